What follows belongs to an exercise in optimizing a design on an open flow for small area; a production flow would make more cautious choices. RTL that was checked went through simulation tests only; none was proved equivalent to the original. The runs stand in the order in which they began. Some may have run side by side, so a run need not build on the results above it, and the first need not be the original design. Not every run is shown, and edits may drop behaviour that the tests do not exercise. Only the layout flow was run in run 1; the RTL was not checked for function there. No activity file was given, so power comes from the tool's default toggle rates.

File: flow/design.v
module ExtendMUX(
	 input[23:0] in,
	 input[1:0] ImmSrc,
	 output reg[31:0] ExtImm
	 );
	integer i;
	always @ (*)
	begin
		case(ImmSrc)
		2'b00:  
		begin
			ExtImm[7:0] = in[7:0];
			for(i=8;i<32;i=i+1)
				ExtImm[i] = in[7];
		end
		2'b01: 
		begin
			ExtImm[11:0] = in[11:0];
			for(i=12;i<32;i=i+1)
				ExtImm[i] = 'b0;
		end
		2'b10:  
		begin
			ExtImm[1:0] = 2'b00;
			ExtImm[25:2] = in[23:0];
			for(i=26;i<32;i=i+1)
				ExtImm[i] = in[23];
		end
		default:
			ExtImm = 'h00000000;
		endcase
	end
endmodule
module RegisterFile(
	input clk,
	input reset,
	input we,
	input RegSrcW,
	input[1:0] RegSrc,
	input[3:0] addr1,
	input[3:0] addr2,
	input[3:0] addr3,
	input[3:0] waddr,
	input[31:0] wdata,
	input[31:0] pcin,
	output reg[31:0] data1,
	output reg[31:0] data2,
	output reg[31:0] data3,
	output[31:0] pcout
	);
	reg[31:0] registers[15:0];
	integer idx;
	assign pcout = registers[15] + 32'd4;
	always @ (negedge clk)
	begin
		if (reset)
		begin
			for(idx=0; idx<=15; idx=idx+1) begin
				registers[idx] <= 'h00000000;
			end
		end
		else
		  begin
			if(we)
					registers[waddr] <= wdata;
		    if (RegSrcW == 1'b1) registers[15] <= pcin;
			else if (waddr != 4'b1111)
			    registers[15] <= pcin;	
		end
	end
	always @ (posedge clk)
	begin
		if (reset)
		begin
			data1 <= 'h00000000;
			data2 <= 'h00000000;
		end
		else
	    begin
			if (addr1 == 15) begin
				data1 <= registers[15] +32'd8;
			end
			else begin
				if(RegSrc[0] != 1'b1)
					data1 <= registers[addr1];
				else
					data1 <= registers[15] + 32'd8;
			end
			if (addr2 == 15) begin
				data2 <= registers[15] + 32'd8;
			end
			else
			begin
					data2 <= registers[addr2];
			end
			if (addr3 == 15) begin
				data3 <= registers[15] + 32'd8;
			end
			else begin
				data3 <= registers[addr3];
			end
		end
	end
endmodule
module armreduced(
	input clk,
	input reset,
	output[31:0] pc,
	input[31:0] inst,
	input nIRQ,
	output[3:0] be,
	output[31:0] memaddr,
	output memwrite,
	output memread,
	output[31:0] writedata,
	input[31:0] readdata
	);
	wire PCSrcD, PCSrcE, PCSrcM, PCSrcW;
	wire RegWriteD, RegWriteE, RegWriteM, RegWriteW;
	wire MemtoRegD, MemtoRegE, MemtoRegM, MemtoRegW;
	wire MemWriteD, MemWriteE, MemWriteM;
	wire [3:0] ALUControlD, ALUControlE;
	wire BranchD, BranchE, BranchTakenE;
	wire ALUSrcD, ALUSrcE;
	wire FlagWriteD, FlagWriteE;
	wire [1:0] ImmSrcD;
	wire [1:0] RegSrcD;
	wire [3:0] condE;
	wire condEx;
	wire [3:0] NZCV, FlagsE;
	wire newPCSrcE, newRegWriteE, newMemWriteE;
	wire [3:0] ALUFlags;
	wire InvalidRegD, InvalidRegE;
	wire StallF, StallD;
	wire FlushD, FlushE;
	wire FlushCtrlD;
	wire [1:0] ForwardAE, ForwardBE;
	wire[31:0] PCPlus4F, PCBranch;
	wire[31:0] NextPC;
	wire [31:0] PCF;
	wire [31:0] ResultW;
	assign be = 4'b1111;
	assign PCBranch = ALUResultE;
	assign NextPC = (BranchTakenE == 1'b1) ? PCBranch : (PCSrcW == 1'b1) ? ResultW : PCPlus4F;
	RegisterWBIF _RegisterWBIF(.clk(clk), .en(~StallF), .PC(NextPC), .PCF(PCF), .reset(reset));
	wire [31:0] instF;
	wire [31:0] instD;
	assign pc = PCF;
	assign PCPlus4F = PCF + 32'd4;
	RegisterIFID _RegisterIFID(.instF(inst), .clk(clk), .clr(FlushD), .en(~StallD), .instD(instD), .reset(reset));
	wire [1:0] OpcodeD;
	wire [3:0] ReadAddr1, ReadAddr2, WriteAddr, WA3D;
	wire [31:0] ReadData1, ReadData2, ReadData3;
	assign OpcodeD = instD[27:26];
	assign ReadAddr1 = instD[19:16];
	assign ReadAddr2 = (RegSrcD[1] == 1'b0) ? instD[3:0] : instD[15:12];
	assign WA3D = instD[15:12];
	ctrlSig _ctrlSig(.op(OpcodeD), .funct(instD[25:20]), .ALUOp(ALUControlD), .ImmSrc(ImmSrcD), .RegSrc(RegSrcD),  
		.PCSrc(PCSrcD), .RegWrite(RegWriteD), .MemWrite(MemWriteD), .MemtoReg(MemtoRegD), 
		.ALUSrc(ALUSrcD), .Svalue(FlagWriteD), .Branch(BranchD), .InvalidReg(InvalidRegD));
	wire newPCSrcD;
	assign newPCSrcD = (instD[15:12] == 4'b1111 && instD[24:21] == 4'b1101) ? 1'b1 : 1'b0;
	wire[31:0] pcoutD, pcoutE, pcoutM, pcoutW;	
	RegisterFile _RegisterFile(.clk(clk), .reset(reset), .we(RegWriteW), .RegSrcW(RegSrcW), .RegSrc(RegSrcD), 
		.addr1(ReadAddr1), .addr2(ReadAddr2), .addr3(WA3D), .waddr(WA3W), .wdata(ResultW), .pcin(PCF), 
		.data1(ReadData1), .data2(ReadData2), .data3(ReadData3), .pcout(pcoutD));
    wire IsReadAddr1_ValidD; 
    wire IsReadAddr2_ValidD;  
    assign IsReadAddr1_ValidD = ((instD[25:21] == 4'b1101 && OpcodeD == 2'b00) || BranchD)?  1'b0 : 1'b1;
    assign IsReadAddr2_ValidD = ( RegSrcD[1] == 1'b0 || (OpcodeD == 2'b01 && instD[20] == 1'b1 ) || (instD[25:21] ==4'b1101 &&
    OpcodeD == 2'b00)) ? 1'b1 : 1'b0;
	wire [31:0] ExtImmD;
	ExtendMUX _ExtendMUX(.in(instD[23:0]), .ImmSrc(ImmSrcD), .ExtImm(ExtImmD));
    wire RegSrcE;
	wire [1:0] OpcodeE;
    wire [3:0] ReadAddr1E, ReadAddr2E;
    wire [31:0] ReadData1E, ReadData2E;
    wire [3:0] WA3E, newWA3E;
    wire [31:0] ExtImmE;
	RegisterIDEXE _RegisterIDEXE(.ReadAddr1D(ReadAddr1), .ReadAddr2D(ReadAddr2), .OpcodeD(OpcodeD),
		.PCSrcD(newPCSrcD), .RegWriteD(RegWriteD), .MemtoRegD(MemtoRegD), .MemWriteD(MemWriteD),
        .ALUControlD(ALUControlD),.BranchD(BranchD),.ALUSrcD(ALUSrcD),.FlagWriteD(FlagWriteD),
		.CondD(instD[31:28]),.FlagsD(NZCV), .RegSrcD(RegSrcD[0]),
		.ReadData1D(ReadData1), .ReadData2D(ReadData2), .WriteAddress3D(WA3D),
		.ExtImmD(ExtImmD), .IsReadAddr1_ValidD(IsReadAddr1_ValidD), .IsReadAddr2_ValidD(IsReadAddr2_ValidD),
		.pcoutD(pcoutD), .clk(clk), .clr(FlushE), .reset(reset), .flushCtrlSig(FlushCtrlD),
        .ReadAddr1E(ReadAddr1E), .ReadAddr2E(ReadAddr2E), .OpcodeE(OpcodeE),
		.PCSrcE(PCSrcE),.RegWriteE(RegWriteE), .MemtoRegE(MemtoRegE),.MemWriteE(MemWriteE),
		.ALUControlE(ALUControlE),.BranchE(BranchE),.ALUSrcE(ALUSrcE), .FlagWriteE(FlagWriteE),
		.condE(condE),.FlagsE(FlagsE), .RegSrcE(RegSrcE),
		.ReadData1E(ReadData1E),.ReadData2E(ReadData2E),.WriteAddress3E(WA3E),
		.ExtImmE(ExtImmE), .IsReadAddr1_ValidE(IsReadAddr1_ValidE), .IsReadAddr2_ValidE(IsReadAddr2_ValidE), .pcoutE(pcoutE)
    );
	wire [31:0] WriteDataE, ALUResultE;
    wire [31:0] SrcAE,SrcBE; 
    wire IsReadAddr1_ValidE, IsReadAddr2_ValidE;
    assign  newWA3E = (BranchTakenE) ? 4'd14 : WA3E;
    assign SrcAE = (ForwardAE == 2'b00) ? ReadData1E : (ForwardAE == 2'b01) ? ResultW : ALUOutM;
    assign WriteDataE = (ForwardBE == 2'b00) ? ReadData2E :(ForwardBE == 2'b01) ? ResultW : ALUOutM;
    assign SrcBE = (ALUSrcE == 1'b0) ? WriteDataE : ExtImmE;
    ALU32bit _ALU32bit (.SrcA(SrcAE), .SrcB(SrcBE), .ALUOp(ALUControlE), .ALUResult(ALUResultE), .ALUFlags(ALUFlags));
	conditionUnit _conditionUnit(.FlagWriteE(FlagWriteE), .condE(condE), .FlagsE(FlagsE), .ALUFlags(ALUFlags), 
		.NZCV(NZCV), .condEx(condEx));
	assign BranchTakenE = BranchE & condEx;
    assign newPCSrcE = PCSrcE & condEx;
    assign newRegWriteE = RegWriteE & condEx;
    assign newMemWriteE = MemWriteE & condEx;
	wire [3:0] WA3M;
    wire [31:0] WriteDataM;
    wire [31:0] ALUOutM;
    wire RegSrcM;
    wire BranchTakenM, BranchTakenW;
    RegisterEXEMEM _RegisterEXEMEM(
		.PCSrcE(newPCSrcE),.RegWriteE(newRegWriteE),.MemtoRegE(MemtoRegE),.MemWriteE(newMemWriteE),
        .clk(clk), .reset(reset),
		.ALUResultE(ALUResultE),.WriteDataE(WriteDataE),.WA3E(newWA3E), .RegSrcE(RegSrcE), .pcoutE(pcoutE), .BranchTakenE(BranchTakenE), 
        .PCSrcM(PCSrcM), .RegWriteM(RegWriteM), .MemtoRegM(MemtoRegM), .MemWriteM(MemWriteM), 
        .WriteDataM(WriteDataM),.ALUOutM(ALUOutM), .WA3M(WA3M), .RegSrcM(RegSrcM), .pcoutM(pcoutM), .BranchTakenM(BranchTakenM));
	assign memaddr = ALUOutM;
    assign memread = 1'b1;  
    assign memwrite = MemWriteM;
    assign writedata = WriteDataM;
	wire [31:0] ReadDataW, ALUOutW;
	wire [3:0] WA3W;
	wire RegSrcW;
	RegisterMEMWB _RegisterMEMWB(
		.clk(clk),
		.reset(reset),
		.PCSrcM(PCSrcM),
		.RegWriteM(RegWriteM),
		.MemtoRegM(MemtoRegM),
		.ALUOutM(ALUOutM),
		.ReadDataM(readdata),
		.WA3M(WA3M),
		.RegSrcM(RegSrcM),
		.pcoutM(pcoutM),
		.BranchTakenM(BranchTakenM),
		.PCSrcW(PCSrcW),
		.RegWriteW(RegWriteW),
		.MemtoRegW(MemtoRegW),
		.ReadDataW(ReadDataW),
		.ALUOutW(ALUOutW),
		.WA3W(WA3W),
		.RegSrcW(RegSrcW),
		.pcoutW(pcoutW),
		.BranchTakenW(BranchTakenW));
	assign ResultW = (BranchTakenW) ? pcoutW : (MemtoRegW == 1'b1) ? ReadDataW : ALUOutW;
	StallforControlHazard _StallforControlHazard(.newPCSrcE(newPCSrcE), .PCSrcM(PCSrcM), .PCSrcW(PCSrcW), 
	 .BranchTakenE(BranchTakenE), .FlushD(FlushD), .FlushE(FlushE));
    StallforDataHazard _StallforDataHazard(
		.ReadRegister1(ReadAddr1), .ReadRegister2(ReadAddr2),.WriteRegisterE(WA3E),
		.OpcodeE(OpcodeE), .RegWriteE(RegWriteE), .BranchTakenE(BranchTakenE),
		.StallF(StallF),.StallD(StallD),.FlushCtrlD(FlushCtrlD), .IsReadAddr1_ValidE(IsReadAddr1_ValidE),
		.WriteRegisterW(WA3W), .RegWriteW(RegWriteW));
	ForwardforDataHazard _ForwardforDataHazard(
    	.ReadAddr1E(ReadAddr1E), .ReadAddr2E(ReadAddr2E),
		.WriteAddrM(WA3M),.regWriteM(RegWriteM),
    	.WriteAddrW(WA3W), .regWriteW(RegWriteW), 
		.ForwardAE(ForwardAE), .ForwardBE(ForwardBE),
		.IsReadAddr1_ValidE(IsReadAddr1_ValidE), 
        .IsReadAddr2_ValidE(IsReadAddr2_ValidE) 
		);
endmodule
module RegisterIFID(
    input [31:0] instF,
    input clk,
    input clr,
    input en,
    input reset,
    output reg [31:0] instD
);
    always @(negedge clk) begin
        if (clr)
            instD <= 32'd0;
        else if (reset)
            instD <= 32'd0;
        else if (en)
            instD <= instF;
        else 
            instD <= instD;
    end
endmodule
module RegisterIDEXE(
    input [3:0]ReadAddr1D,
    input [3:0]ReadAddr2D,
    input [1:0]OpcodeD,
    input PCSrcD,
    input RegWriteD,
    input MemtoRegD,
    input MemWriteD,
    input [3:0] ALUControlD,
    input BranchD,
    input ALUSrcD,
    input FlagWriteD,
    input [3:0] CondD,
    input [3:0] FlagsD,
    input RegSrcD,
    input [31:0] ReadData1D,
    input [31:0] ReadData2D,
    input [3:0] WriteAddress3D,
    input [31:0] ExtImmD,
    input flushCtrlSig,
    input InvalidRegD,
    input IsReadAddr1_ValidD,
    input IsReadAddr2_ValidD,
    input [31:0]pcoutD,
    input clk,
    input clr,
    input reset,
    output reg [3:0] ReadAddr1E,
    output reg [3:0] ReadAddr2E,
    output reg [1:0] OpcodeE,
    output reg PCSrcE,
    output reg RegWriteE,
    output reg MemtoRegE,
    output reg MemWriteE,
    output reg [3:0] ALUControlE,
    output reg BranchE,
    output reg ALUSrcE,
    output reg FlagWriteE,
    output reg [3:0] condE,
    output reg [3:0] FlagsE,
    output reg RegSrcE,
    output reg [31:0] ReadData1E,
    output reg [31:0] ReadData2E,
    output reg [3:0] WriteAddress3E,
    output reg [31:0] ExtImmE,
    output reg InvalidRegE,
    output reg IsReadAddr1_ValidE,
    output reg IsReadAddr2_ValidE,
    output reg [31:0] pcoutE
);
    always @(negedge clk) begin
        if (clr) begin
            ReadAddr1E <= 4'b0;
            ReadAddr2E <= 4'b0;
            OpcodeE <= 2'b0;
            PCSrcE <= 1'b0;
            RegWriteE <= 1'b0;
            MemtoRegE <= 1'b0;
            MemWriteE <= 1'b0;
            ALUControlE <= 4'b0000;
            BranchE <= 1'b0;
            ALUSrcE <= 1'b0;
            FlagWriteE <= 1'b0;
            condE <= 4'b0;
            RegSrcE <= 1'b0;
            ReadData1E <= 32'b0;
            ReadData2E <= 32'b0;
            WriteAddress3E <= 4'b0;
            ExtImmE <= 32'b0;
            InvalidRegE <= 1'b0;
            IsReadAddr1_ValidE <= 1'b0; 
            IsReadAddr2_ValidE <= 1'b0;
            pcoutE <= 32'b0;
            FlagsE <= 4'b0000;
        end
        else if (reset) begin
            ReadAddr1E <= 4'b0;
            ReadAddr2E <= 4'b0;
            OpcodeE <= 2'b0;
            PCSrcE <= 1'b0;
            RegWriteE <= 1'b0;
            MemtoRegE <= 1'b0;
            MemWriteE <= 1'b0;
            ALUControlE <= 4'b0000;
            BranchE <= 1'b0;
            ALUSrcE <= 1'b0;
            FlagWriteE <= 1'b0;
            condE <= 4'b0;
            RegSrcE <= 1'b0;
            FlagsE <= 4'b0;
            ReadData1E <= 32'b0;
            ReadData2E <= 32'b0;
            WriteAddress3E <= 4'b0;
            ExtImmE <= 32'b0;
            InvalidRegE <= 1'b0;
            IsReadAddr1_ValidE <= 1'b0; 
            IsReadAddr2_ValidE <= 1'b0;
            pcoutE <= 32'b0;
            FlagsE <= 4'b0000;
		end
        else begin
            if (flushCtrlSig == 1'b1) begin
                PCSrcE <= 1'b0;
                RegWriteE <= 1'b0;
                MemtoRegE <= 1'b0;
                MemWriteE <= 1'b0;
                ALUControlE <= 4'b0000;
                BranchE <= 1'b0;
                ALUSrcE <= 1'b0;
                FlagWriteE <= 1'b0;
                condE <= 4'b0;     
                RegSrcE <= 1'b0;
                InvalidRegE <= 1'b0;   
                IsReadAddr1_ValidE <= 1'b0; 
                IsReadAddr2_ValidE <= 1'b0;
            end
            else begin
                PCSrcE <= PCSrcD;
                RegWriteE <= RegWriteD;
                MemtoRegE <= MemtoRegD;
                MemWriteE <= MemWriteD;
                ALUControlE <= ALUControlD;
                BranchE <= BranchD;
                ALUSrcE <= ALUSrcD;
                FlagWriteE <= FlagWriteD;
                condE <= CondD;
                RegSrcE <= RegSrcD;
                InvalidRegE <= InvalidRegD;
                IsReadAddr1_ValidE <= IsReadAddr1_ValidD; 
                IsReadAddr2_ValidE <= IsReadAddr2_ValidD; 
            end
            ReadAddr1E <= ReadAddr1D;
            ReadAddr2E <= ReadAddr2D;
            OpcodeE <= OpcodeD;
            ReadData1E <= ReadData1D;
            ReadData2E <= ReadData2D;
            WriteAddress3E <= WriteAddress3D;
            ExtImmE <= ExtImmD;
            pcoutE <= pcoutD;
            FlagsE <= FlagsD;
        end
    end
endmodule
module RegisterEXEMEM(
   input PCSrcE,
   input RegWriteE,
   input MemtoRegE,
   input MemWriteE,
   input clk,
   input reset,
   input [31:0] ALUResultE,
   input [31:0] WriteDataE,
   input [3:0] WA3E,
   input RegSrcE,
   input [31:0]pcoutE,
   input BranchTakenE,
   output reg PCSrcM,
   output reg RegWriteM,
   output reg MemtoRegM,
   output reg MemWriteM,
   output reg [3:0] WA3M,
   output reg [31:0] WriteDataM,
   output reg [31:0] ALUOutM,
   output reg RegSrcM,
   output reg [31:0]pcoutM,
   output reg BranchTakenM
   );
   always @ (negedge clk) begin
      if (reset) begin
            PCSrcM <= 1'b0;
            RegWriteM <= 1'b0;
            MemtoRegM <= 1'b0;
            MemWriteM <= 1'b0;
            WA3M <= 4'b0;
            ALUOutM <= 32'b0;
            WriteDataM <= 32'b0;
            RegSrcM <= 1'b0;
            pcoutM <= 32'b0;
            BranchTakenM <= 1'b0;
      end
      else
            PCSrcM <= PCSrcE;
            RegWriteM <= RegWriteE;
            MemtoRegM <= MemtoRegE;
            MemWriteM <= MemWriteE;
            WA3M <= WA3E;
            ALUOutM <= ALUResultE;
            WriteDataM <= WriteDataE;
            RegSrcM <= RegSrcE;
            pcoutM <= pcoutE;
            BranchTakenM <= BranchTakenE;
      end
endmodule
module RegisterMEMWB(
   input clk,
   input reset,
   input PCSrcM,
   input RegWriteM,
   input MemtoRegM,
   input [31:0] ALUOutM,
   input [31:0] ReadDataM,
   input [3:0] WA3M,
   input RegSrcM,
   input [31:0]pcoutM,
   input BranchTakenM,
   output reg PCSrcW,
   output reg RegWriteW,
   output reg MemtoRegW,
   output reg [31:0]ReadDataW,
   output reg [31:0] ALUOutW,
   output reg [3:0] WA3W,
   output reg RegSrcW,
   output reg [31:0]pcoutW,
   output reg BranchTakenW
);
 always @ (negedge clk) begin
      if (reset) begin
            PCSrcW <= 1'b0;
            RegWriteW <= 1'b0;
            MemtoRegW <= 1'b0;
            ReadDataW <= 32'b0;
            ALUOutW <= 32'b0;
            WA3W <= 4'b0;
            RegSrcW <= 1'b0;
            pcoutW <= 32'b0;
            BranchTakenW <= 1'b0;
      end
      else
           PCSrcW <= PCSrcM;
           RegWriteW <= RegWriteM;
           MemtoRegW <= MemtoRegM;
           ReadDataW <= ReadDataM;
           ALUOutW <= ALUOutM;
           WA3W <= WA3M;
           RegSrcW <= RegSrcM;
           pcoutW <= pcoutM;
           BranchTakenW <= BranchTakenM;
      end
endmodule
module RegisterWBIF(
    input clk,
    input en,
    input [31:0] PC,
    input reset,
    output reg [31:0] PCF
);
    always @(negedge clk) begin
		if (reset)
			PCF <= 'h00000000;
        else if (en)
            PCF <= PC;
        else
            PCF <= PCF;
    end
endmodule
module StallforControlHazard(
    input newPCSrcE,
    input PCSrcM,
    input PCSrcW,
    input BranchTakenE,
    output reg FlushD,
    output reg FlushE
);
  always @(*) begin
    if (BranchTakenE == 1'b1) begin
       FlushD = 1'b1;
       FlushE = 1'b1;
    end
    else if (newPCSrcE == 1'b1 || PCSrcM == 1'b1 || PCSrcW == 1'b1) begin
       FlushD = 1'b1;
       FlushE = 1'b1;
    end
    else begin
       FlushD = 1'b0;
       FlushE = 1'b0;
    end
  end
endmodule
module StallforDataHazard(
    input [3:0] ReadRegister1,
    input [3:0] ReadRegister2,
    input [3:0] WriteRegisterE,
    input [3:0] WriteRegisterW,
    input [1:0] OpcodeE,
    input RegWriteE,
    input RegWriteW,
    input BranchTakenE,
    input IsReadAddr1_ValidE,
    output reg StallF,
    output reg StallD,
    output reg FlushCtrlD
);
    always @(*) begin
        if (RegWriteE == 1'b1 && OpcodeE == 2'b01 && (WriteRegisterE == ReadRegister1 || WriteRegisterE == ReadRegister2
    )) begin  
                StallF = 1;  
                StallD = 1;
                FlushCtrlD = 1;
          end
        else if (BranchTakenE == 1'b0 && RegWriteW == 1'b1 && (WriteRegisterW == ReadRegister1 || WriteRegisterW == ReadRegister2))
           begin StallF = 1; StallD = 1; FlushCtrlD = 1;
           end
        else begin
            StallF = 0;
            StallD = 0;
            FlushCtrlD = 0;
        end
    end
endmodule
module ForwardforDataHazard(
    input [3:0] ReadAddr1E,
    input [3:0] ReadAddr2E,
    input InvalidRegE,  
    input [3:0] WriteAddrM,
    input regWriteM,
    input [3:0] WriteAddrW,
    input regWriteW,
    input IsReadAddr1_ValidE, 
    input IsReadAddr2_ValidE, 
    output reg [1:0] ForwardAE,
    output reg [1:0] ForwardBE
);
    wire match1EM;
    wire match1EW;
    wire match2EM;
    wire match2EW;
    assign match1EM = (ReadAddr1E == WriteAddrM) ? 1'b1 : 1'b0;
    assign match1EW = (ReadAddr1E == WriteAddrW) ? 1'b1 : 1'b0;
    assign match2EM = (ReadAddr2E == WriteAddrM) ? 1'b1 : 1'b0;
    assign match2EW = (ReadAddr2E == WriteAddrW) ? 1'b1 : 1'b0;
    always @(*) begin
        begin
            if (match1EM && regWriteM)
                ForwardAE = 2'b10;
            else if (match1EW && regWriteW)
                ForwardAE = 2'b01;
            else
                ForwardAE = 2'b00;
        end
        begin
            if (match2EM && regWriteM)
                ForwardBE = 2'b10;
            else if (match2EW && regWriteW)
                ForwardBE = 2'b01;
            else
                ForwardBE = 2'b00;
        end
    end
endmodule
module ctrlSig(
	input [1:0] op,
	input [5:0] funct,
	output reg [3:0] ALUOp,
	output reg [1:0] ImmSrc,
	output reg [1:0] RegSrc,
	output reg PCSrc,
	output reg RegWrite,
	output reg MemWrite,
	output reg MemtoReg,
	output reg ALUSrc,
	output reg Svalue,
	output reg Branch,
	output reg InvalidReg
	);
	wire [3:0] cmd = funct[4:1];
	wire cmpOnly = (cmd[3:2] == 2'b10);
	always @ (*)
	begin
		ALUOp = 4'b0100;
		ImmSrc = 2'b00;
		RegSrc = 2'b00;
		PCSrc = 1'b0;
		RegWrite = 1'b0;
		MemWrite = 1'b0;
		MemtoReg = 1'b0;
		ALUSrc = 1'b0;
		Svalue = 1'b0;
		Branch = 1'b0;
		InvalidReg = 1'b0;
		case(op)
		2'b00:  
		begin
			ALUOp = cmd;
			ImmSrc = 2'b00;
			ALUSrc = funct[5];
			RegWrite = ~cmpOnly;
			Svalue = funct[0] | cmpOnly;
		end
		2'b01:  
		begin
			ALUOp = funct[3] ? 4'b0100 : 4'b0010;
			ImmSrc = 2'b01;
			ALUSrc = 1'b1;
			RegWrite = funct[0];
			MemtoReg = funct[0];
			MemWrite = ~funct[0];
			RegSrc = {~funct[0], 1'b0};
		end
		2'b10:  
		begin
			ALUOp = 4'b0100;
			ImmSrc = 2'b10;
			ALUSrc = 1'b1;
			RegSrc = 2'b01;
			Branch = 1'b1;
			RegWrite = funct[4];
		end
		default: ;
		endcase
	end
endmodule
module ALU32bit(
	input [31:0] SrcA,
	input [31:0] SrcB,
	input [3:0] ALUOp,
	output reg [31:0] ALUResult,
	output [3:0] ALUFlags
	);
	reg [32:0] sum;
	reg arith;
	reg [31:0] opA, opB;
	always @ (*)
	begin
		arith = 1'b0;
		opA = SrcA;
		opB = SrcB;
		sum = 33'd0;
		case(ALUOp)
		4'b0000, 4'b1000: ALUResult = SrcA & SrcB;        
		4'b0001, 4'b1001: ALUResult = SrcA ^ SrcB;        
		4'b0010, 4'b0110, 4'b1010:                        
		begin
			arith = 1'b1;
			opB = ~SrcB;
			sum = {1'b0, SrcA} + {1'b0, ~SrcB} + 33'd1;
			ALUResult = sum[31:0];
		end
		4'b0011, 4'b0111:                                 
		begin
			arith = 1'b1;
			opA = SrcB;
			opB = ~SrcA;
			sum = {1'b0, SrcB} + {1'b0, ~SrcA} + 33'd1;
			ALUResult = sum[31:0];
		end
		4'b0100, 4'b0101, 4'b1011:                        
		begin
			arith = 1'b1;
			sum = {1'b0, SrcA} + {1'b0, SrcB};
			ALUResult = sum[31:0];
		end
		4'b1100: ALUResult = SrcA | SrcB;                 
		4'b1101: ALUResult = SrcB;                        
		4'b1110: ALUResult = SrcA & ~SrcB;                
		default: ALUResult = ~SrcB;                       
		endcase
	end
	assign ALUFlags[3] = ALUResult[31];
	assign ALUFlags[2] = (ALUResult == 32'd0);
	assign ALUFlags[1] = arith & sum[32];
	assign ALUFlags[0] = arith & (opA[31] == opB[31]) & (ALUResult[31] != opA[31]);
endmodule
module conditionUnit(
	input FlagWriteE,
	input [3:0] condE,
	input [3:0] FlagsE,
	input [3:0] ALUFlags,
	output [3:0] NZCV,
	output reg condEx
	);
	wire N = FlagsE[3];
	wire Z = FlagsE[2];
	wire C = FlagsE[1];
	wire V = FlagsE[0];
	always @ (*)
	begin
		case(condE)
		4'b0000: condEx = Z;                  
		4'b0001: condEx = ~Z;                 
		4'b0010: condEx = C;                  
		4'b0011: condEx = ~C;                 
		4'b0100: condEx = N;                  
		4'b0101: condEx = ~N;                 
		4'b0110: condEx = V;                  
		4'b0111: condEx = ~V;                 
		4'b1000: condEx = C & ~Z;             
		4'b1001: condEx = ~C | Z;             
		4'b1010: condEx = (N == V);           
		4'b1011: condEx = (N != V);           
		4'b1100: condEx = ~Z & (N == V);      
		4'b1101: condEx = Z | (N != V);       
		default: condEx = 1'b1;               
		endcase
	end
	assign NZCV = (FlagWriteE & condEx) ? ALUFlags : FlagsE;
endmodule
File: flow/run.sh
#!/bin/bash
# synth_recipe.tcl (not shown) runs the flow's synth.tcl, then flattens the netlist and writes it again
# the make line also repeats each setting of config.mk as NAME=value (left out here)
make -C /OpenROAD-flow-scripts/flow DESIGN_CONFIG=/design/flow/config.mk WORK_HOME=/design/flow/orfs CLKGATE_MAP_FILE= SYNTH_SCRIPT=/design/flow/synth_recipe.tcl finish
File: flow/config.mk
export PLATFORM = sky130hd
export DESIGN_NAME = armreduced
export DESIGN_NICKNAME = armreduced
export VERILOG_FILES = /design/flow/design.v
export SDC_FILE = /design/flow/constraint.sdc
export NUM_CORES = 4
export LEC_CHECK = 0
export CAP_MARGIN = 20
export CORE_MARGIN = 2
export CORE_UTILIZATION = 40
export SLEW_MARGIN = 20
File: flow/constraint.sdc
create_clock -name core_clock -period 20.0 [get_ports {clk}]
set_input_delay 4.0000 -clock core_clock [delete_from_list [all_inputs] [get_ports {clk}]]
set_output_delay 4.0000 -clock core_clock [all_outputs]
set_load 0.01 [all_outputs]
==> summary.md, run 1 <==
| Metric | Value |
|---|---|
| Fin util | `48.3%` |
| Synthesized flop and latch total | `1,010` |
| Met3 usage | `6.58%` |
| YS warnings | `13` |
| Top reg by flops | `_RegisterFile.registers` |
| Synth cell types | `112` |
| PostCTS Resize Cnt | `0` |
| Pre-antenna DRT Iters | `6` |
| CTS Buf Count | `110` |
| Die height | `368 µm` |
| Die W | `368 µm` |
| Hold EP | `_RegisterMEMWB.pcoutW[25]$_DFF_N_` |
| Post-synth top area cell | `edfxtp_1` |
| Final Wtd Congestion | `0.993` |
| Syn avg cell area | `9.64 µm²` |
| Largest cells by area after synthesis | `edfxtp_1 29%, dfxtp_1 19%, mux4_2 7.4%` |
| Post-route setup TNS | `0 ns` |
| Clock Skew | `0.0409 ns` |
| Clock-pin slew on the worst setup and hold paths | `0.05 ns` |
| R2r startpoint | `_RegisterIFID.instD[27]$_SDFFE_NP0N_` |
| Leak | `26.7 nW` |
| Clk pwr share | `42.5%` |
| Starting density of the core | `40.3%` |
| Worst Tran Pin Value | `1.18 ns` |
| Initial antenna violation count | `8` |
| Vias in the first global route | `47,255` |
| CP arrival | `7.13 ns` |
| Critical Path Start Type | `primary input` |
| Crit path buffers/inverters | `1` |
| Switching Fraction | `37.6%` |
| Power Density | `108 nW/µm²` |
| FF-to-FF setup slack | `5.47 ns` |
| Top cell family by delay on the critical path | `simple AND/OR/NAND/NOR gates` |
| Core Box Area | `132,000 µm²` |
| FF-to-FF path depth | `15` |
| Max Root-Sink Buffers | `3` |
| Min-delay worst type | `register to register` |
| Crit-path cells | `buf_4 > nor2b_1 > nor3b_1 > nand3_2 > nand2b_2` |
| Post-CTS setup buffers | `0` |
| Largest net degree at the start of global routing | `154` |
| Sequential Power Share | `35.6%` |
| Hold depth | `0` |
| Placed cell count | `7,091` |
| Max stage delay cell, worst path | `nand2b_2` |
| Global-route wire length before repair | `299,000 µm` |
| CP max stage delay | `1.14 ns` |
| Peak supply drop | `0.0000893 V` |
| RSZ-0062 raised after global routing | `no` |
| Number of flip-flops in the largest register | `512` |
| Final setup viols | `0` |
| CTS tree | `built` |
| Final Power | `6.89 mW` |
| GRT busiest layer | `met2` |
| R2R Path End | `_RegisterFile.data2[25]$_SDFF_PP0_` |
| Routed wire length | `205,000 µm` |
| Max-slew violations | `0` |
| Final WS setup | `3.21 ns` |
| ANT nets after route | `0` |
| Top_reg_cell synth | `edfxtp_1` |
| Headroom to the max-slew limit | `20.9%` |
| Area delta synth->final | `19.9%` |
| Dpl ws | `2.51 ns` |
| Crit end category | `register` |
| Peak fanout along the critical path | `39` |
| Gate power share | `21.9%` |
| DRC | `0` |
| Commonest cells after routing, fill and taps aside | `1,085 x inv_1, 792 x nand2_1, 788 x nor2_1, 512 x edfxtp_1, 491 x dfxtp_1` |
| Post-synth EDFFs | `512` |
| WL/cell | `24.9 µm` |
| Final Hold Viols | `0` |
| Kind of critical path | `primary input to register` |
| Commonest non-fill, non-tap cell in the layout | `inv_1` |
| Layout Cells excl Fill | `8,241` |
| Hold path start | `_RegisterEXEMEM.pcoutM[25]$_DFF_N_` |
| Met2 usage | `46.0%` |
| FFs w/ async S/R, synth | `0%` |
| Hpwl dp | `138,000 µm` |
| Synth Instances | `5,502` |
| Number of DRC markers in iteration 0 | `5,386` |
| Ports | `169` |
| Status | `finished clean` |
| Clock sink count | `1,010` |
| Global-route usage over all layers | `29.4%` |
| Yosys top cell area share | `29.0%` |
| CTS Root Cell | `clkbuf_16` |
| Port Buffers | `162` |
| Max-capacitance violation count | `0` |
| Netlist Area Pre-Place | `53,100 µm²` |
| Met1 Use GR | `36.8%` |
| Die ar. | `136,000 µm²` |
| Vias per inst | `5.83` |
| Vias after detailed routing | `48,028` |
| WP data required | `10.33 ns` |
| Int Pwr | `4.30 mW` |
| Switch Pwr | `2.59 mW` |
| # rows | `133` |
| Seq/Total Area, Yosys | `47.8%` |
| Nets | `6,608` |
| H-tree levels | `3` |
| Share of layout cells above drive strength 1 | `9.75%` |
| Skew-Pair Late Insertion Delay | `0.74 ns` |
| Hold_buf cts | `0` |
| Grt ovf | `0` |
==> metrics by stage <==
| stage | hold slack [ns] | area [µm²] |
|---|---|---|
| floorplan | 0.310 | 53100 |
| global placement | 0.310 | 56200 |
| detailed placement | 0.312 | 56200 |
| CTS | 0.310 | 63600 |
| global route | 0.314 | 63600 |
| finish | 0.309 | 63600 |
==> layer usage <==
layer  part of all wire [%]  up-vias
met5                  0.013        -
met4                    5.7        4
met3                    9.1      510
met2                     46     2569
met1                     39    23459
li1                       -    21486
==> how the worst max path moves through the flow <==
stage,startpoint,endpoint,slack [ns],cells past startpoint
3_3_place_gp,reset,_RegisterFile.registers[12][25]$_SDFFCE_NN0P_,2.51,5
4_1_cts,reset,_RegisterFile.registers[12][15]$_SDFFCE_NN0P_,3.24,5
2_1_floorplan,reset,_RegisterFile.registers[12][0]$_SDFFCE_NN0P_,3.92,5
6_report,reset,_RegisterFile.registers[12][27]$_SDFFCE_NN0P_,3.21,5
3_5_place_dp,reset,_RegisterFile.registers[12][27]$_SDFFCE_NN0P_,2.51,5
5_1_grt,reset,_RegisterFile.registers[12][15]$_SDFFCE_NN0P_,3.01,5
==> logic make-up after synthesis <==
logic type | Yosys count | synth area share (%)
AO/OA/AOI/OAI | 1099 | 14.1
adder cells (fa/ha/maj) | 148 | 3.53
multiplexers | 280 | 9.56
other | 1 | 0.00707
XOR/XNOR | 128 | 2.11
buffers and inverters | 585 | 4.43
AND/OR/NAND/NOR | 2251 | 18.5
flip-flops | 1010 | 47.8
==> Yosys cell counts (all sizes together) (22+ instances only) <==
library cell / n
a31oi: 69
o21ai: 254
nand2: 793
a221oi: 32
xnor2: 91
nor2b: 34
nor2: 795
nand4: 32
a21oi: 254
nand3: 208
and2: 92
a211oi: 121
clkbuf: 343
mux2: 26
o22ai: 22
dfxtp: 498
xor2: 37
mux4: 174
buf: 100
and3: 74
nor3: 100
inv: 139
o31ai: 26
mux2i: 80
a311oi: 73
edfxtp: 512
nand2b: 39
ha: 145
o211ai: 53
nor4: 23
==> cell type report <==
cell class / instances / area [µm²]
Fill cell: 12325 / 68000
Multi-Input combinational cell: 3911 / 25600
Sequential cell: 1010 / 25400
Clock inverter: 1034 / 4560
Clock buffer: 115 / 2820
Timing Repair Buffer: 273 / 2500
Tap cell: 1755 / 2200
Inverter: 141 / 532
Antenna cell: 2 / 5.00
==> power by group through the flow <==
stage / logic, mW / clock network, mW / registers, mW
floorplan: 0.888 / 0.282 / 2.42
global placement: 1.45 / 0.282 / 2.47
detailed placement: 1.46 / 0.282 / 2.48
CTS: 1.46 / 2.98 / 2.45
global route: 1.58 / 3.20 / 2.46
finish: 1.51 / 2.93 / 2.45
==> run 2: changes to the inputs <==
==> flow/design.v (replaced) <==
module armreduced(
	input clk,
	input reset,
	output[31:0] pc,
	input[31:0] inst,
	input nIRQ,
	output[3:0] be,
	output[31:0] memaddr,
	output memwrite,
	output memread,
	output[31:0] writedata,
	input[31:0] readdata
	);
	reg [31:0] PCF;
	reg [31:0] instD;
	reg [31:0] rf [0:14];      
	reg [14:0] valid_q;        
	reg [31:0] r15;            
	reg [31:0] instE;          
	reg        validE;         
	reg [3:0]  FlagsE;
	reg [31:0] ReadData1E, ReadData2E;
	reg [31:0] ALUOutM, WriteDataM;
	reg        RegWriteM, MemtoRegM, MemWriteM, PCSrcM, RegSrcM, BranchTakenM;
	reg [3:0]  WA3M;
	reg [31:0] ResultW;
	reg        RegWriteW, PCSrcW, RegSrcW;
	reg [3:0]  WA3W;
	assign be = 4'b1111;
	assign memread = 1'b1;
	assign pc = PCF;
	assign memaddr = ALUOutM;
	assign memwrite = MemWriteM;
	assign writedata = WriteDataM;
	wire brD = (instD[27:26] == 2'b10);
	wire [3:0] RA1D = instD[19:16];
	wire [3:0] RA2D = (instD[27:26] == 2'b01 && !instD[20]) ? instD[15:12] : instD[3:0];
	wire [28:0] r15inc = r15[31:3] + 29'd1;
	wire [31:0] r15p8 = {r15inc, r15[2:0]};
	wire [31:0] r15p4 = {r15[2] ? r15inc : r15[31:3], ~r15[2], r15[1:0]};
	reg [31:0] RD1, RD2;
	integer k;
	always @(*) begin
		RD1 = (brD || RA1D == 4'd15) ? r15p8 : 32'd0;
		RD2 = brD ? r15p4 : (RA2D == 4'd15) ? r15p8 : 32'd0;
		for (k = 0; k < 15; k = k + 1) begin
			RD1 = RD1 | ({32{!brD && valid_q[k] && RA1D == k}} & rf[k]);
			RD2 = RD2 | ({32{!brD && valid_q[k] && RA2D == k}} & rf[k]);
		end
	end
	wire [1:0] opE  = instE[27:26];
	wire [3:0] cmdE = instE[24:21];
	wire dpE  = (opE == 2'b00);
	wire memE = (opE == 2'b01);
	wire brE  = (opE == 2'b10);
	wire LE   = instE[20];
	wire cmpOnlyE = (cmdE[3:2] == 2'b10);
	wire RegWriteE  = validE & ((dpE & ~cmpOnlyE) | (memE & LE) | (brE & instE[24]));
	wire MemtoRegE  = validE & memE & LE;
	wire MemWriteE  = validE & memE & ~LE;
	wire BranchE    = validE & brE;
	wire RegSrcE    = validE & brE;
	wire FlagWriteE = validE & dpE & (instE[20] | cmpOnlyE);
	wire PCSrcE     = validE & (instE[15:12] == 4'b1111) & (cmdE == 4'b1101);
	wire ALUSrcE    = dpE ? instE[25] : ~opE[1] | ~opE[0];
	wire [3:0] ALUOpE = dpE ? cmdE : (memE & ~instE[23]) ? 4'b0010 : 4'b0100;
	wire [3:0] RA1E = instE[19:16];
	wire [3:0] RA2E = (memE && !LE) ? instE[15:12] : instE[3:0];
	wire [3:0] WA3E = instE[15:12];
	wire [31:0] ExtImmE = memE ? {20'd0, instE[11:0]} :
	                      brE  ? {{6{instE[23]}}, instE[23:0], 2'b00} :
	                             {{24{instE[7]}}, instE[7:0]};
	wire fA_M = RegWriteM && (RA1E == WA3M);
	wire fA_W = RegWriteW && (RA1E == WA3W);
	wire fB_M = !brE && RegWriteM && (RA2E == WA3M);
	wire fB_W = !brE && RegWriteW && (RA2E == WA3W);
	wire [31:0] SrcAE = fA_M ? ALUOutM : fA_W ? ResultW : ReadData1E;
	wire [31:0] WriteDataE = fB_M ? ALUOutM : fB_W ? ResultW : ReadData2E;
	wire [31:0] SrcBE = ALUSrcE ? ExtImmE : WriteDataE;
	wire [31:0] ALUResultE;
	wire [3:0] ALUFlags;
	ALU32bit _ALU32bit(.SrcA(SrcAE), .SrcB(SrcBE), .ALUOp(ALUOpE), .ALUResult(ALUResultE), .ALUFlags(ALUFlags));
	wire condEx;
	condCheck _condCheck(.cond(instE[31:28]), .flags(FlagsE), .condEx(condEx));
	wire BranchTakenE = BranchE & condEx;
	wire [3:0] NZCV = (FlagWriteE & condEx) ? ALUFlags : FlagsE;
	wire Flush = BranchTakenE | (PCSrcE & condEx) | PCSrcM | PCSrcW;
	wire Stall = (RegWriteE && memE && (WA3E == RA1D || WA3E == RA2D)) ||
	             (!BranchTakenE && RegWriteW && (WA3W == RA1D || WA3W == RA2D));
	wire [31:0] NextPC = BranchTakenE ? ALUResultE : PCSrcW ? ResultW : PCF + 32'd4;
	always @(negedge clk) begin
		if (reset)
			PCF <= 32'd0;
		else if (!Stall)
			PCF <= NextPC;
		if (Flush || reset)
			instD <= 32'd0;
		else if (!Stall)
			instD <= inst;
		instE <= instD;
		if (Flush || reset)
			instE[15:12] <= 4'd0;
		validE <= !(Flush || reset || Stall);
		FlagsE <= (Flush || reset) ? 4'd0 : NZCV;
		ReadData1E <= RD1;
		ReadData2E <= RD2;
		PCSrcM <= reset ? 1'b0 : (PCSrcE & condEx);
		RegWriteM <= RegWriteE & condEx;
		MemtoRegM <= MemtoRegE;
		MemWriteM <= MemWriteE & condEx;
		WA3M <= BranchTakenE ? 4'd14 : WA3E;
		ALUOutM <= ALUResultE;
		WriteDataM <= WriteDataE;
		RegSrcM <= RegSrcE;
		BranchTakenM <= BranchTakenE;
		PCSrcW <= reset ? 1'b0 : PCSrcM;
		RegWriteW <= RegWriteM;
		WA3W <= WA3M;
		RegSrcW <= RegSrcM;
		ResultW <= BranchTakenM ? WriteDataM : MemtoRegM ? readdata : ALUOutM;
		if (reset)
			r15 <= 32'd0;
		else if (RegSrcW || WA3W != 4'd15)
			r15 <= PCF;
		else if (RegWriteW)
			r15 <= ResultW;
	end
	integer i;
	always @(posedge clk) begin
		for (i = 0; i < 15; i = i + 1)
			if (RegWriteW && WA3W == i)
				rf[i] <= ResultW;
		if (reset)
			valid_q <= 15'd0;
		else if (RegWriteW && WA3W != 4'd15)
			valid_q[WA3W] <= 1'b1;
	end
endmodule
module ALU32bit(
	input [31:0] SrcA,
	input [31:0] SrcB,
	input [3:0] ALUOp,
	output reg [31:0] ALUResult,
	output [3:0] ALUFlags
	);
	wire sub   = (ALUOp == 4'b0010) | (ALUOp == 4'b0110) | (ALUOp == 4'b1010);
	wire rsb   = (ALUOp == 4'b0011) | (ALUOp == 4'b0111);
	wire add   = (ALUOp == 4'b0100) | (ALUOp == 4'b0101) | (ALUOp == 4'b1011);
	wire arith = sub | rsb | add;
	wire invB  = sub;
	wire [31:0] X = SrcA ^ {32{rsb}};
	wire [31:0] Y = SrcB ^ {32{invB}};
	wire [32:0] c;
	wire [31:0] s;
	assign c[0] = sub | rsb;
	genvar g;
	generate
		for (g = 0; g < 32; g = g + 1) begin : rc
			assign s[g] = X[g] ^ Y[g] ^ c[g];
			assign c[g+1] = (X[g] & Y[g]) | (c[g] & (X[g] ^ Y[g]));
		end
	endgenerate
	reg [3:0] T;
	always @ (*)
	begin
		case(ALUOp)
		4'b0000, 4'b1000: T = 4'b1000;    
		4'b0001, 4'b1001: T = 4'b0110;    
		4'b1100: T = 4'b1110;             
		4'b1101: T = 4'b1100;             
		4'b1110: T = 4'b0010;             
		default: T = 4'b0011;             
		endcase
	end
	integer j;
	always @ (*)
	begin
		for (j = 0; j < 32; j = j + 1)
			ALUResult[j] = arith ? s[j] : T[{SrcB[j], SrcA[j]}];
	end
	assign ALUFlags[3] = ALUResult[31];
	assign ALUFlags[2] = (ALUResult == 32'd0);
	assign ALUFlags[1] = arith & c[32];
	assign ALUFlags[0] = arith & (X[31] == Y[31]) & (ALUResult[31] != X[31]);
endmodule
module condCheck(
	input [3:0] cond,
	input [3:0] flags,
	output reg condEx
	);
	wire N = flags[3];
	wire Z = flags[2];
	wire C = flags[1];
	wire V = flags[0];
	always @ (*)
	begin
		case(cond)
		4'b0000: condEx = Z;
		4'b0001: condEx = ~Z;
		4'b0010: condEx = C;
		4'b0011: condEx = ~C;
		4'b0100: condEx = N;
		4'b0101: condEx = ~N;
		4'b0110: condEx = V;
		4'b0111: condEx = ~V;
		4'b1000: condEx = C & ~Z;
		4'b1001: condEx = ~C | Z;
		4'b1010: condEx = (N == V);
		4'b1011: condEx = (N != V);
		4'b1100: condEx = ~Z & (N == V);
		4'b1101: condEx = Z | (N != V);
		default: condEx = 1'b1;
		endcase
	end
endmodule
--- a/flow/config.mk
+++ b/flow/config.mk
@@ -8,4 +8,7 @@
 export CAP_MARGIN = 20
 export CORE_MARGIN = 2
-export CORE_UTILIZATION = 40
+export CORE_UTILIZATION = 55
+export CTS_BUF_LIST = sky130_fd_sc_hd__clkbuf_8
+export CTS_CLUSTER_DIAMETER = 60
+export CTS_CLUSTER_SIZE = 14
 export SLEW_MARGIN = 20
==> run 2 against run 1 <==
  * Global-route usage grew 14 points
  * Critical path type is now register to register
  * Final cell count down 43%
  * Flip-flop and latch count decreased by 205
  * Clock skew rose by 0.026 ns
  * Highest routed layer unchanged
  * Critical path depth up 46
  * First-iteration DRC count rose by 23%
  * Count of clock-buffer cells in the layout down 41
  * Still clean
==> summary.md, run 2 <==
| Metric | Value |
|---|---|
| ANT nets after route | `0 (unchanged)` |
| Fmax | `0.0522 GHz` |
| Critical Path Start Type | `register` |
| Syn avg cell area | `11.1 µm² (+15%)` |
| FFs w/ async S/R, synth | `0% (unchanged)` |
| Multi-input gate area in the final layout | `15,600 µm² (-39%)` |
| Skew-Pair Late Insertion Delay | `0.74 ns (about the same)` |
| Vias per inst | `7.20 (+24%)` |
| Ports | `169 (unchanged)` |
| CTS Buf Count | `72 (-35%)` |
| Peak fanout along the critical path | `9 (-77%)` |
| # rows | `95 (-29%)` |
| Final Wtd Congestion | `1.01 (+1.8%)` |
| CP startpoint | `instE[20]$_DFF_N_` |
| R2R Path End | `FlagsE[2]$_SDFFE_NP0P_` |
| Core Box Area | `67,400 µm² (-49%)` |
| Fin util | `63.8% (+15 points)` |
| Area delta synth->final | `14.6%` |
| Routed wire length | `157,000 µm (-23%)` |
| Crit end category | `register` |
| Yosys top cell area share | `38.4% (+9.4 points)` |
| Final WS setup | `0.854 ns (-2.36 ns)` |
| Headroom to the max-slew limit | `16.0% (-4.9 points)` |
| Synth top cells by count | `480 x edfxtp_1, 325 x dfxtp_1, 292 x nand2_1` |
| Critical Path Sink | `FlagsE[2]$_SDFFE_NP0P_` |
| H-tree levels | `3 (unchanged)` |
| YS warnings | `4 (-9)` |
| Post-route setup TNS | `0 ns (unchanged)` |
| CTS Root Cell | `clkbuf_8` |
| Die W | `265 µm (-28%)` |
| Largest net degree at the start of global routing | `65 (-58%)` |
| Leak | `15.9 nW (-41%)` |
| Number of DRC markers in iteration 0 | `6,602 (+23%)` |
| Worst Tran Pin Value | `1.25 ns (+0.0701 ns)` |
| Placed Area | `40,100 µm² (-29%)` |
| Final Cycle Share | `95.7%` |
| Min-delay worst type | `register to register` |
| Status | `finished clean` |
| Hpwl dp | `96,100 µm (-30%)` |
| Peak supply drop | `0.000107 V (+20%)` |
| Clock Skew | `0.0665 ns (+0.0256 ns)` |
| Clock sink count | `805 (-20%)` |
| Nets | `3,854 (-42%)` |
| Global-route usage over all layers | `43.7% (+14 points)` |
| Grt ovf | `0 (unchanged)` |
| WL/cell | `33.7 µm (+35%)` |
| Fill count | `5,429 (-56%)` |
| FF-to-FF path depth | `51 (+36)` |
| FF-to-FF setup slack | `0.85 ns (-4.62 ns)` |
| Number of flip-flops in the largest register | `480 (-6.3%)` |
| Seq/Total Area, Yosys | `55.8% (+8.0 points)` |
| Post-synth top area cell | `edfxtp_1` |
| Vias in the first global route | `32,438 (-31%)` |
| Period minus WS final | `19.15 ns` |
| Clock-pin slew on the worst setup and hold paths | `0.05 ns (about the same)` |
| Commonest non-fill, non-tap cell in the layout | `edfxtp_1` |
| FF/Latch Area | `20,900 µm² (-17%)` |
| Final setup viols | `0 (unchanged)` |
| DRC | `0 (unchanged)` |
| Power Density | `100 nW/µm² (-7.3%)` |
| Final Hold Viols | `0 (unchanged)` |
| Synthesized flop and latch total | `805 (-20%)` |
| Design Area, Final | `43,000 µm² (-32%)` |
| Share of layout cells above drive strength 1 | `7.93% (-1.8 points)` |
| Kind of critical path | `register to register` |
| Post-synth EDFFs | `480 (-6.3%)` |
| Largest cells by area after synthesis | `edfxtp_1 38%, dfxtp_1 17%, a22oi_1 4.3%` |
| Max-slew violations | `0 (unchanged)` |
| Max stage delay cell, worst path | `fa_1` |
| Die ar. | `70,300 µm² (-48%)` |
| CP arrival | `29.79 ns (+22.66 ns)` |
| R2r startpoint | `instE[20]$_DFF_N_` |
| WP data required | `30.65 ns (+20.32 ns)` |
| Synth Instances | `3,370 (-39%)` |
| Port Buffers | `162 (unchanged)` |
| Critical Path Most Common Cell | `fa_1` |
| CTS tree | `built` |
| Commonest cells after routing, fill and taps aside | `480 x edfxtp_1, 353 x inv_1, 321 x dfxtp_1, 291 x nand2_1, 233 x nor2_1` |
| Pre-antenna DRT Iters | `17 (+11)` |
| Max-capacitance violation count | `0 (unchanged)` |
| Post-CTS setup buffers | `0 (unchanged)` |
| Max Root-Sink Buffers | `3 (unchanged)` |
| Starting density of the core | `55.7% (+15 points)` |
| Dpl ws | `0.493 ns (-2.02 ns)` |
| Initial antenna violation count | `2 (-6)` |
| CP max stage delay | `0.57 ns (-0.57 ns)` |
| RSZ-0062 raised after global routing | `no` |
| Die height | `265 µm (-28%)` |
| Global-route wire length before repair | `221,000 µm (-26%)` |
| Top_reg_cell synth | `edfxtp_1` |
| Netlist Area Pre-Place | `37,500 µm² (-29%)` |
| Count leader, synth | `edfxtp_1` |
| Top reg by flops | `rf` |
| Synth cell types | `89 (-21%)` |
| Vias after detailed routing | `33,629 (-30%)` |
-- run 2: changes by cell type in the layout (fill, tap and decap cells not counted), sizes merged, moves of 138 or more --
cell   previous run  this run
o21ai           254       116
nor2            795       249
mux4            174         1
nand2           793       292
inv            1115       364
a22oi            11       214
dfxtp           498       325
-- run 2: worst min path at each step --
stage | from | to | slack, ns | cells after the start
3_5_place_dp | RegSrcM$_DFF_N_ | RegSrcW$_DFF_N_ | 0.32 | 0
6_report | RegSrcM$_DFF_N_ | RegSrcW$_DFF_N_ | 0.32 | 0
2_1_floorplan | RegSrcM$_DFF_N_ | RegSrcW$_DFF_N_ | 0.31 | 0
5_1_grt | RegSrcM$_DFF_N_ | RegSrcW$_DFF_N_ | 0.32 | 0
3_3_place_gp | RegSrcM$_DFF_N_ | RegSrcW$_DFF_N_ | 0.32 | 0
4_1_cts | RegSrcM$_DFF_N_ | RegSrcW$_DFF_N_ | 0.33 | 0
-- run 2: cell families after synthesis --
kind of cell	Yosys count	share of synthesized area [%]
flops	805	55.8
xor+xnor	173	4.04
simple gates	922	11.6
fa+ha+maj	40	1.97
mux	159	4.37
other cells	1	0.00999
buf+inv	317	3.31
compound gates	953	18.9
-- run 2: report_power, final --
| part | total (mW) | switching [mW] | internal (mW) |
|---|---|---|---|
| combinational | 0.733 | 0.472 | 0.261 |
| sequential | 2.19 | 0.213 | 1.98 |
| clock | 1.39 | 0.779 | 0.614 |
| total | 4.32 | 1.46 | 2.85 |
-- run 2: area by class of cell --
cell class | instances | share of cell area [%]
well taps | 873 | 2.54
repair buffers | 274 | 5.72
multi-input cells | 2252 | 36.2
inverters | 32 | 0.279
clock inverters | 357 | 4.19
diodes | 2 | 0.0116
clock buffers | 74 | 2.37
flip-flops and latches | 805 | 48.7
-- run 2: what timing repair did --
item                       in CTS  in global routing
gates resized for setup         0                  4
setup endpoints to repair       0                  1
hold buffers                    0                  0
-- run 2: critical path, delay by kind of cell, from the launching register on --
family / cells / cell delay (ns)
buf+inv: 3 / 0.19
compound gates: 6 / 1.55
flops: 1 / 0.40
simple gates: 9 / 2.80
xor+xnor: 1 / 0.18
fa+ha+maj: 32 / 13.98
-- run 2: metal layers --
| metal | GRT usage, % | up-vias | part of all wire [%] |
|---|---|---|---|
| met5 | 0 | - | 0.0083 |
| met4 | 25.9 | 2 | 6.9 |
| met3 | 14.0 | 718 | 15 |
| met2 | 64.5 | 3107 | 43 |
| met1 | 56.6 | 16126 | 36 |
| li1 | - | 13676 | - |
-- run 2: through the flow --
| step | total power [mW] | hold WS, ns | cells |
|---|---|---|---|
| 2_1_floorplan | 2.57 | 0.310 | 3374 |
| 3_5_place_dp | 3.02 | 0.319 | 4237 |
| 4_1_cts | 4.29 | 0.327 | 4667 |
| 3_3_place_gp | 3.01 | 0.322 | 4237 |
| 6_report | 4.32 | 0.322 | 4669 |
| 5_1_grt | 4.46 | 0.323 | 4667 |
==> run 3: changes to the inputs <==
--- a/flow/design.v
+++ b/flow/design.v
@@ -29,5 +29,5 @@
 	assign be = 4'b1111;
 	assign memread = 1'b1;
-	assign pc = PCF;
+	assign pc = reset ? 32'd0 : PCF;
 	assign memaddr = ALUOutM;
 	assign memwrite = MemWriteM;
@@ -39,14 +39,22 @@
 	wire [31:0] r15p8 = {r15inc, r15[2:0]};
 	wire [31:0] r15p4 = {r15[2] ? r15inc : r15[31:3], ~r15[2], r15[1:0]};
-	reg [31:0] RD1, RD2;
-	integer k;
-	always @(*) begin
-		RD1 = (brD || RA1D == 4'd15) ? r15p8 : 32'd0;
-		RD2 = brD ? r15p4 : (RA2D == 4'd15) ? r15p8 : 32'd0;
-		for (k = 0; k < 15; k = k + 1) begin
-			RD1 = RD1 | ({32{!brD && valid_q[k] && RA1D == k}} & rf[k]);
-			RD2 = RD2 | ({32{!brD && valid_q[k] && RA2D == k}} & rf[k]);
+	wire [16:0] selA, selB;
+	genvar g;
+	generate
+		for (g = 0; g < 15; g = g + 1) begin : rd
+			assign selA[g] = !brD && valid_q[g] && RA1D == g;
+			assign selB[g] = !brD && valid_q[g] && RA2D == g;
 		end
-	end
+	endgenerate
+	assign selA[15] = brD || RA1D == 4'd15;
+	assign selA[16] = 1'b0;
+	assign selB[15] = !brD && RA2D == 4'd15;
+	assign selB[16] = brD;
+	wire [32*17-1:0] rdin = {r15p4, r15p8,
+		rf[14], rf[13], rf[12], rf[11], rf[10], rf[9], rf[8], rf[7],
+		rf[6], rf[5], rf[4], rf[3], rf[2], rf[1], rf[0]};
+	wire [31:0] RD1, RD2;
+	selectOr17 _readA(.sel(selA), .d(rdin), .y(RD1));
+	selectOr17 _readB(.sel(selB), .d(rdin), .y(RD2));
 	wire [1:0] opE  = instE[27:26];
 	wire [3:0] cmdE = instE[24:21];
@@ -89,33 +97,40 @@
 	             (!BranchTakenE && RegWriteW && (WA3W == RA1D || WA3W == RA2D));
 	wire [31:0] NextPC = BranchTakenE ? ALUResultE : PCSrcW ? ResultW : PCF + 32'd4;
-	always @(negedge clk) begin
-		if (reset)
-			PCF <= 32'd0;
+	always @(posedge clk) begin
+		if (reset)
+			PCF <= 32'd4;
 		else if (!Stall)
 			PCF <= NextPC;
-		if (Flush || reset)
+		if (reset)
+			instD <= inst;
+		else if (Flush)
 			instD <= 32'd0;
 		else if (!Stall)
 			instD <= inst;
-		instE <= instD;
-		if (Flush || reset)
-			instE[15:12] <= 4'd0;
-		validE <= !(Flush || reset || Stall);
+		if (reset) begin
+			instE <= 32'd0;
+			validE <= 1'b1;
+		end else begin
+			instE <= instD;
+			if (Flush)
+				instE[15:12] <= 4'd0;
+			validE <= !(Flush || Stall);
+		end
 		FlagsE <= (Flush || reset) ? 4'd0 : NZCV;
 		ReadData1E <= RD1;
 		ReadData2E <= RD2;
 		PCSrcM <= reset ? 1'b0 : (PCSrcE & condEx);
-		RegWriteM <= RegWriteE & condEx;
-		MemtoRegM <= MemtoRegE;
-		MemWriteM <= MemWriteE & condEx;
-		WA3M <= BranchTakenE ? 4'd14 : WA3E;
+		RegWriteM <= reset ? 1'b0 : (RegWriteE & condEx);
+		MemtoRegM <= reset ? 1'b0 : MemtoRegE;
+		MemWriteM <= reset ? 1'b0 : (MemWriteE & condEx);
+		WA3M <= reset ? 4'd0 : BranchTakenE ? 4'd14 : WA3E;
 		ALUOutM <= ALUResultE;
 		WriteDataM <= WriteDataE;
-		RegSrcM <= RegSrcE;
-		BranchTakenM <= BranchTakenE;
+		RegSrcM <= reset ? 1'b0 : RegSrcE;
+		BranchTakenM <= reset ? 1'b0 : BranchTakenE;
 		PCSrcW <= reset ? 1'b0 : PCSrcM;
-		RegWriteW <= RegWriteM;
-		WA3W <= WA3M;
-		RegSrcW <= RegSrcM;
+		RegWriteW <= reset ? 1'b0 : RegWriteM;
+		WA3W <= reset ? 4'd0 : WA3M;
+		RegSrcW <= reset ? 1'b0 : RegSrcM;
 		ResultW <= BranchTakenM ? WriteDataM : MemtoRegM ? readdata : ALUOutM;
 		if (reset)
@@ -135,4 +150,16 @@
 		else if (RegWriteW && WA3W != 4'd15)
 			valid_q[WA3W] <= 1'b1;
+	end
+endmodule
+module selectOr17(
+	input [16:0] sel,
+	input [32*17-1:0] d,
+	output reg [31:0] y
+	);
+	integer k;
+	always @(*) begin
+		y = 32'd0;
+		for (k = 0; k < 17; k = k + 1)
+			y = y | ({32{sel[k]}} & d[32*k +: 32]);
 	end
 endmodule
==> run 3 against run 2 <==
  * Still clean
  * Count of clock-buffer cells in the layout rose by 1
  * Flip-flop and latch count did not move
  * Clock power fell by 31%
  * Die area rose by 0.22%
  * Critical path type unchanged
  * Critical endpoint is now FlagsE[2]$_SDFFE_PP0P_
  * Largest cell class unchanged
==> summary.md, run 3 <==
| Metric | Value |
|---|---|
| Max stage delay cell, worst path | `dfxtp_1` |
| RSZ-0062 raised after global routing | `no` |
| Post-synth top area cell | `edfxtp_1` |
| Area delta synth->final | `10.1%` |
| Seq/Total Area, Yosys | `56.5% (+0.73 points)` |
| Commonest cells after routing, fill and taps aside | `512 x edfxtp_1, 289 x dfxtp_1, 238 x nor2_1, 193 x nand2_1, 184 x a22oi_1` |
| Placed Area | `40,100 µm² (-0.17%)` |
| ANT nets after route | `0 (unchanged)` |
| Vias per inst | `7.27 (+0.94%)` |
| WL/cell | `35.1 µm (+4.2%)` |
| Critical Path Most Common Cell | `fa_1` |
| Die height | `265 µm (+0.11%)` |
| Netlist Area Pre-Place | `37,600 µm² (+0.23%)` |
| Number of DRC markers in iteration 0 | `5,005 (-24%)` |
| # rows | `95 (unchanged)` |
| Grt ovf | `0 (unchanged)` |
| Hpwl dp | `93,700 µm (-2.5%)` |
| Period minus WS final | `18.49 ns (-0.661 ns)` |
| Critical Path Start Type | `register` |
| CTS Buf Count | `72 (unchanged)` |
| H-tree levels | `3 (unchanged)` |
| Power Density | `88.4 nW/µm² (-12%)` |
| Mux share of post-synthesis cell area | `3.63% (-0.74 points)` |
| Largest net degree at the start of global routing | `66 (+1.5%)` |
| Fmax | `0.0541 GHz (+3.6%)` |
| Synthesized flop and latch total | `805 (unchanged)` |
| Pre-antenna DRT Iters | `8 (-9)` |
| Post-Synth Simple-Gate Area | `11.7% (+0.074 points)` |
| Number of flip-flops in the largest register | `480 (unchanged)` |
| Peak supply drop | `0.0000775 V (-28%)` |
| Xor/xnor cell area share of the yosys netlist | `3.54% (-0.50 points)` |
| YS warnings | `5 (+1)` |
| Global-route usage over all layers | `42.1% (-1.6 points)` |
| Main combinational cell family by area after synthesis | `compound AO/OA/AOI/OAI gates` |
| Clock-pin slew on the worst setup and hold paths | `0.09 ns (+0.04 ns)` |
| Clock Skew | `0.0636 ns (-0.00292 ns)` |
| Design Area, Final | `41,400 µm² (-3.6%)` |
| Layout Cells excl Fill | `4,306 (-7.8%)` |
| Clock sink count | `805 (unchanged)` |
| Hold_ws | `0.459 ns (+0.137 ns)` |
| CTS Root Cell | `clkbuf_8` |
| Post-synth EDFFs | `512 (+6.7%)` |
| Starting density of the core | `55.8% (+0.13 points)` |
| Share of layout cells above drive strength 1 | `6.91% (-1.0 points)` |
| Port Buffers | `162 (unchanged)` |
| Headroom to the max-slew limit | `19.3% (+3.2 points)` |
| Peak fanout along the critical path | `23 (+14)` |
| DRC | `0 (unchanged)` |
| Max-capacitance violation count | `0 (unchanged)` |
| Count leader, synth | `edfxtp_1` |
| Vias after detailed routing | `31,307 (-6.9%)` |
| Fin util | `61.5% (-2.3 points)` |
| Max Root-Sink Buffers | `3 (unchanged)` |
| Placed cell count | `4,176 (-1.4%)` |
| Max-slew violations | `0 (unchanged)` |
| Commonest non-fill, non-tap cell in the layout | `edfxtp_1` |
| CP max stage delay | `0.81 ns (+0.24 ns)` |
| Leak | `14.2 nW (-11%)` |
| Final Wtd Congestion | `0.956 (-5.4%)` |
| Complex-gate fraction of the synthesized area | `19.3% (+0.40 points)` |
| FF/Latch Area | `21,200 µm² (+1.5%)` |
| Synth cell types | `80 (-10%)` |
| Fill count | `5,466 (+0.68%)` |
| FFs w/ async S/R, synth | `0% (unchanged)` |
| Core Box Area | `67,400 µm² (unchanged)` |
| Global-route wire length before repair | `213,000 µm (-3.7%)` |
| Kind of critical path | `register to register` |
| Hold_buf cts | `0 (unchanged)` |
| WP data required | `20.63 ns (-10.02 ns)` |
| Die W | `265 µm (+0.11%)` |
| Top_reg_cell synth | `edfxtp_1` |
| PostCTS Resize Cnt | `0 (unchanged)` |
| Top reg by flops | `rf` |
| Die ar. | `70,500 µm² (+0.22%)` |
| Multi-input gate area in the final layout | `15,300 µm² (-1.6%)` |
| Post-route setup TNS | `0 ns (unchanged)` |
| Post-Synth Adder-Cell Area | `1.97% (-0.0045 points)` |
| Initial antenna violation count | `9 (+7)` |
| Min-delay worst type | `register to register` |
| Synth top cells by count | `512 x edfxtp_1, 293 x dfxtp_1, 257 x nor2_1` |
| Worst Tran Pin Value | `1.21 ns (-0.0452 ns)` |
| Yosys top cell area share | `40.9% (+2.5 points)` |
| Crit end category | `register` |
| Vias in the first global route | `30,475 (-6.1%)` |
| Final Cycle Share | `92.4% (-3.3 points)` |
| Largest cells by area after synthesis | `edfxtp_1 41%, dfxtp_1 16%, a22oi_1 3.7%` |
| CP arrival | `19.11 ns (-10.68 ns)` |
| Ports | `169 (unchanged)` |
| CTS tree | `built` |
| Status | `finished clean` |
| Routed wire length | `151,000 µm (-3.9%)` |
| Post-CTS setup buffers | `0 (unchanged)` |
| Skew-Pair Late Insertion Delay | `0.75 ns (about the same)` |
| Syn avg cell area | `11.3 µm² (+1.4%)` |
| Nets | `3,484 (-9.6%)` |
| Final setup viols | `0 (unchanged)` |
| Final Hold Viols | `0 (unchanged)` |
| Synth Instances | `3,330 (-1.2%)` |
==> run 3: cell types whose count changed after synthesis, sizes merged, moves of 30 or more <==
cell / before / now
nand2: 292 / 195
nor2b: 20 / 116
a22o: 87 / 135
a221oi: 108 / 144
dfxtp: 325 / 293
edfxtp: 480 / 512
a21oi: 132 / 102
a22oi: 214 / 184
==> run 3: logic make-up after synthesis <==
kind of cell	count (synthesis)
AO/OA/AOI/OAI	980
AND/OR/NAND/NOR	896
flip-flops	805
buffers and inverters	322
XOR/XNOR	152
multiplexers	134
adder cells (fa/ha/maj)	40
other	1
==> run 3: final timing paths <==
check,from,endpoint,slack [ns],depth (start not counted)
setup / recovery,instE[27]$_SDFF_PP0_,FlagsE[2]$_SDFFE_PP0P_,1.51,50
hold / removal,RegSrcM$_SDFF_PP0_,RegSrcW$_SDFF_PP0_,0.46,1
setup reg to reg,instE[27]$_SDFF_PP0_,FlagsE[2]$_SDFFE_PP0P_,1.51,50
hold reg to reg,RegSrcM$_SDFF_PP0_,RegSrcW$_SDFF_PP0_,0.46,1
==> run 3: metal layers <==
layer  vias to the layer above  track usage (%)  share of wire [%]
li1                      12881                -                  -
met1                     15011             55.0                 36
met2                      2726             63.0                 43
met3                       685             11.8                 14
met4                         4             24.6                7.1
met5                         -                0              0.018
==> run 3: final cells by class <==
| class | instances | area share (%) |
|---|---|---|
| clock buffer | 75 | 2.49 |
| antenna | 3 | 0.0181 |
| tap | 873 | 2.64 |
| clock inverter | 52 | 0.731 |
| inverter | 43 | 0.390 |
| multi-input combinational | 2207 | 37.0 |
| sequential | 805 | 51.3 |
| timing repair buffer | 248 | 5.47 |
==> run 3: critical path: cells and delay by family (launching register included) <==
| kind | cells | cell delay (ns) |
|---|---|---|
| adder cells (fa/ha/maj) | 31 | 13.73 |
| AND/OR/NAND/NOR | 8 | 1.87 |
| flip-flops | 1 | 0.81 |
| buffers and inverters | 5 | 0.76 |
| AO/OA/AOI/OAI | 4 | 0.75 |
| multiplexers | 1 | 0.33 |
| XOR/XNOR | 1 | 0.16 |
==> run 3: through the flow <==
step | power, mW | setup WS (ns)
after floorplan | 2.36 | 3.29
after global placement | 2.71 | 1.60
after CTS | 3.64 | 1.50
final | 3.66 | 1.51
after global routing | 3.76 | 0.723
after detailed placement | 2.72 | 1.67
==> run 3: power breakdown <==
part / total [mW] / switching (mW) / internal, mW
combinational: 0.517 / 0.316 / 0.202
clock: 0.962 / 0.590 / 0.372
sequential: 2.18 / 0.235 / 1.95
total: 3.66 / 1.14 / 2.52
==> run 4: changes to the inputs <==
==> flow/flow/run.sh (new file) <==
#!/bin/bash
# Layout flow: the standard layout (standard.sh: the standard synthesis,
# floorplan, placement, CTS and routing), with two changes:
#  - the port buffers that placement inserts are the smallest buffer
#    (buf_1; the resizer may still upsize them),
#  - clock tree synthesis inserts no dummy loads.
# The make output goes to flow_make.log; each ORFS step writes its own log
# under orfs/logs/.
set -euo pipefail
bash standard.sh \
  "BUFFER_PORTS_ARGS=-buffer_cell sky130_fd_sc_hd__buf_1" \
  "CTS_ARGS=-sink_clustering_enable -repair_clock_nets -sink_clustering_size 14 -sink_clustering_max_diameter 60 -buf_list sky130_fd_sc_hd__clkbuf_8 -dont_use_dummy_load" \
  finish > flow_make.log 2>&1
==> flow/standard.sh (new file) <==
#!/bin/bash
# synth_recipe.tcl (not shown) runs the flow's synth.tcl, then flattens the netlist and writes it again
# the make line also repeats each setting of config.mk as NAME=value (left out here)
make -C /OpenROAD-flow-scripts/flow DESIGN_CONFIG=/design/flow/config.mk WORK_HOME=/design/flow/orfs CLKGATE_MAP_FILE= SYNTH_SCRIPT=/design/flow/synth_recipe.tcl "${@:-finish}"
removed: flow/run.sh
==> run 4 against run 3 <==
  * Fmax is 0.70% lower
  * Via count hardly changed
  * Combinational power fell by 7.7%
  * Count of clock-buffer cells in the layout fell by 3
  * Final cell count fell by 1.2%
  * Critical path depth shrank 1
  * Clock power shrank 11%
  * Worst setup slack got worse by 0.13 ns
  * Sequential share of layout area grew 1.7 points
  * Hold slack lost 0.011 ns
==> summary.md, run 4 <==
| Metric | Value |
|---|---|
| FFs w/ async S/R, synth | `0% (unchanged)` |
| Count leader, synth | `edfxtp_1` |
| Fin util | `59.5% (-2.0 points)` |
| Synthesized flop and latch total | `805 (unchanged)` |
| Crit path buffers/inverters | `4 (-1)` |
| Port Buffers | `162 (unchanged)` |
| Routed wire length | `153,000 µm (+0.87%)` |
| Seq/Total Area, Yosys | `56.5% (unchanged)` |
| Period minus WS final | `18.61 ns (+0.129 ns)` |
| Hold_buf cts | `0 (unchanged)` |
| Vias after detailed routing | `31,287 (-0.064%)` |
| Crit end category | `register` |
| Max Root-Sink Buffers | `3 (unchanged)` |
| DRC | `0 (unchanged)` |
| Ports | `169 (unchanged)` |
| Multi-input gate area in the final layout | `15,300 µm² (about the same)` |
| Final Cycle Share | `93.1% (+0.65 points)` |
| Peak fanout along the critical path | `22 (-4.3%)` |
| Max stage delay cell, worst path | `dfxtp_1` |
| CP max stage delay | `0.71 ns (-0.10 ns)` |
| Fill count | `5,489 (+0.42%)` |
| Worst Tran Pin Value | `1.22 ns (+0.0157 ns)` |
| Peak supply drop | `0.0000637 V (-18%)` |
| CTS tree | `built` |
| Clock-pin slew on the worst setup and hold paths | `0.09 ns (about the same)` |
| Largest cells by area after synthesis | `edfxtp_1 41%, dfxtp_1 16%, a22oi_1 3.7%` |
| Post-route setup TNS | `0 ns (unchanged)` |
| ANT nets after route | `0 (unchanged)` |
| Synth Instances | `3,330 (unchanged)` |
| FF-to-FF path depth | `49 (-2.0%)` |
| CTS Root Cell | `clkbuf_8` |
| Global-route wire length before repair | `215,000 µm (+0.91%)` |
| Pre-antenna DRT Iters | `6 (-2)` |
| Fmax | `0.0537 GHz (-0.70%)` |
| Commonest cells after routing, fill and taps aside | `512 x edfxtp_1, 289 x dfxtp_1, 239 x nor2_1, 193 x nand2_1, 184 x a22oi_1` |
| Largest net degree at the start of global routing | `68 (+3.0%)` |
| Yosys top cell area share | `40.9% (unchanged)` |
| Sequential Power Share | `62.0% (+2.4 points)` |
| Critical Path Stages | `49 (-2.0%)` |
| Gate power share | `13.6% (-0.5 points)` |
| Min-delay worst type | `register to register` |
| WP data required | `20.57 ns (-0.06 ns)` |
| YS warnings | `5 (unchanged)` |
| Final Power | `3.51 mW (-4.2%)` |
| Final setup viols | `0 (unchanged)` |
| Post-CTS setup buffers | `0 (unchanged)` |
| Critical Path Start Type | `register` |
| Number of flip-flops in the largest register | `480 (unchanged)` |
| Starting density of the core | `55.8% (unchanged)` |
| Clock Skew | `0.121 ns (+0.0574 ns)` |
| Final Hold Viols | `0 (unchanged)` |
| Switching Fraction | `30.9% (-0.25 points)` |
| R2R Path End | `FlagsE[2]$_SDFFE_PP0P_` |
| Placed Area | `39,100 µm² (-2.5%)` |
| Synth top cells by count | `512 x edfxtp_1, 293 x dfxtp_1, 257 x nor2_1` |
| Die height | `265 µm (unchanged)` |
| Die ar. | `70,500 µm² (unchanged)` |
| Max-capacitance violation count | `0 (unchanged)` |
| Top_reg_cell synth | `edfxtp_1` |
| Kind of critical path | `register to register` |
| Share of layout cells above drive strength 1 | `6.66% (-0.24 points)` |
| WL/cell | `35.9 µm (+2.1%)` |
| Int Pwr | `2.42 mW (-3.8%)` |
| CP startpoint | `instE[26]$_SDFF_PP0_` |
| CTS Buf Count | `72 (unchanged)` |
| FF/Latch Area | `21,200 µm² (about the same)` |
| Clk pwr share | `24.4% (-1.9 points)` |
| Grt ovf | `0 (unchanged)` |
| Top reg by flops | `rf` |
| Vias per inst | `7.36 (+1.2%)` |
| Critical Path Most Common Cell | `fa_1` |
| Top cell family by delay on the critical path | `adder cells` |
| Power Density | `87.5 nW/µm² (-0.97%)` |
| Initial antenna violation count | `6 (-3)` |
| PostCTS Resize Cnt | `0 (unchanged)` |
| Core Box Area | `67,400 µm² (unchanged)` |
| Vias in the first global route | `30,036 (-1.4%)` |
| RSZ-0062 raised after global routing | `no` |
| # rows | `95 (unchanged)` |
| R2r startpoint | `instE[26]$_SDFF_PP0_` |
| Number of DRC markers in iteration 0 | `5,107 (+2.0%)` |
| Switch Pwr | `1.08 mW (-4.9%)` |
| Final Wtd Congestion | `0.997 (+4.2%)` |
| Area delta synth->final | `6.58%` |
| Skew-Pair Late Insertion Delay | `0.73 ns (-0.02 ns)` |
| Global-route usage over all layers | `42.6% (+0.51 points)` |
| Design Area, Final | `40,100 µm² (-3.2%)` |
| Hpwl dp | `94,000 µm (+0.31%)` |
| Leak | `13.5 nW (-4.8%)` |
| FF-to-FF setup slack | `1.39 ns (-0.13 ns)` |
| Commonest non-fill, non-tap cell in the layout | `edfxtp_1` |
| Post-synth top area cell | `edfxtp_1` |
| Die W | `265 µm (unchanged)` |
| CP arrival | `19.18 ns (+0.07 ns)` |
| Post-synth EDFFs | `512 (unchanged)` |
| Status | `finished clean` |
| Syn avg cell area | `11.3 µm² (unchanged)` |
| H-tree levels | `3 (unchanged)` |
| Max-slew violations | `0 (unchanged)` |
| Clock sink count | `805 (unchanged)` |
| Synth cell types | `80 (unchanged)` |
| Nets | `3,485 (+0.029%)` |
| Netlist Area Pre-Place | `37,600 µm² (unchanged)` |
| Headroom to the max-slew limit | `18.1% (-1.2 points)` |
| Critical Path Sink | `FlagsE[2]$_SDFFE_PP0P_` |
[run 4: cell counts after synthesis]
Identical to the previous run, type by type.
[run 4: cell families (layout without fill, tap and decap cells)]
| kind of cell | count (synthesis) | in the layout | synth area share [%] |
|---|---|---|---|
| buffers and inverters | 322 | 364 | 3.36 |
| XOR/XNOR | 152 | 152 | 3.54 |
| flip-flops | 805 | 805 | 56.5 |
| AND/OR/NAND/NOR | 896 | 896 | 11.7 |
| other | 1 | 9 | 0.00997 |
| adder cells (fa/ha/maj) | 40 | 40 | 1.97 |
| AO/OA/AOI/OAI | 980 | 980 | 19.3 |
| multiplexers | 134 | 134 | 3.63 |
[run 4: worst min path at each step]
stage | slack (ns) | cells after the start | start | endpoint
3_3_place_gp | 0.42 | 1 | RegSrcM$_SDFF_PP0_ | RegSrcW$_SDFF_PP0_
5_1_grt | 0.46 | 1 | RegSrcM$_SDFF_PP0_ | RegSrcW$_SDFF_PP0_
6_report | 0.45 | 1 | RegSrcM$_SDFF_PP0_ | RegSrcW$_SDFF_PP0_
4_1_cts | 0.45 | 1 | RegSrcM$_SDFF_PP0_ | RegSrcW$_SDFF_PP0_
3_5_place_dp | 0.43 | 1 | RegSrcM$_SDFF_PP0_ | RegSrcW$_SDFF_PP0_
2_1_floorplan | 0.41 | 1 | RegSrcM$_SDFF_PP0_ | RegSrcW$_SDFF_PP0_
[run 4: area by class of cell]
cell class	instances	area share [%]
Antenna cell	4	0.0250
Clock buffer	72	2.47
Inverter	43	0.403
Multi-Input combinational cell	2207	38.2
Sequential cell	805	53.0
Tap cell	873	2.73
Timing Repair Buffer	249	3.16
[run 4: power by group through the flow]
stage / sequential, mW / clock [mW] / combinational [mW]
finish: 2.17 / 0.857 / 0.477
global route: 2.18 / 0.919 / 0.503
CTS: 2.17 / 0.858 / 0.462
detailed placement: 2.21 / 0 / 0.460
global placement: 2.20 / 0 / 0.457
floorplan: 2.10 / 0 / 0.260
[run 4: through the flow]
step | instances | setup WS [ns] | hold WS, ns
detailed placement | 4177 | 1.66 | 0.435
finish | 4253 | 1.39 | 0.447
floorplan | 3334 | 3.29 | 0.414
global route | 4251 | 0.814 | 0.459
global placement | 4177 | 1.80 | 0.424
CTS | 4249 | 1.51 | 0.447
[run 4: layer usage]
metal / vias to the layer above / wire [µm] / global-route usage, %
met1: 15122 / 54900 / 56.5
met3: 626 / 21000 / 11.2
met5: - / 45 / 0
met4: 8 / 10300 / 22.7
met2: 2700 / 66300 / 64.4
li1: 12831 / - / -
==> run 5: changes to the inputs <==
--- a/flow/config.mk
+++ b/flow/config.mk
@@ -8,7 +8,8 @@
 export CAP_MARGIN = 20
 export CORE_MARGIN = 2
-export CORE_UTILIZATION = 55
+export CORE_UTILIZATION = 80
 export CTS_BUF_LIST = sky130_fd_sc_hd__clkbuf_8
 export CTS_CLUSTER_DIAMETER = 60
 export CTS_CLUSTER_SIZE = 14
+export PLACE_DENSITY = 0.85
 export SLEW_MARGIN = 20
==> run 5 against run 4 <==
  * Still clean on timing, DRC and antenna
  * Flip-flop and latch count did not move
  * Critical path depth did not move
  * Sequential power barely moved
  * Critical endpoint unchanged
  * Largest power group unchanged
  * Highest routed layer unchanged
==> summary.md, run 5 <==
| Metric | Value |
|---|---|
| Status | `finished clean` |
| R2R Path End | `FlagsE[2]$_SDFFE_PP0P_` |
| Placed Area | `38,600 µm² (-1.1%)` |
| Die height | `221 µm (-17%)` |
| CTS Root Cell | `clkbuf_8` |
| RSZ-0062 raised after global routing | `no` |
| Synth cell types | `80 (unchanged)` |
| Min-delay worst type | `register to register` |
| Met2 usage | `79.6% (+15 points)` |
| Clock-pin slew on the worst setup and hold paths | `0.09 ns (about the same)` |
| Commonest cells after routing, fill and taps aside | `512 x edfxtp_1, 289 x dfxtp_1, 239 x nor2_1, 193 x nand2_1, 184 x a22oi_1` |
| FFs w/ async S/R, synth | `0% (unchanged)` |
| Hold_buf cts | `0 (unchanged)` |
| CTS Buf Count | `69 (-4.2%)` |
| Clock Skew | `0.0845 ns (-0.0364 ns)` |
| Vias after detailed routing | `33,788 (+8.0%)` |
| Synth Instances | `3,330 (unchanged)` |
| Netlist Area Pre-Place | `37,600 µm² (unchanged)` |
| Headroom to the max-slew limit | `16.2% (-1.9 points)` |
| Seq/Total Area, Yosys | `56.5% (unchanged)` |
| Crit path buffers/inverters | `4 (unchanged)` |
| Pre-antenna DRT Iters | `22 (+16)` |
| Hold depth | `2 (+1)` |
| CP max stage delay | `0.70 ns (about the same)` |
| Fmax | `0.0543 GHz (+1.1%)` |
| Peak supply drop | `0.0000854 V (+34%)` |
| Top_reg_cell synth | `edfxtp_1` |
| Syn avg cell area | `11.3 µm² (unchanged)` |
| FF-to-FF setup slack | `1.59 ns (+0.20 ns)` |
| Global-route wire length before repair | `210,000 µm (-2.3%)` |
| Final setup viols | `0 (unchanged)` |
| GRT busiest layer | `met2` |
| Number of DRC markers in iteration 0 | `8,887 (+74%)` |
| Worst Tran Pin Value | `1.25 ns (+0.0276 ns)` |
| Routed wire length | `146,000 µm (-4.4%)` |
| Skew-Pair Late Insertion Delay | `0.73 ns (about the same)` |
| Post-route setup TNS | `0 ns (unchanged)` |
| Hpwl dp | `87,700 µm (-6.7%)` |
| Top reg by flops | `rf` |
| Crit end category | `register` |
| Die W | `221 µm (-17%)` |
| Number of flip-flops in the largest register | `480 (unchanged)` |
| Largest net degree at the start of global routing | `73 (+7.4%)` |
| Max-capacitance violation count | `0 (unchanged)` |
| Grt ovf | `0 (unchanged)` |
| Port Buffers | `162 (unchanged)` |
| Vias in the first global route | `32,878 (+9.5%)` |
| H-tree levels | `3 (unchanged)` |
| Max-slew violations | `0 (unchanged)` |
| Core Box Area | `46,500 µm² (-31%)` |
| CP arrival | `19.02 ns (-0.16 ns)` |
| Synth top cells by count | `512 x edfxtp_1, 293 x dfxtp_1, 257 x nor2_1` |
| R2r startpoint | `instE[26]$_SDFF_PP0_` |
| Critical Path Start Type | `register` |
| Hold EP | `ResultW[11]$_DFF_P_` |
| Count leader, synth | `edfxtp_1` |
| Final Wtd Congestion | `1.09 (+9.5%)` |
| Kind of critical path | `register to register` |
| Top cell family by delay on the critical path | `adder cells` |
| Nets | `3,471 (-0.40%)` |
| Vias per inst | `8.50 (+16%)` |
| Max stage delay cell, worst path | `dfxtp_1` |
| YS warnings | `5 (unchanged)` |
| WL/cell | `36.7 µm (+2.3%)` |
| CTS tree | `built` |
| Die ar. | `48,800 µm² (-31%)` |
| Largest cells by area after synthesis | `edfxtp_1 41%, dfxtp_1 16%, a22oi_1 3.7%` |
| Period minus WS final | `18.41 ns (-0.205 ns)` |
| Post-CTS setup buffers | `0 (unchanged)` |
| Power Density | `87.8 nW/µm² (+0.35%)` |
| Global-route usage over all layers | `58.6% (+16 points)` |
| Post-synth EDFFs | `512 (unchanged)` |
| FF-to-FF path depth | `49 (unchanged)` |
| Met3 usage | `30.7% (+19 points)` |
| Leak | `13.4 nW (-0.54%)` |
| Yosys top cell area share | `40.9% (unchanged)` |
| Commonest non-fill, non-tap cell in the layout | `edfxtp_1` |
| Final Power | `3.48 mW (-0.83%)` |
| Area delta synth->final | `5.33%` |
| Synthesized flop and latch total | `805 (unchanged)` |
| # rows | `79 (-17%)` |
| Critical Path Most Common Cell | `fa_1` |
| Post-synth top area cell | `edfxtp_1` |
| Design Area, Final | `39,600 µm² (-1.2%)` |
| Starting density of the core | `80.9% (+25 points)` |
| Final Cycle Share | `92.1% (-1.0 points)` |
| Met1 Use GR | `69.4% (+13 points)` |
| Share of layout cells above drive strength 1 | `6.07% (-0.60 points)` |
| Ports | `169 (unchanged)` |
| Final Hold Viols | `0 (unchanged)` |
| ANT nets after route | `0 (unchanged)` |
| DRC | `0 (unchanged)` |
| WP data required | `20.61 ns (+0.04 ns)` |
| PostCTS Resize Cnt | `0 (unchanged)` |
| Peak fanout along the critical path | `22 (unchanged)` |
| Hold path start | `WriteDataM[11]$_DFF_P_` |
| Initial antenna violation count | `12 (+6)` |
| Max Root-Sink Buffers | `3 (unchanged)` |
| Clock sink count | `805 (unchanged)` |
==> run 5: cell counts after synthesis <==
Identical to the previous run, type by type.
==> run 5: logic make-up (layout without fill, tap and decap cells) <==
group                    Yosys count  count (layout)  share of synthesized area, %
AO/OA/AOI/OAI                    980             980                          19.3
AND/OR/NAND/NOR                  896             896                          11.7
flip-flops                       805             805                          56.5
buffers and inverters            322             350                          3.36
XOR/XNOR                         152             152                          3.54
multiplexers                     134             134                          3.63
adder cells (fa/ha/maj)           40              40                          1.97
other                              1               9                       0.00997
==> run 5: tightest hold or removal path, delay by kind of cell (launching register included) <==
| kind | cells | cell delay, ns |
|---|---|---|
| compound gates | 1 | 0.06 |
| flops | 1 | 0.34 |
| simple gates | 1 | 0.05 |
==> run 5: cell type report <==
class                           instances  area, µm²
Tap cell                              607        759
Antenna cell                            4       10.0
Clock buffer                           69        950
Inverter                               43        161
Fill cell                            2274       6850
Timing Repair Buffer                  238       1180
Sequential cell                       805      21200
Multi-Input combinational cell       2207      15300
==> run 5: per-layer routing <==
metal | up-vias | part of all wire (%)
li1 | 12789 | -
met1 | 15082 | 28
met5 | - | 0.048
met4 | 12 | 12
met3 | 1538 | 20
met2 | 4367 | 39
==> run 5: per-stage QoR <==
step                instances  util (%)  worst slack (ns)  hold WS [ns]
finish                   3973      85.3              1.59         0.444
detailed placement       3899      83.2              1.78         0.443
floorplan                3334         -              3.29         0.414
global placement         3899      83.2              1.99         0.430
CTS                      3968      85.2              1.70         0.443
global route             3970      85.2             0.865         0.455
==> run 5: how the worst max path moves through the flow <==
stage | from | end | slack [ns] | depth (start not counted)
6_report | instE[26]$_SDFF_PP0_ | FlagsE[2]$_SDFFE_PP0P_ | 1.59 | 49
3_5_place_dp | instE[26]$_SDFF_PP0_ | FlagsE[2]$_SDFFE_PP0P_ | 1.78 | 49
5_1_grt | instE[26]$_SDFF_PP0_ | FlagsE[2]$_SDFFE_PP0P_ | 0.86 | 49
2_1_floorplan | instE[20]$_SDFF_PP0_ | FlagsE[2]$_SDFFE_PP0P_ | 3.29 | 50
4_1_cts | instE[26]$_SDFF_PP0_ | FlagsE[2]$_SDFFE_PP0P_ | 1.70 | 49
3_3_place_gp | instE[26]$_SDFF_PP0_ | FlagsE[2]$_SDFFE_PP0P_ | 1.99 | 47
==> run 5: power breakdown <==
part           leakage [nW]  internal [mW]  switching [mW]
clock                 0.496          0.310           0.528
sequential             7.08           1.95           0.258
combinational          5.84          0.150           0.287
total                  13.4           2.41            1.07
==> run 6: changes to the inputs <==
==> flow/flow/run.sh (replaced) <==
#!/bin/bash
# Layout flow: the standard layout (standard.sh), with these changes:
#  - after the floorplan, OpenROAD's restructure remaps the combinational
#    logic for area (flow/restructure.tcl); registers are not touched,
#  - the port buffers that placement inserts are the smallest buffer (buf_1;
#    the resizer may still upsize them),
#  - clock tree synthesis inserts no dummy loads.
# Each tool's output goes to a log file of its own in this folder; each ORFS
# step also writes its own log under orfs/logs/.
set -euo pipefail
ARGS=(
  "BUFFER_PORTS_ARGS=-buffer_cell sky130_fd_sc_hd__buf_1"
  "CTS_ARGS=-sink_clustering_enable -repair_clock_nets -sink_clustering_size 14 -sink_clustering_max_diameter 60 -buf_list sky130_fd_sc_hd__clkbuf_8 -dont_use_dummy_load"
)
bash standard.sh "${ARGS[@]}" floorplan > flow_make_floorplan.log 2>&1
mkdir -p orfs/restructure
python3 flow/filterlib.py "$FLOW_HOME/platforms/sky130hd/lib/sky130_fd_sc_hd__tt_025C_1v80.lib" \
  orfs/restructure/lib_no_dont_use.lib > flow_filterlib.log 2>&1
openroad -no_init -exit flow/restructure.tcl > flow_restructure.log 2>&1
bash standard.sh "${ARGS[@]}" finish > flow_make_finish.log 2>&1
==> flow/flow/filterlib.py (new file) <==
#!/usr/bin/env python3
"""Copy a Liberty file without the cells the platform marks don't-use
(sky130_fd_sc_hd__lpflow_*, probe_p_8, probec_p_8), so that a remapping
step cannot pick them. Usage: filterlib.py IN OUT"""
import re, sys

def dont_use(name):
    return (name.startswith("sky130_fd_sc_hd__lpflow_")
            or name in ("sky130_fd_sc_hd__probe_p_8", "sky130_fd_sc_hd__probec_p_8"))

src = open(sys.argv[1]).read()
out = []
i = 0
pat = re.compile(r'\n(\s*)cell\s*\(\s*"?([A-Za-z0-9_]+)"?\s*\)\s*\{')
while True:
    m = pat.search(src, i)
    if not m:
        out.append(src[i:])
        break
    start = m.start() + 1
    # find the matching closing brace of this cell group
    depth = 0
    j = m.end() - 1
    while True:
        c = src[j]
        if c == '{':
            depth += 1
        elif c == '}':
            depth -= 1
            if depth == 0:
                break
        j += 1
    if dont_use(m.group(2)):
        out.append(src[i:start])
    else:
        out.append(src[i:j + 1])
    i = j + 1
open(sys.argv[2], "w").write("".join(out))
==> flow/flow/restructure.tcl (new file) <==
# Area recovery on the floorplan: OpenROAD's restructure remaps the
# combinational logic between registers and ports with ABC for area. The
# registers are left as the standard synthesis made them. The library given
# to ABC is the platform's without its don't-use cells.
set R orfs/results/sky130hd/armreduced/base
read_liberty $::env(FLOW_HOME)/platforms/sky130hd/lib/sky130_fd_sc_hd__tt_025C_1v80.lib
read_db $R/2_floorplan.odb
read_sdc $R/2_floorplan.sdc
source $::env(FLOW_HOME)/platforms/sky130hd/setRC.tcl
report_design_area
file mkdir orfs/restructure
restructure -target area -liberty_file orfs/restructure/lib_no_dont_use.lib \
  -tielo_port sky130_fd_sc_hd__conb_1/LO -tiehi_port sky130_fd_sc_hd__conb_1/HI \
  -work_dir orfs/restructure -abc_logfile orfs/restructure/abc.log
report_design_area
write_db $R/2_floorplan.odb
--- a/flow/config.mk
+++ b/flow/config.mk
@@ -8,8 +8,8 @@
 export CAP_MARGIN = 20
 export CORE_MARGIN = 2
-export CORE_UTILIZATION = 80
+export CORE_UTILIZATION = 70
 export CTS_BUF_LIST = sky130_fd_sc_hd__clkbuf_8
 export CTS_CLUSTER_DIAMETER = 60
 export CTS_CLUSTER_SIZE = 14
-export PLACE_DENSITY = 0.85
+export PLACE_DENSITY = 0.78
 export SLEW_MARGIN = 20
==> run 6 against run 5 <==
  * Still clean on timing, DRC and antenna
  * Via count increased by 5.4%
  * Sequential share of layout area rose by 0.70 points
  * Fmax is 35% higher
  * Critical path depth is 13 higher
  * Synthesized cell count is the same
  * Count of clock-buffer cells in the layout rose by 1
  * Non-clock buffer count increased by 19
  * Total power decreased by 0.48%
  * Worst setup slack gained 4.7 ns
  * Largest cell class unchanged
==> summary.md, run 6 <==
| Metric | Value |
|---|---|
| Status | `finished clean` |
| Vias per inst | `8.38 (-1.5%)` |
| WL/cell | `37.9 µm (+3.2%)` |
| H-tree levels | `3 (unchanged)` |
| Placed cell count | `4,174 (+7.1%)` |
| Skew-Pair Late Insertion Delay | `0.75 ns (+0.02 ns)` |
| Die W | `236 µm (+6.8%)` |
| Critical Path Most Common Cell | `o21ai_0` |
| Post-CTS setup buffers | `0 (unchanged)` |
| Starting density of the core | `71.1% (-9.8 points)` |
| Synth Instances | `3,330 (unchanged)` |
| FFs w/ async S/R, synth | `0% (unchanged)` |
| Synthesized flop and latch total | `805 (unchanged)` |
| Final Wtd Congestion | `1.00 (-8.3%)` |
| Commonest non-fill, non-tap cell in the layout | `edfxtp_1` |
| Post-synth EDFFs | `512 (unchanged)` |
| Peak fanout along the critical path | `32 (+45%)` |
| Clock sink count | `805 (unchanged)` |
| Post-route setup TNS | `0 ns (unchanged)` |
| DRC | `0 (unchanged)` |
| Grt ovf | `0 (unchanged)` |
| CTS Buf Count | `70 (+1.4%)` |
| Syn avg cell area | `11.3 µm² (unchanged)` |
| Dpl ws | `7.23 ns (+5.45 ns)` |
| Global-route wire length before repair | `223,000 µm (+6.1%)` |
| Max Root-Sink Buffers | `3 (unchanged)` |
| Final Hold Viols | `0 (unchanged)` |
| Hpwl dp | `95,000 µm (+8.3%)` |
| Netlist Area Pre-Place | `37,600 µm² (unchanged)` |
| Seq/Total Area, Yosys | `56.5% (unchanged)` |
| Leak | `12.1 nW (-9.6%)` |
| Worst Tran Pin Value | `1.33 ns (+0.0816 ns)` |
| Final Cycle Share | `68.4% (-24 points)` |
| Global-route usage over all layers | `56.2% (-2.4 points)` |
| Fmax | `0.0731 GHz (+35%)` |
| Die height | `236 µm (+6.8%)` |
| Final setup viols | `0 (unchanged)` |
| YS warnings | `5 (unchanged)` |
| Top reg by flops | `rf` |
| Largest net degree at the start of global routing | `54 (-26%)` |
| Count leader, synth | `edfxtp_1` |
| Hold_buf cts | `0 (unchanged)` |
| Top_reg_cell synth | `edfxtp_1` |
| Pre-antenna DRT Iters | `14 (-36%)` |
| Synth cell types | `80 (unchanged)` |
| Commonest cells after routing, fill and taps aside | `512 x edfxtp_1, 429 x clkinv_1, 381 x o22ai_1, 291 x dfxtp_1, 221 x o21ai_0` |
| Largest cells by area after synthesis | `edfxtp_1 41%, dfxtp_1 16%, a22oi_1 3.7%` |
| Clock-pin slew on the worst setup and hold paths | `0.09 ns (about the same)` |
| Critical Path Start Type | `register` |
| CP arrival | `14.29 ns (-4.73 ns)` |
| Max-capacitance violation count | `0 (unchanged)` |
| Min-delay worst type | `register to register` |
| Yosys top cell area share | `40.9% (unchanged)` |
| Core Box Area | `52,900 µm² (+14%)` |
| Max stage delay cell, worst path | `nor3_1` |
| CTS tree | `built` |
| WP data required | `20.60 ns (about the same)` |
| Crit end category | `register` |
| ANT nets after route | `0 (unchanged)` |
| Synth top cells by count | `512 x edfxtp_1, 293 x dfxtp_1, 257 x nor2_1` |
| Vias in the first global route | `32,844 (-0.10%)` |
| Kind of critical path | `register to register` |
| Period minus WS final | `13.69 ns (-4.72 ns)` |
| Share of layout cells above drive strength 1 | `6.41% (+0.34 points)` |
| # rows | `84 (+6.3%)` |
| Final WS setup | `6.31 ns (+4.72 ns)` |
| Max-slew violations | `0 (unchanged)` |
| Initial antenna violation count | `10 (-2)` |
| Clock Skew | `0.113 ns (+0.0288 ns)` |
| Die ar. | `55,600 µm² (+14%)` |
| Headroom to the max-slew limit | `10.3% (-5.9 points)` |
| Nets | `3,625 (+4.4%)` |
| CTS Root Cell | `clkbuf_8` |
| Number of DRC markers in iteration 0 | `9,369 (+5.4%)` |
| CP max stage delay | `0.84 ns (+0.14 ns)` |
| Fill count | `3,678 (+62%)` |
| Power Density | `88.6 nW/µm² (+0.83%)` |
| Port Buffers | `162 (unchanged)` |
| Layout Cells excl Fill | `4,251 (+7.0%)` |
| Post-synth top area cell | `edfxtp_1` |
| Area delta synth->final | `3.95%` |
| Routed wire length | `161,000 µm (+10%)` |
| RSZ-0062 raised after global routing | `no` |
| PostCTS Resize Cnt | `0 (unchanged)` |
| Ports | `169 (unchanged)` |
| Number of flip-flops in the largest register | `480 (unchanged)` |
| Vias after detailed routing | `35,615 (+5.4%)` |
| Peak supply drop | `0.0000754 V (-12%)` |
==> run 6: path summary, 6_finish.rpt <==
check,endpoint,slack (ns),startpoint,depth (start not counted)
setup / recovery,PCF[31]$_SDFFE_PP0P_,6.31,instE[26]$_SDFF_PP0_,62
hold / removal,ResultW[8]$_DFF_P_,0.43,WriteDataM[8]$_DFF_P_,2
setup reg to reg,PCF[31]$_SDFFE_PP0P_,6.31,instE[26]$_SDFF_PP0_,62
hold reg to reg,ResultW[8]$_DFF_P_,0.43,WriteDataM[8]$_DFF_P_,2
==> run 6: where the power goes <==
group | total (mW) | internal, mW | switching, mW | leakage, nW
registers | 2.13 | 1.93 | 0.197 | 7.09
logic | 0.483 | 0.147 | 0.336 | 4.54
clock network | 0.850 | 0.314 | 0.537 | 0.503
==> run 6: critical path: cells and delay by family (launching register included) <==
kind / cells / cell delay, ns
AOI/OAI and AO/OA: 36 / 7.97
and+or+nand+nor: 19 / 3.00
buffers and inverters: 7 / 2.19
DFF: 1 / 0.45
==> run 6: kinds of logic after synthesis <==
logic type               Yosys count  synth area share (%)
flip-flops                       805                  56.5
adder cells (fa/ha/maj)           40                  1.97
AND/OR/NAND/NOR                  896                  11.7
XOR/XNOR                         152                  3.54
other                              1               0.00997
buffers and inverters            322                  3.36
multiplexers                     134                  3.63
AO/OA/AOI/OAI                    980                  19.3
==> run 6: stage by stage <==
step                      power [mW]  hold slack (ns)  utilization [%]  instance area, µm²
after floorplan                 2.36            0.414                -               37600
after global placement          2.57            0.426             72.1               38100
after detailed placement        2.59            0.437             72.1               38100
after CTS                       3.39            0.429             73.9               39100
after global routing            3.51            0.451             73.9               39100
final                           3.46            0.432             73.9               39100
==> run 6: layout make-up <==
type                    instances  area [µm²]  area share [%]
diodes                          7        17.5          0.0448
inverters                     430        1610            4.13
flip-flops and latches        805       21200            54.3
repair buffers                257        1330            3.39
clock buffers                  70         963            2.46
well taps                     688         861            2.20
multi-input cells            1994       13100            33.4
==> run 6: per-layer routing <==
metal  up-vias  GRT usage (%)  wire, µm
met1     16080           68.6     48700
met3      1490           30.5     34100
li1      13504              -         -
met4        14           41.4     17100
met2      4527           74.6     61000
met5         -           1.56       218
==> run 7: changes to the inputs <==
--- a/flow/flow/run.sh
+++ b/flow/flow/run.sh
@@ -2,5 +2,6 @@
 # Layout flow: the standard layout (standard.sh), with these changes:
 #  - after the floorplan, OpenROAD's restructure remaps the combinational
-#    logic for area (flow/restructure.tcl); registers are not touched,
+#    logic for area, four times over (flow/restructure.tcl); registers are
+#    not touched,
 #  - the port buffers that placement inserts are the smallest buffer (buf_1;
 #    the resizer may still upsize them),
@@ -11,5 +12,5 @@
 ARGS=(
   "BUFFER_PORTS_ARGS=-buffer_cell sky130_fd_sc_hd__buf_1"
-  "CTS_ARGS=-sink_clustering_enable -repair_clock_nets -sink_clustering_size 14 -sink_clustering_max_diameter 60 -buf_list sky130_fd_sc_hd__clkbuf_8 -dont_use_dummy_load"
+  "CTS_ARGS=-sink_clustering_enable -repair_clock_nets -sink_clustering_size 16 -sink_clustering_max_diameter 60 -buf_list sky130_fd_sc_hd__clkbuf_8 -dont_use_dummy_load"
 )
 bash standard.sh "${ARGS[@]}" floorplan > flow_make_floorplan.log 2>&1
--- a/flow/flow/restructure.tcl
+++ b/flow/flow/restructure.tcl
@@ -9,8 +9,19 @@
 source $::env(FLOW_HOME)/platforms/sky130hd/setRC.tcl
 report_design_area
-file mkdir orfs/restructure
-restructure -target area -liberty_file orfs/restructure/lib_no_dont_use.lib \
-  -tielo_port sky130_fd_sc_hd__conb_1/LO -tiehi_port sky130_fd_sc_hd__conb_1/HI \
-  -work_dir orfs/restructure -abc_logfile orfs/restructure/abc.log
+# four passes: each one remaps the result of the one before
+foreach pass {1 2 3 4} {
+  file mkdir orfs/restructure/pass$pass
+  restructure -target area -liberty_file orfs/restructure/lib_no_dont_use.lib \
+    -tielo_port sky130_fd_sc_hd__conb_1/LO -tiehi_port sky130_fd_sc_hd__conb_1/HI \
+    -work_dir orfs/restructure/pass$pass -abc_logfile orfs/restructure/pass$pass/abc.log
+  report_design_area
+  # the next pass makes its tie cells under the same names: rename these
+  foreach inst [[ord::get_db_block] getInsts] {
+    set name [$inst getName]
+    if {[string match "rmp_const_*" $name]} {
+      $inst rename "rmp_p${pass}_[string range $name 4 end]"
+    }
+  }
+}
 report_design_area
 write_db $R/2_floorplan.odb
--- a/flow/config.mk
+++ b/flow/config.mk
@@ -8,8 +8,8 @@
 export CAP_MARGIN = 20
 export CORE_MARGIN = 2
-export CORE_UTILIZATION = 70
+export CORE_UTILIZATION = 65
 export CTS_BUF_LIST = sky130_fd_sc_hd__clkbuf_8
 export CTS_CLUSTER_DIAMETER = 60
-export CTS_CLUSTER_SIZE = 14
-export PLACE_DENSITY = 0.78
+export CTS_CLUSTER_SIZE = 16
+export PLACE_DENSITY = 0.75
 export SLEW_MARGIN = 20
==> run 7 against run 6 <==
  * Still clean on timing, DRC and antenna
  * Clock power down 8.7%
  * Sequential share of layout area up 0.20 points
  * First-iteration DRC count down 12%
  * Global-route usage down 3.5 points
==> summary.md, run 7 <==
| Metric | Value |
|---|---|
| PostCTS Resize Cnt | `0 (unchanged)` |
| Max stage delay cell, worst path | `clkinv_1` |
| DRC | `0 (unchanged)` |
| Post-route setup TNS | `0 ns (unchanged)` |
| Max-slew violations | `0 (unchanged)` |
| Final WS setup | `5.81 ns (-0.506 ns)` |
| Area delta synth->final | `3.57%` |
| Number of flip-flops in the largest register | `480 (unchanged)` |
| WL/cell | `37.6 µm (-0.77%)` |
| FFs w/ async S/R, synth | `0% (unchanged)` |
| Final Hold Viols | `0 (unchanged)` |
| Initial antenna violation count | `13 (+3)` |
| Hold depth | `2 (unchanged)` |
| Worst Tran Pin Value | `1.37 ns (+0.0321 ns)` |
| Commonest non-fill, non-tap cell in the layout | `edfxtp_1` |
| CTS tree | `built` |
| Commonest cells after routing, fill and taps aside | `512 x edfxtp_1, 401 x clkinv_1, 369 x o22ai_1, 291 x dfxtp_1, 246 x o21ai_0` |
| Die ar. | `59,800 µm² (+7.6%)` |
| Synth top cells by count | `512 x edfxtp_1, 293 x dfxtp_1, 257 x nor2_1` |
| Hpwl dp | `97,000 µm (+2.0%)` |
| Peak supply drop | `0.0000709 V (-6.0%)` |
| Headroom to the max-slew limit | `8.41% (-1.9 points)` |
| Final Cycle Share | `71.0% (+2.5 points)` |
| Share of layout cells above drive strength 1 | `6.19% (-0.22 points)` |
| Routed wire length | `162,000 µm (+0.33%)` |
| CTS Buf Count | `58 (-17%)` |
| R2R Path End | `PCF[31]$_SDFFE_PP0P_` |
| Synthesized flop and latch total | `805 (unchanged)` |
| Fmax | `0.0705 GHz (-3.6%)` |
| Post-synth EDFFs | `512 (unchanged)` |
| FF-to-FF path depth | `54 (-13%)` |
| ANT nets after route | `0 (unchanged)` |
| Final setup viols | `0 (unchanged)` |
| Post-synth top area cell | `edfxtp_1` |
| Hold_buf cts | `0 (unchanged)` |
| Status | `finished clean` |
| Clock sink count | `805 (unchanged)` |
| WP data required | `20.69 ns (+0.09 ns)` |
| Clock Skew | `0.132 ns (+0.0182 ns)` |
| Global-route wire length before repair | `222,000 µm (-0.31%)` |
| # rows | `88 (+4.8%)` |
| Largest net degree at the start of global routing | `68 (+26%)` |
| Grt ovf | `0 (unchanged)` |
| Dpl ws | `6.57 ns (-0.657 ns)` |
| Nets | `3,588 (-1.0%)` |
| Port Buffers | `162 (unchanged)` |
| Vias per inst | `8.00 (-4.5%)` |
| Top reg by flops | `rf` |
| Peak fanout along the critical path | `33 (+3.1%)` |
| Number of DRC markers in iteration 0 | `8,210 (-12%)` |
| Max Root-Sink Buffers | `3 (unchanged)` |
| YS warnings | `5 (unchanged)` |
| Die height | `245 µm (+3.7%)` |
| CTS Root Cell | `clkbuf_8` |
| Vias after detailed routing | `34,403 (-3.4%)` |
| Syn avg cell area | `11.3 µm² (unchanged)` |
| Power Density | `85.6 nW/µm² (-3.4%)` |
| R2r startpoint | `instE[26]$_SDFF_PP0_` |
| Hold path start | `WriteDataM[21]$_DFF_P_` |
| Critical Path Most Common Cell | `o21ai_0` |
| Hold EP | `ResultW[21]$_DFF_P_` |
| Top_reg_cell synth | `edfxtp_1` |
| Seq/Total Area, Yosys | `56.5% (unchanged)` |
| Vias in the first global route | `31,368 (-4.5%)` |
| Period minus WS final | `14.19 ns (+0.506 ns)` |
| Crit end category | `register` |
| Starting density of the core | `65.4% (-5.7 points)` |
| Largest cells by area after synthesis | `edfxtp_1 41%, dfxtp_1 16%, a22oi_1 3.7%` |
| Kind of critical path | `register to register` |
| Netlist Area Pre-Place | `37,600 µm² (unchanged)` |
| Yosys top cell area share | `40.9% (unchanged)` |
| Pre-antenna DRT Iters | `14 (unchanged)` |
| Critical Path Start Type | `register` |
| Core Box Area | `57,500 µm² (+8.7%)` |
| Post-CTS setup buffers | `0 (unchanged)` |
| Synth Instances | `3,330 (unchanged)` |
| Die W | `245 µm (+3.7%)` |
| Final Wtd Congestion | `1.07 (+7.2%)` |
| H-tree levels | `2 (-1)` |
| CP arrival | `14.88 ns (+0.59 ns)` |
| FF-to-FF setup slack | `5.81 ns (-0.51 ns)` |
| Clock-pin slew on the worst setup and hold paths | `0.11 ns (+0.02 ns)` |
| RSZ-0062 raised after global routing | `no` |
| Max-capacitance violation count | `0 (unchanged)` |
| Global-route usage over all layers | `52.7% (-3.5 points)` |
| Ports | `169 (unchanged)` |
| Synth cell types | `80 (unchanged)` |
| CP max stage delay | `0.77 ns (-0.07 ns)` |
| Skew-Pair Late Insertion Delay | `0.81 ns (+0.06 ns)` |
| Count leader, synth | `edfxtp_1` |
| Min-delay worst type | `register to register` |
| Leak | `12.0 nW (-0.89%)` |
-- run 7: worst max-delay path by stage --
stage	start	endpoint	slack (ns)	cells after the start
6_report	instE[26]$_SDFF_PP0_	PCF[31]$_SDFFE_PP0P_	5.81	54
5_1_grt	instE[26]$_SDFF_PP0_	PCF[31]$_SDFFE_PP0P_	4.91	54
4_1_cts	instE[26]$_SDFF_PP0_	PCF[31]$_SDFFE_PP0P_	6.56	54
3_5_place_dp	instE[26]$_SDFF_PP0_	PCF[31]$_SDFFE_PP0P_	6.57	54
3_3_place_gp	instE[26]$_SDFF_PP0_	PCF[31]$_SDFFE_PP0P_	6.81	54
2_1_floorplan	instE[20]$_SDFF_PP0_	FlagsE[2]$_SDFFE_PP0P_	3.29	50
-- run 7: kinds of logic (layout without fill, tap and decap cells) --
group                    count (synthesis)  count (layout)  share of synthesized area (%)
flip-flops                             805             805                           56.5
AND/OR/NAND/NOR                        896             576                           11.7
other                                    1              24                        0.00997
multiplexers                           134               0                           3.63
adder cells (fa/ha/maj)                 40               0                           1.97
AO/OA/AOI/OAI                          980            1393                           19.3
XOR/XNOR                               152              16                           3.54
buffers and inverters                  322             719                           3.36
-- run 7: layer usage --
layer  vias up  track usage [%]  wire length (µm)
met3      1110             26.3             31700
met2      4048             72.9             63000
met4        20             35.8             15300
met1     15802             64.3             51300
met5         -            0.654               297
li1      13423                -                 -
-- run 7: cell type report --
type,instances,area [µm²]
Antenna cell,14,35.0
Timing Repair Buffer,259,1340
Clock buffer,58,798
Inverter,402,1510
Tap cell,765,957
Sequential cell,805,21200
Multi-Input combinational cell,1995,13100
Fill cell,4416,18500
-- run 7: critical path, delay by kind of cell (launching register included) --
kind	cells	cell delay [ns]
AOI/OAI and AO/OA	40	10.01
buffers and inverters	8	2.54
DFF	1	0.47
and+or+nand+nor	6	1.16
-- run 7: where the power goes --
part / switching [mW] / internal (mW) / total (mW)
Clock: 0.519 / 0.258 / 0.776
Combinational: 0.296 / 0.144 / 0.440
Sequential: 0.189 / 1.93 / 2.12
-- run 7: metrics by stage --
stage / cells / area (µm²) / hold WS (ns) / power (mW) / util (%)
after floorplan: 3334 / 37600 / 0.414 / 2.36 / -
after global placement: 4226 / 38100 / 0.423 / 2.54 / 66.3
after detailed placement: 4226 / 38100 / 0.429 / 2.55 / 66.3
after CTS: 4284 / 38900 / 0.413 / 3.27 / 67.7
after global routing: 4285 / 38900 / 0.473 / 3.40 / 67.7
final: 4298 / 38900 / 0.404 / 3.33 / 67.8
==> run 8: changes to the inputs <==
--- a/flow/flow/run.sh
+++ b/flow/flow/run.sh
@@ -12,5 +12,5 @@
 ARGS=(
   "BUFFER_PORTS_ARGS=-buffer_cell sky130_fd_sc_hd__buf_1"
-  "CTS_ARGS=-sink_clustering_enable -repair_clock_nets -sink_clustering_size 16 -sink_clustering_max_diameter 60 -buf_list sky130_fd_sc_hd__clkbuf_8 -dont_use_dummy_load"
+  "CTS_ARGS=-sink_clustering_enable -repair_clock_nets -sink_clustering_size 14 -sink_clustering_max_diameter 60 -buf_list sky130_fd_sc_hd__clkbuf_8 -dont_use_dummy_load"
 )
 bash standard.sh "${ARGS[@]}" floorplan > flow_make_floorplan.log 2>&1
--- a/flow/config.mk
+++ b/flow/config.mk
@@ -8,8 +8,8 @@
 export CAP_MARGIN = 20
 export CORE_MARGIN = 2
-export CORE_UTILIZATION = 65
+export CORE_UTILIZATION = 70
 export CTS_BUF_LIST = sky130_fd_sc_hd__clkbuf_8
 export CTS_CLUSTER_DIAMETER = 60
-export CTS_CLUSTER_SIZE = 16
-export PLACE_DENSITY = 0.75
+export CTS_CLUSTER_SIZE = 14
+export PLACE_DENSITY = 0.78
 export SLEW_MARGIN = 20
==> run 8 against run 7 <==
  * Total power grew 2.4%
  * Global-route usage increased by 3.4 points
  * Flip-flop and latch count unchanged
  * Core utilization grew 5.9 points
  * Final cell count down 1.7%
  * Non-clock buffer count fell by 2
  * First-iteration DRC count increased by 13%
  * Combinational power up 2%
  * Wire length fell by 0.62%
  * Clock power increased by 8.4%
  * Highest routed layer unchanged
==> summary.md, run 8 <==
| Metric | Value |
|---|---|
| Commonest cells after routing, fill and taps aside | `512 x edfxtp_1, 401 x clkinv_1, 369 x o22ai_1, 291 x dfxtp_1, 246 x o21ai_0` |
| CP arrival | `15.15 ns (+0.27 ns)` |
| Grt ovf | `0 (unchanged)` |
| Final setup viols | `0 (unchanged)` |
| Netlist Area Pre-Place | `37,600 µm² (unchanged)` |
| Commonest non-fill, non-tap cell in the layout | `edfxtp_1` |
| Headroom to the max-slew limit | `16.7% (+8.3 points)` |
| Share of layout cells above drive strength 1 | `6.41% (+0.21 points)` |
| Worst Tran Pin Value | `1.24 ns (-0.130 ns)` |
| Kind of critical path | `register to register` |
| RSZ-0062 raised after global routing | `no` |
| Max Root-Sink Buffers | `3 (unchanged)` |
| Placed cell count | `4,147 (-1.9%)` |
| Largest net degree at the start of global routing | `68 (unchanged)` |
| Layout Cells excl Fill | `4,223 (-1.7%)` |
| Fill count | `3,696 (-16%)` |
| Global-route usage over all layers | `56.1% (+3.4 points)` |
| Clock-pin slew on the worst setup and hold paths | `0.10 ns (about the same)` |
| CTS Buf Count | `69 (+19%)` |
| Syn avg cell area | `11.3 µm² (unchanged)` |
| Critical Path Start Type | `register` |
| Die W | `236 µm (-3.6%)` |
| DRC | `0 (unchanged)` |
| R2r startpoint | `instE[26]$_SDFF_PP0_` |
| CP max stage delay | `0.75 ns (-0.02 ns)` |
| Yosys top cell area share | `40.9% (unchanged)` |
| Min-delay worst type | `register to register` |
| Global-route wire length before repair | `222,000 µm (about the same)` |
| WP data required | `20.63 ns (-0.06 ns)` |
| CTS Root Cell | `clkbuf_8` |
| Pre-antenna DRT Iters | `13 (-1)` |
| Final Power | `3.41 mW (+2.4%)` |
| Max stage delay cell, worst path | `clkinv_1` |
| Synthesized flop and latch total | `805 (unchanged)` |
| Hold EP | `r15[1]$_SDFFE_PP0P_` |
| Fin util | `73.7% (+5.9 points)` |
| Synth cell types | `80 (unchanged)` |
| Number of flip-flops in the largest register | `480 (unchanged)` |
| Final Wtd Congestion | `1.05 (-1.7%)` |
| FF-to-FF path depth | `54 (unchanged)` |
| Crit path buffers/inverters | `10 (+2)` |
| Multi-input gate area in the final layout | `13,100 µm² (about the same)` |
| Nets | `3,597 (+0.25%)` |
| Starting density of the core | `71.1% (+5.7 points)` |
| Count leader, synth | `edfxtp_1` |
| Ports | `169 (unchanged)` |
| Vias per inst | `8.31 (+3.8%)` |
| Hold_buf cts | `0 (unchanged)` |
| Skew-Pair Late Insertion Delay | `0.73 ns (-0.08 ns)` |
| H-tree levels | `3 (+1)` |
| Status | `finished clean` |
| Clock Skew | `0.128 ns (-0.00307 ns)` |
| Number of DRC markers in iteration 0 | `9,277 (+13%)` |
| YS warnings | `5 (unchanged)` |
| Crit end category | `register` |
| Core Box Area | `52,900 µm² (-8.0%)` |
| Post-CTS setup buffers | `0 (unchanged)` |
| Period minus WS final | `14.53 ns (+0.332 ns)` |
| Top_reg_cell synth | `edfxtp_1` |
| Peak supply drop | `0.0000843 V (+19%)` |
| Area delta synth->final | `3.62% (about the same)` |
| Die ar. | `55,600 µm² (-7.0%)` |
| WL/cell | `38.0 µm (+1.1%)` |
| Largest cells by area after synthesis | `edfxtp_1 41%, dfxtp_1 16%, a22oi_1 3.7%` |
| Power Density | `87.6 nW/µm² (+2.3%)` |
| Die height | `236 µm (-3.6%)` |
| ANT nets after route | `0 (unchanged)` |
| Post-route setup TNS | `0 ns (unchanged)` |
| Hold_ws | `0.411 ns (+0.00754 ns)` |
| Vias after detailed routing | `35,083 (+2.0%)` |
| Routed wire length | `161,000 µm (-0.62%)` |
| Peak fanout along the critical path | `31 (-6.1%)` |
| Final Hold Viols | `0 (unchanged)` |
| Critical Path Most Common Cell | `o21ai_0` |
| Fmax | `0.0688 GHz (-2.3%)` |
| Clock sink count | `805 (unchanged)` |
| Seq/Total Area, Yosys | `56.5% (unchanged)` |
| Port Buffers | `162 (unchanged)` |
| FF/Latch Area | `21,200 µm² (unchanged)` |
| Final Cycle Share | `72.6% (+1.7 points)` |
| R2R Path End | `PCF[31]$_SDFFE_PP0P_` |
| Max-capacitance violation count | `0 (unchanged)` |
| Top reg by flops | `rf` |
| CTS tree | `built` |
| Post-synth top area cell | `edfxtp_1` |
| Post-synth EDFFs | `512 (unchanged)` |
| # rows | `84 (-4.5%)` |
| FFs w/ async S/R, synth | `0% (unchanged)` |
| Synth Instances | `3,330 (unchanged)` |
| Hold path start | `PCF[1]$_SDFFE_PP0P_` |
| Top cell family by delay on the critical path | `compound AO/OA/AOI/OAI gates` |
| FF-to-FF setup slack | `5.47 ns (-0.33 ns)` |
| Vias in the first global route | `32,164 (+2.5%)` |
| Leak | `12.1 nW (+0.54%)` |
| Synth top cells by count | `512 x edfxtp_1, 293 x dfxtp_1, 257 x nor2_1` |
| PostCTS Resize Cnt | `0 (unchanged)` |
| Max-slew violations | `0 (unchanged)` |
| Initial antenna violation count | `11 (-2)` |
| Hold depth | `2 (unchanged)` |
| Hpwl dp | `94,100 µm (-3.0%)` |
## run 8: per-layer routing
metal | global-route usage, % | wire, µm
met1 | 67.0 | 49200
met2 | 74.2 | 60000
met3 | 33.9 | 34200
met4 | 39.9 | 16900
met5 | 1.73 | 285
## run 8: cells by family after synthesis
kind of cell             Yosys count  share of synthesized area (%)
flip-flops                       805                           56.5
other                              1                        0.00997
XOR/XNOR                         152                           3.54
adder cells (fa/ha/maj)           40                           1.97
AND/OR/NAND/NOR                  896                           11.7
buffers and inverters            322                           3.36
AO/OA/AOI/OAI                    980                           19.3
multiplexers                     134                           3.63
## run 8: power by group
group	leakage [nW]	total (mW)	internal [mW]	switching [mW]
clock network	0.496	0.841	0.309	0.531
registers	7.09	2.12	1.93	0.193
logic	4.51	0.451	0.144	0.308
total	12.1	3.41	2.38	1.03
## run 8: layout make-up
type | instances | share of cell area (%)
flip-flops and latches | 805 | 54.5
multi-input cells | 1995 | 33.5
inverters | 402 | 3.87
repair buffers | 257 | 3.40
clock buffers | 69 | 2.44
well taps | 688 | 2.21
diodes | 7 | 0.0450
## run 8: tightest hold or removal path: cells and delay by family, from the launching register on
family / cells / cell delay, ns
AOI/OAI and AO/OA: 1 / 0.05
DFF: 1 / 0.33
buffers and inverters: 1 / 0.07
## run 8: through the flow
step | instance area (µm²) | setup slack, ns
final | 39000 | 5.47
after floorplan | 37600 | 3.29
after global placement | 38000 | 6.62
after global routing | 39000 | 4.71
after detailed placement | 38000 | 6.31
after CTS | 38900 | 6.28
## run 8: worst max-delay path by stage
stage / to / cells after the start / slack, ns / from
CTS: PCF[31]$_SDFFE_PP0P_ / 54 / 6.28 / instE[26]$_SDFF_PP0_
detailed placement: PCF[31]$_SDFFE_PP0P_ / 54 / 6.31 / instE[26]$_SDFF_PP0_
floorplan: FlagsE[2]$_SDFFE_PP0P_ / 50 / 3.29 / instE[20]$_SDFF_PP0_
global route: PCF[31]$_SDFFE_PP0P_ / 54 / 4.71 / instE[26]$_SDFF_PP0_
finish: PCF[31]$_SDFFE_PP0P_ / 54 / 5.47 / instE[26]$_SDFF_PP0_
global placement: PCF[31]$_SDFFE_PP0P_ / 54 / 6.62 / instE[26]$_SDFF_PP0_
==> run 9: changes to the inputs <==
--- a/flow/design.v
+++ b/flow/design.v
@@ -15,5 +15,4 @@
 	reg [31:0] instD;
 	reg [31:0] rf [0:14];      
-	reg [14:0] valid_q;        
 	reg [31:0] r15;            
 	reg [31:0] instE;          
@@ -43,6 +42,6 @@
 	generate
 		for (g = 0; g < 15; g = g + 1) begin : rd
-			assign selA[g] = !brD && valid_q[g] && RA1D == g;
-			assign selB[g] = !brD && valid_q[g] && RA2D == g;
+			assign selA[g] = !brD && RA1D == g;
+			assign selB[g] = !brD && RA2D == g;
 		end
 	endgenerate
@@ -141,13 +140,10 @@
 			r15 <= ResultW;
 	end
+	wire [31:0] rfWriteData = ResultW & {32{~reset}};
 	integer i;
 	always @(posedge clk) begin
 		for (i = 0; i < 15; i = i + 1)
-			if (RegWriteW && WA3W == i)
-				rf[i] <= ResultW;
-		if (reset)
-			valid_q <= 15'd0;
-		else if (RegWriteW && WA3W != 4'd15)
-			valid_q[WA3W] <= 1'b1;
+			if (reset || (RegWriteW && WA3W == i))
+				rf[i] <= rfWriteData;
 	end
 endmodule
--- a/flow/flow/run.sh
+++ b/flow/flow/run.sh
@@ -12,5 +12,5 @@
 ARGS=(
   "BUFFER_PORTS_ARGS=-buffer_cell sky130_fd_sc_hd__buf_1"
-  "CTS_ARGS=-sink_clustering_enable -repair_clock_nets -sink_clustering_size 14 -sink_clustering_max_diameter 60 -buf_list sky130_fd_sc_hd__clkbuf_8 -dont_use_dummy_load"
+  "CTS_ARGS=-sink_clustering_enable -repair_clock_nets -sink_clustering_size 16 -sink_clustering_max_diameter 60 -buf_list sky130_fd_sc_hd__clkbuf_8 -dont_use_dummy_load"
 )
 bash standard.sh "${ARGS[@]}" floorplan > flow_make_floorplan.log 2>&1
--- a/flow/config.mk
+++ b/flow/config.mk
@@ -8,8 +8,8 @@
 export CAP_MARGIN = 20
 export CORE_MARGIN = 2
-export CORE_UTILIZATION = 70
+export CORE_UTILIZATION = 65
 export CTS_BUF_LIST = sky130_fd_sc_hd__clkbuf_8
 export CTS_CLUSTER_DIAMETER = 60
-export CTS_CLUSTER_SIZE = 14
-export PLACE_DENSITY = 0.78
+export CTS_CLUSTER_SIZE = 16
+export PLACE_DENSITY = 0.75
 export SLEW_MARGIN = 20
==> run 9 against run 8 <==
  * Total power grew 28%
  * Area after synthesis grew 0.23%
  * First-iteration DRC count shrank 11%
  * Still clean on timing, DRC and antenna
  * Die area grew 7.8%
  * Critical path type unchanged
  * Count of clock-buffer cells in the layout shrank 10
  * Final cell count grew 1.9%
==> summary.md, run 9 <==
| Metric | Value |
|---|---|
| Number of flip-flops in the largest register | `480 (unchanged)` |
| Post-CTS setup buffers | `0 (unchanged)` |
| Vias after detailed routing | `34,062 (-2.9%)` |
| Hold_ws | `0.462 ns (+0.0506 ns)` |
| Final WS setup | `5.63 ns (+0.153 ns)` |
| Fin util | `67.5% (-6.2 points)` |
| Routed wire length | `153,000 µm (-5.0%)` |
| Placed cell count | `4,237 (+2.2%)` |
| FF-to-FF setup slack | `5.63 ns (+0.15 ns)` |
| Fmax | `0.0696 GHz (+1.1%)` |
| # rows | `88 (+4.8%)` |
| Synth top cells by count | `512 x edfxtp_1, 300 x nor2_1, 278 x dfxtp_1` |
| Share of layout cells above drive strength 1 | `6.29% (-0.12 points)` |
| Max-slew violations | `0 (unchanged)` |
| CTS Root Cell | `clkbuf_8` |
| Netlist Area Pre-Place | `37,700 µm² (+0.23%)` |
| Count leader, synth | `edfxtp_1` |
| Post-synth EDFFs | `512 (unchanged)` |
| Placed Area | `38,000 µm² (about the same)` |
| Top reg by flops | `rf` |
| Synthesized flop and latch total | `790 (-1.9%)` |
| Commonest non-fill, non-tap cell in the layout | `edfxtp_1` |
| WP data required | `20.63 ns (about the same)` |
| CP arrival | `15.01 ns (-0.14 ns)` |
| Commonest cells after routing, fill and taps aside | `512 x edfxtp_1, 374 x clkinv_1, 337 x o22ai_1, 277 x dfxtp_1, 235 x o21ai_0` |
| Largest net degree at the start of global routing | `65 (-4.4%)` |
| FF/Latch Area | `20,900 µm² (-1.4%)` |
| Layout Cells excl Fill | `4,302 (+1.9%)` |
| Critical Path Sink | `FlagsE[2]$_SDFFE_PP0P_` |
| H-tree levels | `2 (-1)` |
| Design Area, Final | `38,800 µm² (-0.44%)` |
| Initial antenna violation count | `6 (-5)` |
| Met2 usage | `67.7% (-6.5 points)` |
| FF-to-FF path depth | `57 (+5.6%)` |
| Multi-input gate area in the final layout | `13,300 µm² (+1.5%)` |
| Final setup viols | `0 (unchanged)` |
| WL/cell | `35.5 µm (-6.7%)` |
| Leak | `12.6 nW (+4.2%)` |
| Peak fanout along the critical path | `47 (+52%)` |
| Seq/Total Area, Yosys | `55.6% (-0.92 points)` |
| ANT nets after route | `0 (unchanged)` |
| R2R Path End | `FlagsE[2]$_SDFFE_PP0P_` |
| Port Buffers | `162 (unchanged)` |
| RSZ-0062 raised after global routing | `no` |
| Global-route wire length before repair | `213,000 µm (-4.0%)` |
| Yosys top cell area share | `40.8% (-0.092 points)` |
| Global-route usage over all layers | `49.4% (-6.7 points)` |
| Clock Skew | `0.0925 ns (-0.0360 ns)` |
| Final Hold Viols | `0 (unchanged)` |
| Headroom to the max-slew limit | `14.5% (-2.2 points)` |
| Number of DRC markers in iteration 0 | `8,244 (-11%)` |
| R2r startpoint | `instE[26]$_SDFF_PP0_` |
| Status | `finished clean` |
| GRT busiest layer | `met2` |
| Die W | `245 µm (+3.8%)` |
| Final Wtd Congestion | `1.06 (+0.28%)` |
| FFs w/ async S/R, synth | `0% (unchanged)` |
| Vias in the first global route | `30,789 (-4.3%)` |
| CP startpoint | `instE[26]$_SDFF_PP0_` |
| Met1 Use GR | `63.5% (-3.5 points)` |
| Hpwl dp | `96,300 µm (+2.3%)` |
| Nets | `3,600 (+0.083%)` |
| PostCTS Resize Cnt | `0 (unchanged)` |
| Ports | `169 (unchanged)` |
| Worst Tran Pin Value | `1.28 ns (+0.0450 ns)` |
| Crit end category | `register` |
| Grt ovf | `0 (unchanged)` |
| Met3 usage | `22.2% (-12 points)` |
| Max Root-Sink Buffers | `3 (unchanged)` |
| Peak supply drop | `0.0000886 V (+5.1%)` |
| Final Power | `4.38 mW (+28%)` |
| Syn avg cell area | `11.3 µm² (-0.34%)` |
| Min-delay worst type | `register to register` |
| Final Cycle Share | `71.9% (-0.76 points)` |
| DRC | `0 (unchanged)` |
| Dpl ws | `6.48 ns (+0.179 ns)` |
| Die ar. | `59,900 µm² (+7.8%)` |
| Clock-pin slew on the worst setup and hold paths | `0.08 ns (-0.02 ns)` |
| Critical Path Start Type | `register` |
| Fill count | `4,464 (+21%)` |
| Starting density of the core | `65.6% (-5.6 points)` |
| Area delta synth->final | `2.94%` |
| Skew-Pair Late Insertion Delay | `0.77 ns (+0.04 ns)` |
| Period minus WS final | `14.37 ns (-0.153 ns)` |
| Post-synth top area cell | `edfxtp_1` |
| Die height | `245 µm (+3.8%)` |
| Kind of critical path | `register to register` |
| Power Density | `113 nW/µm² (+29%)` |
| Hold_buf cts | `0 (unchanged)` |
| Clock sink count | `790 (-1.9%)` |
| YS warnings | `5 (unchanged)` |
| CTS Buf Count | `59 (-14%)` |
| Post-route setup TNS | `0 ns (unchanged)` |
| Pre-antenna DRT Iters | `10 (-3)` |
| CTS tree | `built` |
| Max-capacitance violation count | `0 (unchanged)` |
| Top_reg_cell synth | `edfxtp_1` |
| Max stage delay cell, worst path | `clkinv_1` |
| Critical Path Most Common Cell | `o21ai_0` |
| CP max stage delay | `0.87 ns (+0.12 ns)` |
| Largest cells by area after synthesis | `edfxtp_1 41%, dfxtp_1 15%, mux2i_1 3.9%` |
| Vias per inst | `7.92 (-4.7%)` |
| Synth Instances | `3,349 (+0.57%)` |
| Core Box Area | `57,500 µm² (+8.7%)` |
| Synth cell types | `88 (+10%)` |
[run 9: cell count changes in the layout (fill, tap and decap cells not counted), moves of 17 or more]
cell	delta
a221oi_1	-43
nand2_1	-25
o2bb2ai_1	+17
a2bb2oi_1	-21
o22ai_1	-32
nor2_1	+67
nor2_2	+21
clkinv_1	-27
o21a_1	-17
a22oi_1	+78
nor3_2	-29
[run 9: critical path: cells and delay by family, from the launching register on]
kind	cells	cell delay [ns]
AOI/OAI and AO/OA	37	9.03
xor gates and xnor gates	1	0.16
buffers and inverters	9	2.68
DFF	1	0.50
and+or+nand+nor	10	1.92
[run 9: layout make-up]
type | instances | area share, %
antenna | 6 | 0.0387
clock buffer | 59 | 2.09
inverter | 375 | 3.63
multi-input combinational | 2039 | 34.2
sequential | 790 | 54.0
tap | 765 | 2.47
timing repair buffer | 268 | 3.63
[run 9: where the power goes]
| part | switching [mW] | internal (mW) |
|---|---|---|
| registers | 0.263 | 2.14 |
| clock network | 0.508 | 0.262 |
| logic | 0.845 | 0.354 |
[run 9: per-layer routing]
layer	up-vias	routed length [µm]
li1	13463	-
met1	15786	50100
met2	3804	60200
met3	1005	29300
met4	4	12900
met5	-	100
[run 9: cells by family after synthesis]
kind of cell	count (synthesis)	synth area share, %
AND/OR/NAND/NOR	919	11.9
flip-flops	790	55.6
XOR/XNOR	149	3.46
multiplexers	175	5.14
buffers and inverters	305	3.20
adder cells (fa/ha/maj)	35	1.80
other	1	0.00995
AO/OA/AOI/OAI	975	18.9
[run 9: worst min path at each step]
stage | from | endpoint | slack (ns) | cells past startpoint
global route | instD[31]$_DFFE_PP_ | instE[31]$_SDFF_PP0_ | 0.49 | 1
CTS | WriteDataM[5]$_DFF_P_ | ResultW[5]$_DFF_P_ | 0.47 | 2
floorplan | RegSrcM$_SDFF_PP0_ | RegSrcW$_SDFF_PP0_ | 0.41 | 1
finish | instD[31]$_DFFE_PP_ | instE[31]$_SDFF_PP0_ | 0.46 | 1
detailed placement | instD[7]$_DFFE_PP_ | instE[7]$_SDFF_PP0_ | 0.44 | 1
global placement | WriteDataM[5]$_DFF_P_ | ResultW[5]$_DFF_P_ | 0.44 | 2
==> run 10: changes to the inputs <==
--- a/flow/flow/run.sh
+++ b/flow/flow/run.sh
@@ -12,5 +12,5 @@
 ARGS=(
   "BUFFER_PORTS_ARGS=-buffer_cell sky130_fd_sc_hd__buf_1"
-  "CTS_ARGS=-sink_clustering_enable -repair_clock_nets -sink_clustering_size 16 -sink_clustering_max_diameter 60 -buf_list sky130_fd_sc_hd__clkbuf_8 -dont_use_dummy_load"
+  "CTS_ARGS=-sink_clustering_enable -repair_clock_nets -sink_clustering_size 18 -sink_clustering_max_diameter 55 -buf_list sky130_fd_sc_hd__clkbuf_8 -dont_use_dummy_load"
 )
 bash standard.sh "${ARGS[@]}" floorplan > flow_make_floorplan.log 2>&1
--- a/flow/config.mk
+++ b/flow/config.mk
@@ -10,6 +10,6 @@
 export CORE_UTILIZATION = 65
 export CTS_BUF_LIST = sky130_fd_sc_hd__clkbuf_8
-export CTS_CLUSTER_DIAMETER = 60
-export CTS_CLUSTER_SIZE = 16
+export CTS_CLUSTER_DIAMETER = 55
+export CTS_CLUSTER_SIZE = 18
 export PLACE_DENSITY = 0.75
 export SLEW_MARGIN = 20
==> run 10 against run 9 <==
  * Fmax is 0.63% lower
  * Sequential share of layout area about the same
  * Count of clock-buffer cells in the layout grew 1
  * Cell area about the same
  * Worst setup slack worse by 0.091 ns
  * Total power grew 0.12%
  * Highest routed layer unchanged
==> summary.md, run 10 <==
| Metric | Value |
|---|---|
| Vias in the first global route | `30,828 (+0.13%)` |
| WP data required | `20.64 ns (about the same)` |
| Pre-antenna DRT Iters | `13 (+3)` |
| Largest net degree at the start of global routing | `65 (unchanged)` |
| Max-slew violations | `0 (unchanged)` |
| CTS Buf Count | `60 (+1.7%)` |
| Initial antenna violation count | `6 (unchanged)` |
| Count leader, synth | `edfxtp_1` |
| Min-delay worst type | `register to register` |
| CTS Root Cell | `clkbuf_8` |
| Multi-input gate area in the final layout | `13,300 µm² (unchanged)` |
| Top_reg_cell synth | `edfxtp_1` |
| Hold_buf cts | `0 (unchanged)` |
| Post-synth top area cell | `edfxtp_1` |
| Die height | `245 µm (unchanged)` |
| Clock sink count | `790 (unchanged)` |
| Clock-pin slew on the worst setup and hold paths | `0.11 ns (+0.03 ns)` |
| Crit path buffers/inverters | `9 (unchanged)` |
| Status | `finished clean` |
| Power Density | `113 nW/µm² (about the same)` |
| YS warnings | `5 (unchanged)` |
| FFs w/ async S/R, synth | `0% (unchanged)` |
| Die ar. | `59,900 µm² (unchanged)` |
| CP max stage delay | `0.87 ns (about the same)` |
| Share of layout cells above drive strength 1 | `6.31% (+0.027 points)` |
| Synth Instances | `3,349 (unchanged)` |
| Critical Path Most Common Cell | `o21ai_0` |
| Netlist Area Pre-Place | `37,700 µm² (unchanged)` |
| RSZ-0062 raised after global routing | `no` |
| H-tree levels | `2 (unchanged)` |
| Port Buffers | `162 (unchanged)` |
| Starting density of the core | `65.6% (unchanged)` |
| Ports | `169 (unchanged)` |
| Global-route usage over all layers | `49.3% (-0.058 points)` |
| Nets | `3,601 (+0.028%)` |
| Peak supply drop | `0.0000844 V (-4.7%)` |
| Post-CTS setup buffers | `0 (unchanged)` |
| Crit end category | `register` |
| Grt ovf | `0 (unchanged)` |
| Critical Path Start Type | `register` |
| Top cell family by delay on the critical path | `compound AO/OA/AOI/OAI gates` |
| Layout Cells excl Fill | `4,302 (unchanged)` |
| Area delta synth->final | `2.97% (about the same)` |
| Peak fanout along the critical path | `47 (unchanged)` |
| Kind of critical path | `register to register` |
| Final Cycle Share | `72.3% (+0.46 points)` |
| Worst Tran Pin Value | `1.31 ns (+0.0272 ns)` |
| Fill count | `4,467 (+0.067%)` |
| PostCTS Resize Cnt | `0 (unchanged)` |
| ANT nets after route | `0 (unchanged)` |
| FF/Latch Area | `20,900 µm² (unchanged)` |
| Vias after detailed routing | `34,027 (-0.10%)` |
| Post-synth EDFFs | `512 (unchanged)` |
| Max-capacitance violation count | `0 (unchanged)` |
| Global-route wire length before repair | `213,000 µm (about the same)` |
| Number of DRC markers in iteration 0 | `8,570 (+4.0%)` |
| # rows | `88 (unchanged)` |
| Clock Skew | `0.145 ns (+0.0527 ns)` |
| Synthesized flop and latch total | `790 (unchanged)` |
| Final setup viols | `0 (unchanged)` |
| Synth top cells by count | `512 x edfxtp_1, 300 x nor2_1, 278 x dfxtp_1` |
| DRC | `0 (unchanged)` |
| Headroom to the max-slew limit | `12.7% (-1.8 points)` |
| Leak | `12.6 nW (about the same)` |
| Final Wtd Congestion | `1.06 (unchanged)` |
| Vias per inst | `7.91 (-0.10%)` |
| Max stage delay cell, worst path | `clkinv_1` |
| Die W | `245 µm (unchanged)` |
| Skew-Pair Late Insertion Delay | `0.80 ns (+0.03 ns)` |
| CTS tree | `built` |
| Yosys top cell area share | `40.8% (unchanged)` |
| WL/cell | `35.5 µm (+0.17%)` |
| Commonest non-fill, non-tap cell in the layout | `edfxtp_1` |
| Synth cell types | `88 (unchanged)` |
| Max Root-Sink Buffers | `3 (unchanged)` |
| Number of flip-flops in the largest register | `480 (unchanged)` |
| Fmax | `0.0691 GHz (-0.63%)` |
| Hpwl dp | `96,300 µm (unchanged)` |
| Final Hold Viols | `0 (unchanged)` |
| CP arrival | `15.10 ns (+0.09 ns)` |
| Core Box Area | `57,500 µm² (unchanged)` |
| Seq/Total Area, Yosys | `55.6% (unchanged)` |
| Top reg by flops | `rf` |
| Period minus WS final | `14.46 ns (+0.0911 ns)` |
| Post-route setup TNS | `0 ns (unchanged)` |
| Syn avg cell area | `11.3 µm² (unchanged)` |
| Largest cells by area after synthesis | `edfxtp_1 41%, dfxtp_1 15%, mux2i_1 3.9%` |
| Commonest cells after routing, fill and taps aside | `512 x edfxtp_1, 374 x clkinv_1, 337 x o22ai_1, 277 x dfxtp_1, 235 x o21ai_0` |
| Placed cell count | `4,237 (unchanged)` |
| Routed wire length | `153,000 µm (+0.17%)` |
## run 10: cell counts after synthesis
No cell type changed its count.
## run 10: worst register-to-register path: cells and delay by family, from the launching register on
| kind | cells | cell delay, ns |
|---|---|---|
| AOI/OAI and AO/OA | 37 | 9.17 |
| xor gates and xnor gates | 1 | 0.16 |
| buffers and inverters | 9 | 2.69 |
| DFF | 1 | 0.49 |
| and+or+nand+nor | 10 | 1.91 |
## run 10: kinds of logic (layout without fill, tap and decap cells)
group                      after synthesis  count (layout)  share of synthesized area [%]
AOI/OAI and AO/OA                      975            1407                           18.9
DFF                                    790             790                           55.6
other                                    1              15                        0.00995
buffers and inverters                  305             703                           3.20
and+or+nand+nor                        919             593                           11.9
xor gates and xnor gates               149              29                           3.46
muxes                                  175               0                           5.14
adders and majority gates               35               0                           1.80
## run 10: worst paths after layout
| path | from | to | slack [ns] | depth (start not counted) |
|---|---|---|---|---|
| setup / recovery | instE[26]$_SDFF_PP0_ | FlagsE[2]$_SDFFE_PP0P_ | 5.54 | 57 |
| hold / removal | PCF[23]$_SDFFE_PP0P_ | r15[23]$_SDFFE_PP0P_ | 0.45 | 2 |
| setup reg to reg | instE[26]$_SDFF_PP0_ | FlagsE[2]$_SDFFE_PP0P_ | 5.54 | 57 |
| hold reg to reg | PCF[23]$_SDFFE_PP0P_ | r15[23]$_SDFFE_PP0P_ | 0.45 | 2 |
## run 10: per-stage QoR
stage	worst slack [ns]	hold WS, ns	cell area [µm²]	utilization [%]	total power, mW
floorplan	2.19	0.414	37700	-	2.99
global placement	6.76	0.440	38000	66.1	3.49
detailed placement	6.48	0.441	38000	66.1	3.53
CTS	6.40	0.450	38800	67.5	4.26
global route	4.81	0.485	38800	67.5	4.48
finish	5.54	0.452	38800	67.5	4.38
## run 10: final cells by class
cell class / instances / share of cell area, %
tap: 765 / 2.47
clock buffer: 60 / 2.13
timing repair buffer: 268 / 3.63
sequential: 790 / 54.0
multi-input combinational: 2039 / 34.2
inverter: 375 / 3.63
antenna: 5 / 0.0322
## run 10: per-layer routing
metal / track usage (%) / wire length [µm] / vias to the layer above
met5: 1.14 / 209 / -
met4: 30.0 / 12500 / 6
met3: 22.3 / 29700 / 965
met2: 67.7 / 60500 / 3843
met1: 63.7 / 50000 / 15768
li1: - / - / 13445
## run 10: power breakdown
| part | switching (mW) | internal (mW) |
|---|---|---|
| combinational | 0.846 | 0.354 |
| clock | 0.509 | 0.266 |
| sequential | 0.262 | 2.14 |
| total | 1.62 | 2.77 |

==> static timing again, ports no longer ideal <==
The flow's constraints put no driver on any port. The routed layouts listed below were extracted and timed again, unchanged, in two steps. Step 1 (the two cells are an assumption about what drives the block):
set clk [get_ports {clk}]
set_driving_cell -lib_cell sky130_fd_sc_hd__clkbuf_16 $clk
set_driving_cell -lib_cell sky130_fd_sc_hd__buf_2 [delete_from_list [all_inputs] $clk]
Step 2, shift: input delay + t, output delay - t, t = (earliest + latest rising clock arrival at the registers) / 2. This alone moves slack from input paths to output paths. a / b / c = ideal ports / drivers / drivers and shift; a / b = the first two.
| run | shift t [ns] | setup slack, ns | worst hold slack (ns) |
|---|---|---|---|
| run 3 | 0.782 | 1.515 / 1.515 / 1.515 | 0.459 / 0.459 / 0.459 |
| run 4 | 0.730 | 1.385 / 1.385 / 1.385 | 0.447 / 0.447 / 0.447 |
| run 5 | 0.742 | 1.590 / 1.590 / 1.590 | 0.444 / 0.444 / 0.444 |
| run 6 | 0.755 | 6.313 / 6.313 / 6.313 | 0.432 / 0.432 / 0.432 |
| run 7 | 0.808 | 5.807 / 5.807 / 5.807 | 0.404 / 0.404 / 0.404 |
| run 8 | 0.731 | 5.475 / 5.475 / 5.475 | 0.411 / 0.411 / 0.411 |
| run 9 | 0.793 | 5.627 / 5.627 / 5.627 | 0.462 / 0.462 / 0.462 |
| run 10 | 0.795 | 5.536 / 5.536 / 5.536 | 0.452 / 0.452 / 0.452 |
After both steps setup and hold are still met in every run listed.
